From an optimization exercise on the open Yosys and OpenROAD flow, aimed at small area; shortcuts taken in it are not production practice. In this exercise RTL edits were held to simulation tests only and were not proved equivalent to the original. Order is by start time. A run may have started before the one above it ended, and the first run may already hold edits. The series may have gaps, and a smaller design here may also do less where the tests do not look. No driver is modelled on the clock port, so clock power and skew are understated where the tree is cut down; a real chip needs a root buffer or a tree. Power figures rest on the tool's default switching activity, not on a simulated workload.

==> config.mk <==
export PLATFORM = sky130hd
export DESIGN_NAME = AD_Table
export DESIGN_NICKNAME = AD_Table
export VERILOG_FILES = /design/flow/design.v
export SDC_FILE = /design/flow/constraint.sdc
export NUM_CORES = 4
export LEC_CHECK = 0
export ABC_AREA = 1
export CAP_MARGIN = 20
export CORE_MARGIN = 2
export CORE_UTILIZATION = 30
export SLEW_MARGIN = 20
export SYNTH_MEMORY_MAX_BITS = 65536
==> run.sh <==
#!/bin/bash
# synth_recipe.tcl (not shown) runs the flow's synth.tcl, then flattens the netlist and writes it again
# the make line also repeats each setting of config.mk as NAME=value (left out here)
make -C /OpenROAD-flow-scripts/flow DESIGN_CONFIG=/design/flow/config.mk WORK_HOME=/design/flow/orfs CLKGATE_MAP_FILE= SYNTH_SCRIPT=/design/flow/synth_recipe.tcl finish
==> design.v <==
module AD_Table(Data_In,BCD_Out,Table_CLK);
input Table_CLK;
input [11:0] Data_In;
output [11:0] BCD_Out;
wire [11:0] x = Data_In;
reg [7:0] v;
wire n1 = x[0] ^ x[5] ^ ~x[11];
wire n2 = (x[0] & x[5]) | (x[0] & ~x[11]) | (x[5] & ~x[11]);
wire n3 = ~(x[1] ^ x[6]);
wire n4 = x[1] | x[6];
wire n5 = n2 ^ n3;
wire n6 = n2 & n3;
wire n7 = ~x[0] ^ x[2] ^ x[7];
wire n8 = (~x[0] & x[2]) | (~x[0] & x[7]) | (x[2] & x[7]);
wire n9 = n4 ^ n6 ^ n7;
wire n10 = (n4 & n6) | (n4 & n7) | (n6 & n7);
wire n11 = ~x[1] ^ x[3] ^ x[8];
wire n12 = (~x[1] & x[3]) | (~x[1] & x[8]) | (x[3] & x[8]);
wire n13 = n8 ^ n10 ^ n11;
wire n14 = (n8 & n10) | (n8 & n11) | (n10 & n11);
wire n15 = ~x[2] ^ x[4] ^ x[9];
wire n16 = (~x[2] & x[4]) | (~x[2] & x[9]) | (x[4] & x[9]);
wire n17 = n12 ^ n14 ^ n15;
wire n18 = (n12 & n14) | (n12 & n15) | (n14 & n15);
wire n19 = ~x[3] ^ x[5] ^ x[10];
wire n20 = (~x[3] & x[5]) | (~x[3] & x[10]) | (x[5] & x[10]);
wire n21 = n16 ^ n18 ^ n19;
wire n22 = (n16 & n18) | (n16 & n19) | (n18 & n19);
wire n23 = ~x[4] ^ x[6] ^ x[11];
wire n24 = (~x[4] & x[6]) | (~x[4] & x[11]) | (x[6] & x[11]);
wire n25 = n20 ^ n22 ^ n23;
wire n26 = (n20 & n22) | (n20 & n23) | (n22 & n23);
wire n27 = x[0] ^ ~x[5] ^ x[7];
wire n28 = (x[0] & ~x[5]) | (x[0] & x[7]) | (~x[5] & x[7]);
wire n29 = n24 ^ n26 ^ n27;
wire n30 = (n24 & n26) | (n24 & n27) | (n26 & n27);
wire n31 = x[1] ^ ~x[6] ^ x[8];
wire n32 = (x[1] & ~x[6]) | (x[1] & x[8]) | (~x[6] & x[8]);
wire n33 = n28 ^ n30 ^ n31;
wire n34 = (n28 & n30) | (n28 & n31) | (n30 & n31);
wire n35 = x[2] ^ ~x[7] ^ x[9];
wire n36 = (x[2] & ~x[7]) | (x[2] & x[9]) | (~x[7] & x[9]);
wire n37 = n32 ^ n34 ^ n35;
wire n38 = (n32 & n34) | (n32 & n35) | (n34 & n35);
wire n39 = ~(x[3] ^ ~x[8]);
wire n40 = x[3] | ~x[8];
wire n41 = x[10] ^ n36 ^ n38;
wire n42 = (x[10] & n36) | (x[10] & n38) | (n36 & n38);
wire n43 = n39 ^ n41;
wire n44 = n39 & n41;
wire n45 = x[4] ^ ~x[9] ^ x[11];
wire n46 = (x[4] & ~x[9]) | (x[4] & x[11]) | (~x[9] & x[11]);
wire n47 = n40 ^ n42 ^ n44;
wire n48 = (n40 & n42) | (n40 & n44) | (n42 & n44);
wire n49 = n45 ^ n47;
wire n50 = n45 & n47;
wire n51 = x[5] ^ ~x[10] ^ n46;
wire n52 = (x[5] & ~x[10]) | (x[5] & n46) | (~x[10] & n46);
wire n53 = n48 ^ n50 ^ n51;
wire n54 = (n48 & n50) | (n48 & n51) | (n50 & n51);
wire n55 = x[6] ^ ~x[11] ^ n52;
wire n56 = (x[6] & ~x[11]) | (x[6] & n52) | (~x[11] & n52);
wire n57 = n54 ^ n55;
wire n58 = n54 & n55;
wire n59 = ~(x[7] ^ n56);
wire n60 = x[7] | n56;
wire n61 = n58 ^ n59;
wire n62 = n58 & n59;
wire n63 = ~(x[8] ^ n60);
wire n64 = x[8] | n60;
wire n65 = n62 ^ n63;
wire n66 = n62 & n63;
wire n67 = ~(x[9] ^ n64);
wire n68 = x[9] | n64;
wire n69 = n66 ^ n67;
wire n70 = n66 & n67;
wire n71 = ~(x[10] ^ n68);
wire n72 = x[10] | n68;
wire n73 = n70 ^ n71;
wire n74 = n70 & n71;
wire n75 = ~(x[11] ^ n72);
wire n76 = x[11] | n72;
wire n77 = n74 ^ n75;
wire n78 = n74 & n75;
wire [7:0] vn = {n77, n73, n69, n65, n61, n57, n53, n49};
always @(posedge Table_CLK) v <= vn;
function [3:0] a3(input [3:0] d);
  a3 = {d[3] | (d[2] & (d[1] | d[0])),
        (d[3] & d[0]) | (d[2] & ~d[1] & ~d[0]),
        (d[3] & ~d[0]) | (~d[2] & d[1]) | (d[1] & d[0]),
        (~d[3] & ~d[2] & d[0]) | (d[2] & d[1] & ~d[0]) | (d[3] & ~d[0])};
endfunction
wire [3:0] c1 = a3({1'b0, v[7:5]});
wire [3:0] c2 = a3({c1[2:0], v[4]});
wire [3:0] c3 = a3({c2[2:0], v[3]});
wire [3:0] c4 = a3({1'b0, c1[3], c2[3], c3[3]});
wire [3:0] c5 = a3({c3[2:0], v[2]});
wire [3:0] c6 = a3({c4[2:0], c5[3]});
wire [3:0] c7 = a3({c5[2:0], v[1]});
assign BCD_Out = {2'b00, c4[3], c6[3:0], c7[3:0], v[0]};
endmodule
==> constraint.sdc <==
create_clock -name core_clock -period 10.0 [get_ports {Table_CLK}]
set_input_delay 2.0000 -clock core_clock [delete_from_list [all_inputs] [get_ports {Table_CLK}]]
set_output_delay 2.0000 -clock core_clock [all_outputs]
set_load 0.01 [all_outputs]
==> results.py, run 1 <==
metrics = {
    "critical_path": {
        "crit_path_end_kind": "register",
        "critPathKind": "primary input to register",
        "startpoint_type": "primary input",
        "arrival_ns": 6.71,
        "crit_fanout": 4,
        "required_ns": 10.15,
    },
    "floorplan": {
        "start_util": 0.316,
        "core_area_um2": 4410,
        "die_area_um2": 5210,
        "rows": 24,
        "die_w_um": 72.2,
        "ios": 25,
        "die_y_um": 72.2,
    },
    "cells_and_area": {
        "fill_cells": 482,
        "regArea_um2": 160,
        "top_register": "v",
        "n_antenna_cell": 0,
        "syn2layout_area_growth_pct": 22.1,
        "largest_register_ffs": 8,
        "final_nets": 264,
        "multiInputGateArea_um2": 1020,
        "stdcell_area_um2": 1700,
        "drive_above_1_share": 0.117,
        "reg_top3": "v x8",
    },
    "clocking": {
        "cts_root_buf": "clkbuf_8",
        "cts_resized": 0,
        "cts_tree": "done",
        "cts_buffers": 3,
        "path_clk_slew_ns": 0.04,
        "htree_levels": 1,
        "cts_sinks": 8,
        "post_cts_buffers": 0,
        "hold_buffers": 0,
        "clock_path_buffers": 2,
    },
    "logic_synthesis": {
        "synth-edff-count": 0,
        "ys_top_cells_by_area": "fa_1 20%, inv_1 13%, ha_1 12%, dfxtp_1 11%, nand2_1 11%",
        "ys_seq_area_frac": 0.115,
        "synth_area_per_cell_um2": 7.00,
        "synth_top_area_frac": 0.201,
        "yosys-top-cells-count": "48 x inv_1, 39 x nand2_1, 14 x fa_1, 14 x nand3_1",
        "synth_top_area_cell": "fa_1",
        "ys_types": 29,
        "syn_inst": 199,
        "yosysMostFrequentCell": "inv_1",
        "synth-async-reset-ratio": 0,
        "synth-seq-cells": 8,
        "synth_top_flop_cell": "dfxtp_1",
        "syn_area_um2": 1390,
        "synth_warnings": 1,
    },
    "timing": {
        "rsz0062_at_grt": "no",
        "setup_viol": 0,
        "hold_viol": 0,
        "setup_tns_ns": 0,
        "max_freq_mhz": 152,
        "drv_slew": 0,
        "layout_min_cycle_time_ns": 6.56,
        "min_period_over_period": 0.656,
    },
    "placed_design": {
        "port_buffers": 22,
        "dp_hpwl_um": 2320,
        "place.gp.congestion": 0.892,
        "placed_area_um2": 1660,
    },
    "power": {
        "clkPwrFrac": 0.101,
        "internal-power_mw": 0.195,
        "power_density_nw_per_um2": 214,
        "leakagePower_nw": 0.932,
        "pwr-share-comb": 0.751,
        "pwr-share-seq": 0.147,
        "peakVddDrop_v": 0.0000647,
        "p_sw_mw": 0.169,
        "swShare": 0.463,
    },
    "routing": {
        "vias": 1248,
        "drc": 0,
        "totalWireLength_um": 2540,
        "dr.first_iter.drc_count": 35,
        "via_per_inst": 4.55,
        "dr.pass1.iters": 4,
        "antenna_left": 0,
        "wl_per_cell_um": 9.25,
    },
    "grt": {
        "grt_max_degree": 7,
        "grt.overflow.total": 0,
        "antenna_found_initial": 0,
        "grt_first_pass_wirelength_um": 4860,
        "grt_usage": 0.114,
        "grt_pass1_vias": 1215,
    },
    "job": {
        "maxCapViolCount": 0,
    },
    "hold_path": {
        "holdPathStages": 3,
        "hold_class": "primary input to register",
    },
    "run_status": {
        "outcome": "timing/DRC/antenna clean",
    },
}
[placed cells by master, fill, tap and decap left out, drive strengths merged]
cell type,synthesis,final
a21oi,4,4
a22oi,1,1
a31oi,3,3
clkbuf,0,3
clkdlybuf4s50,0,22
conb,1,2
dfxtp,8,8
fa,14,14
ha,13,13
inv,51,51
nand2,53,53
nand3,16,16
nand4,2,2
nor2,14,14
o21a,2,2
o21ai,8,8
o21bai,1,1
o22ai,3,3
xnor2,1,1
xor2,1,1
[path summary, 6_finish.rpt]
check / from / to
max: Data_In[0] / v[7]
min: Data_In[11] / v[7]
[cells by family (layout without fill, tap and decap cells)]
family,count (synthesis),after routing,synth area share
AND/OR/NAND/NOR,85,85,0.294
adder cells (fa/ha/maj),27,27,0.318
AO/OA/AOI/OAI,22,22,0.105
buffers and inverters,54,76,0.153
XOR/XNOR,2,2,0.0126
other,1,2,0.00269
flip-flops,8,8,0.115
[stage by stage]
stage | hold WS (ns) | instances | total power [mW] | setup slack (ns) | util
floorplan | 2.24 | 200 | 0.235 | 4.00 | -
global placement | 2.75 | 271 | 0.328 | 3.26 | 0.376
detailed placement | 2.75 | 271 | 0.330 | 3.16 | 0.376
CTS | 2.58 | 274 | 0.369 | 3.39 | 0.385
global route | 2.61 | 274 | 0.413 | 3.06 | 0.385
finish | 2.57 | 274 | 0.364 | 3.44 | 0.385
[per-layer routing]
metal  global-route usage  vias to the layer above  share of wire
met5                    0                        -              0
li1                     -                      658              -
met4               0.0629                        0          0.032
met1                0.131                      556           0.43
met2                0.209                       28           0.50
met3              0.00833                        6          0.031
[worst max-delay path, stage by stage]
cell,delay (ns)
clkdlybuf4s50_1,0.55
inv_1,0.08
fa_1,0.49
nor2_1,0.12
nor2_1,0.04
o21ai_0,0.06
a31oi_1,0.10
nor2_1,0.10
o21bai_1,0.07
nand2_1,0.06
a21oi_1,0.07
fa_1,0.48
nand2_1,0.07
fa_1,0.48
inv_1,0.04
ha_1,0.18
fa_1,0.40
ha_1,0.22
ha_1,0.20
ha_1,0.19
ha_1,0.19
ha_1,0.20
xnor2_1,0.16
xor2_1,0.16
[power by group through the flow]
stage | clock network (mW) | registers, mW | logic (mW)
3_3_place_gp | 0 | 0.0542 | 0.274
6_report | 0.0369 | 0.0536 | 0.273
2_1_floorplan | 0 | 0.0520 | 0.183
5_1_grt | 0.0396 | 0.0561 | 0.317
4_1_cts | 0.0378 | 0.0538 | 0.277
3_5_place_dp | 0 | 0.0543 | 0.276
[layout make-up]
cell class                 instances  area share
clock buffer                       3      0.0243
timing repair buffer              22       0.129
inverter                          51       0.113
tap                               52      0.0382
multi-input combinational        138       0.601
sequential                         8      0.0941
==> run 2, diff against run 1 <==
==> design.v (replaced) <==
module AD_Table(Data_In,BCD_Out,Table_CLK);
input Table_CLK;
input [11:0] Data_In;
output [11:0] BCD_Out;
wire [11:0] x = Data_In;
wire [7:0] vn;
reg [7:0] v;
wire [9:0] o;
always @(posedge Table_CLK) v <= vn;
wire a_000_;
wire a_001_;
wire a_002_;
wire a_003_;
wire a_004_;
wire a_005_;
wire a_006_;
wire a_007_;
wire a_008_;
wire a_009_;
wire a_010_;
wire a_011_;
wire a_012_;
wire a_013_;
wire a_014_;
wire a_015_;
wire a_016_;
wire a_017_;
wire a_018_;
wire a_019_;
wire a_020_;
wire a_021_;
wire a_022_;
wire a_023_;
wire a_024_;
wire a_025_;
wire a_026_;
wire a_027_;
wire a_028_;
wire a_029_;
wire a_030_;
wire a_031_;
wire a_032_;
wire a_033_;
wire a_034_;
wire a_035_;
wire a_036_;
wire a_037_;
wire a_038_;
wire a_039_;
wire a_040_;
wire a_041_;
wire a_042_;
wire a_043_;
wire a_044_;
wire a_045_;
wire a_046_;
wire a_047_;
wire a_048_;
wire a_049_;
wire a_050_;
wire a_051_;
wire a_052_;
wire a_053_;
wire a_054_;
wire a_055_;
wire a_056_;
wire a_057_;
wire a_058_;
wire a_059_;
wire a_060_;
wire a_061_;
wire a_062_;
wire a_063_;
wire a_064_;
wire a_065_;
wire a_066_;
wire a_067_;
wire a_068_;
wire a_069_;
wire a_070_;
wire a_071_;
wire a_072_;
wire a_073_;
wire a_074_;
wire a_075_;
wire a_076_;
wire a_077_;
wire a_078_;
wire a_079_;
wire a_080_;
wire a_081_;
wire a_082_;
wire a_083_;
wire a_084_;
wire a_085_;
wire a_086_;
wire a_087_;
wire a_088_;
wire a_089_;
assign a_013_ = ( ~ (x[6]) & ~ (x[11]) );
assign a_014_ = ( ~ (x[6]) );
assign a_015_ = ( ~ (x[11]) );
assign a_016_ = ( ~ (a_014_) & ~ (a_015_) );
assign a_017_ = ( ~ (a_013_) & ~ (a_016_) );
assign a_018_ = ( ~ (x[5]) );
assign a_019_ = ( ~ (x[10]) );
assign a_020_ = ( ~ (a_019_) & ~ (a_018_) );
assign a_021_ = ( ~ (a_020_) );
assign a_022_ = ( ~ (a_019_) ) | ( ~ (a_018_) );
assign a_023_ = ( ~ (a_021_) ) | ( ~ (a_022_) );
assign a_024_ = ( ~ (x[4]) & ~ (x[11]) );
assign a_025_ = ( ~ (x[4]) );
assign a_026_ = ( ~ (a_025_) & ~ (a_015_) );
assign a_027_ = ( ~ (x[9]) & ~ (a_024_) ) | ( (a_026_) );
assign a_028_ = ( ~ (a_023_) ) | ( ~ (a_027_) );
assign a_029_ = ( ~ (x[10]) & ~ (a_018_) ) | ( ~ (a_028_) );
assign a_030_ = ( (a_017_) & ~ (a_029_) ) | ( ~ (a_017_) & (a_029_) );
assign a_031_ = ( ~ (x[7]) );
assign a_032_ = ( ~ (x[2]) & ~ (x[9]) );
assign a_033_ = ( ~ (x[2]) );
assign a_034_ = ( ~ (x[9]) );
assign a_035_ = ( ~ (a_033_) & ~ (a_034_) );
assign a_036_ = ( ~ (a_032_) & ~ (a_035_) );
assign a_037_ = ( (a_031_) & ~ (a_036_) ) | ( ~ (a_031_) & (a_036_) );
assign a_038_ = ( ~ (a_014_) & ~ (a_037_) ) | ( ~ (x[8]) & ~ (a_037_) );
assign a_039_ = ( ~ (x[0]) );
assign a_040_ = ( ~ (x[5]) & ~ (a_039_) );
assign a_041_ = ( ~ (x[0]) & ~ (a_018_) );
assign a_042_ = ( ~ (a_040_) & ~ (a_041_) );
assign a_043_ = ( ~ (a_042_) & ~ (a_040_) ) | ( ~ (x[7]) & ~ (a_040_) );
assign a_044_ = ( ~ (a_043_) );
assign a_045_ = ( ~ (a_044_) ) | ( ~ (x[1]) );
assign a_046_ = ( ~ (a_014_) & ~ (x[8]) ) | ( ~ (a_037_) );
assign a_047_ = ( ~ (a_014_) & ~ (x[1]) & ~ (a_044_) ) | ( ~ (x[8]) & ~ (x[1]) & ~ (a_044_) );
assign a_048_ = ( ~ (x[8]) );
assign a_049_ = ( ~ (x[6]) & ~ (a_045_) ) | ( ~ (a_048_) & ~ (a_045_) );
assign a_050_ = ( ~ (x[1]) & ~ (a_044_) );
assign a_051_ = ( ~ (a_050_) & ~ (a_038_) ) | ( ~ (a_046_) );
assign a_052_ = ( (x[7]) & ~ (a_042_) ) | ( ~ (x[7]) & (a_042_) );
assign a_053_ = ( ~ (x[9]) & ~ (a_025_) & ~ (a_016_) & ~ (a_022_) ) | ( ~ (a_052_) );
assign a_054_ = ( ~ (x[9]) & ~ (a_052_) ) | ( ~ (a_025_) & ~ (a_052_) ) | ( ~ (a_020_) & ~ (a_052_) );
assign a_055_ = ( (a_053_) & (x[3]) ) | ( (a_013_) ) | ( (a_054_) );
assign a_056_ = ( ~ (x[9]) & ~ (a_033_) & ~ (a_039_) ) | ( ~ (a_025_) ) | ( ~ (a_022_) );
assign a_057_ = ( ~ (x[9]) & ~ (x[4]) ) | ( ~ (x[1]) & ~ (x[4]) );
assign a_058_ = ( ~ (x[3]) );
assign a_059_ = ( ~ (a_057_) & ~ (a_020_) ) | ( ~ (a_058_) );
assign a_060_ = ( ~ (x[1]) & ~ (a_058_) ) | ( ~ (a_034_) );
assign a_061_ = ( ~ (a_060_) ) | ( ~ (x[10]) ) | ( ~ (a_033_) ) | ( ~ (a_039_) );
assign a_062_ = ( ~ (a_056_) ) | ( ~ (a_059_) ) | ( ~ (a_061_) );
assign a_063_ = ( ~ (a_016_) & ~ (a_052_) ) | ( ~ (a_062_) );
assign a_064_ = ( ~ (a_055_) ) | ( ~ (a_063_) );
assign a_065_ = ( ~ (a_049_) & ~ (a_051_) ) | ( ~ (a_064_) );
assign a_066_ = ( ~ (a_046_) & ~ (a_047_) ) | ( ~ (a_038_) & ~ (a_045_) ) | ( ~ (a_065_) );
assign a_067_ = ( ~ (x[7]) & ~ (a_032_) ) | ( (a_035_) );
assign a_068_ = ( ~ (x[10]) & ~ (a_048_) & ~ (x[3]) & ~ (a_067_) );
assign a_069_ = ( ~ (x[10]) & ~ (a_067_) ) | ( ~ (a_048_) & ~ (x[3]) );
assign a_070_ = ( ~ (a_067_) ) | ( ~ (x[10]) );
assign a_071_ = ( ~ (x[8]) & ~ (a_058_) ) | ( ~ (a_070_) );
assign a_072_ = ( ~ (a_071_) );
assign a_073_ = ( ~ (a_069_) & ~ (a_072_) );
assign a_074_ = ( ~ (a_068_) & ~ (a_073_) );
assign a_075_ = ( ~ (a_072_) ) | ( ~ (a_069_) );
assign a_076_ = ( ~ (x[8]) & ~ (a_058_) & ~ (a_070_) ) | ( ~ (a_075_) ) | ( ~ (a_066_) );
assign a_077_ = ( ~ (a_066_) & ~ (a_074_) ) | ( ~ (a_076_) );
assign a_078_ = ( ~ (a_024_) & ~ (a_026_) );
assign a_079_ = ( (a_034_) & ~ (a_078_) ) | ( ~ (a_034_) & (a_078_) );
assign a_080_ = ( ~ (a_079_) );
assign a_081_ = ( ~ (a_027_) & ~ (a_023_) ) | ( (a_027_) & (a_023_) );
assign a_082_ = ( ~ (a_073_) );
assign a_083_ = ( ~ (a_076_) ) | ( ~ (a_082_) );
assign a_084_ = ( ~ (a_081_) & ~ (a_083_) ) | ( (a_081_) & (a_083_) );
assign a_085_ = ( ~ (a_077_) & ~ (a_080_) ) | ( ~ (a_084_) );
assign a_086_ = ( ~ (a_076_) ) | ( ~ (a_082_) ) | ( ~ (a_081_) );
assign a_087_ = ( ~ (a_085_) ) | ( ~ (a_086_) );
assign vn[2] = ( (a_030_) & ~ (a_087_) ) | ( ~ (a_030_) & (a_087_) );
assign vn[0] = ( (a_080_) & ~ (a_077_) ) | ( ~ (a_080_) & (a_077_) );
assign a_088_ = ( ~ (a_030_) & ~ (a_087_) );
assign a_089_ = ( ~ (a_029_) );
assign a_000_ = ( ~ (a_017_) & ~ (a_089_) );
assign a_001_ = ( ~ (x[6]) & ~ (a_000_) ) | ( ~ (a_015_) & ~ (a_000_) );
assign a_002_ = ( ~ (a_031_) & ~ (a_001_) );
assign a_003_ = ( ~ (a_001_) ) | ( ~ (a_031_) );
assign a_004_ = ( ~ (a_003_) & ~ (a_088_) );
assign a_005_ = ( ~ (a_088_) & ~ (a_004_) ) | ( ~ (a_002_) & ~ (a_004_) );
assign vn[4] = ( (a_048_) & ~ (a_005_) ) | ( ~ (a_048_) & (a_005_) );
assign a_006_ = ( ~ (a_004_) ) | ( ~ (a_048_) );
assign a_007_ = ( ~ (a_006_) ) | ( ~ (x[9]) );
assign a_008_ = ( ~ (a_004_) ) | ( ~ (a_034_) ) | ( ~ (a_048_) );
assign vn[5] = ( ~ (a_007_) ) | ( ~ (a_008_) );
assign vn[6] = ( (a_019_) & ~ (a_008_) ) | ( ~ (a_019_) & (a_008_) );
assign a_009_ = ( ~ (a_080_) & ~ (a_077_) );
assign vn[1] = ( (a_009_) & ~ (a_084_) ) | ( ~ (a_009_) & (a_084_) );
assign a_010_ = ( ~ (a_003_) );
assign a_011_ = ( ~ (a_002_) & ~ (a_010_) );
assign vn[3] = ( ~ (a_011_) & ~ (a_088_) ) | ( (a_011_) & (a_088_) );
assign a_012_ = ( ~ (x[10]) & ~ (a_008_) );
assign vn[7] = ( ~ (a_015_) & ~ (a_012_) );
wire b_000_;
wire b_001_;
wire b_002_;
wire b_003_;
wire b_004_;
wire b_005_;
wire b_006_;
wire b_007_;
wire b_008_;
wire b_009_;
wire b_010_;
wire b_011_;
wire b_012_;
wire b_013_;
wire b_014_;
wire b_015_;
wire b_016_;
wire b_017_;
wire b_018_;
wire b_019_;
wire b_020_;
wire b_021_;
wire b_022_;
wire b_023_;
wire b_024_;
wire b_025_;
wire b_026_;
wire b_027_;
wire b_028_;
wire b_029_;
wire b_030_;
wire b_031_;
wire b_032_;
wire b_033_;
wire b_034_;
wire b_035_;
wire b_036_;
wire b_037_;
wire b_038_;
wire b_039_;
wire b_040_;
wire b_041_;
wire b_042_;
wire b_043_;
wire b_044_;
wire b_045_;
wire b_046_;
wire b_047_;
wire b_048_;
wire b_049_;
wire b_050_;
wire b_051_;
wire b_052_;
wire b_053_;
wire b_054_;
wire b_055_;
wire b_056_;
wire b_057_;
wire b_058_;
wire b_059_;
wire b_060_;
assign b_000_ = ( ~ (v[7]) );
assign b_001_ = ( ~ (v[5]) & ~ (b_000_) );
assign b_002_ = ( ~ (v[6]) );
assign b_003_ = ( ~ (b_001_) ) | ( ~ (b_002_) );
assign b_004_ = ( ~ (b_003_) );
assign b_005_ = ( ~ (v[5]) );
assign b_006_ = ( ~ (v[7]) & ~ (b_005_) );
assign b_007_ = ( ~ (b_002_) & ~ (b_001_) );
assign b_008_ = ( ~ (v[4]) );
assign b_009_ = ( ~ (b_007_) ) | ( ~ (b_008_) );
assign b_010_ = ( (b_006_) ) | ( (b_009_) );
assign b_011_ = ( ~ (b_010_) ) | ( ~ (b_007_) );
assign b_012_ = ( ~ (b_011_) );
assign b_013_ = ( ~ (b_004_) & ~ (b_012_) );
assign b_014_ = ( ~ (b_000_) & ~ (b_004_) );
assign b_015_ = ( ~ (b_004_) ) | ( ~ (v[4]) );
assign b_016_ = ( ~ (b_006_) & ~ (b_015_) ) | ( ~ (b_006_) & ~ (b_001_) ) | ( ~ (b_009_) & ~ (b_015_) ) | ( ~ (b_009_) & ~ (b_001_) );
assign b_017_ = ( (b_008_) & ~ (b_013_) ) | ( ~ (b_008_) & (b_013_) );
assign b_018_ = ( ~ (v[3]) & ~ (b_016_) ) | ( ~ (b_017_) );
assign b_019_ = ( ~ (v[3]) & ~ (b_016_) );
assign b_020_ = ( ~ (b_017_) ) | ( ~ (b_019_) );
assign b_021_ = ( ~ (b_010_) ) | ( ~ (b_015_) );
assign b_022_ = ( ~ (v[3]) );
assign b_023_ = ( ~ (b_021_) ) | ( ~ (b_022_) );
assign b_024_ = ( ~ (b_020_) ) | ( ~ (b_023_) );
assign b_025_ = ( ~ (b_024_) );
assign b_026_ = ( ~ (b_016_) ) | ( ~ (v[3]) ) | ( ~ (b_010_) ) | ( ~ (b_015_) );
assign b_027_ = ( ~ (b_025_) ) | ( ~ (b_026_) );
assign b_028_ = ( ~ (v[2]) );
assign b_029_ = ( ~ (b_018_) & ~ (b_027_) ) | ( ~ (b_028_) );
assign b_030_ = ( ~ (b_019_) & ~ (b_021_) ) | ( ~ (b_025_) );
assign b_031_ = ( ~ (b_030_) ) | ( ~ (v[2]) );
assign b_032_ = ( ~ (b_029_) ) | ( ~ (b_031_) );
assign b_033_ = ( ~ (b_018_) ) | ( ~ (b_023_) );
assign b_034_ = ( ~ (b_032_) ) | ( ~ (b_033_) );
assign b_035_ = ( ~ (b_034_) ) | ( ~ (b_030_) );
assign b_036_ = ( ~ (b_013_) & ~ (b_014_) & ~ (b_035_) );
assign b_037_ = ( ~ (b_014_) );
assign b_038_ = ( ~ (v[3]) & ~ (b_024_) ) | ( ~ (b_026_) );
assign b_039_ = ( ~ (b_038_) );
assign b_040_ = ( ~ (b_037_) & ~ (b_039_) );
assign b_041_ = ( ~ (b_014_) & ~ (b_038_) );
assign b_042_ = ( ~ (b_040_) & ~ (b_041_) ) | ( ~ (b_012_) & ~ (b_041_) );
assign b_043_ = ( ~ (b_036_) ) | ( ~ (b_042_) );
assign b_044_ = ( ~ (b_014_) & ~ (b_013_) );
assign b_045_ = ( ~ (b_043_) ) | ( ~ (b_044_) );
assign b_046_ = ( ~ (b_040_) ) | ( ~ (b_011_) );
assign o[8] = ( ~ (b_045_) ) | ( ~ (b_046_) );
assign o[9] = ( ~ (b_038_) & ~ (b_037_) ) | ( ~ (b_011_) & ~ (b_037_) );
assign b_047_ = ( ~ (b_035_) ) | ( ~ (b_028_) );
assign b_048_ = ( ~ (b_047_) ) | ( ~ (b_027_) );
assign b_049_ = ( ~ (v[2]) & ~ (b_030_) ) | ( ~ (b_048_) );
assign b_050_ = ( ~ (b_049_) );
assign b_051_ = ( ~ (v[1]) & ~ (b_050_) );
assign b_052_ = ( (b_033_) & (b_047_) ) | ( (b_031_) & (b_047_) );
assign b_053_ = ( ~ (b_051_) ) | ( ~ (b_052_) );
assign b_054_ = ( ~ (b_053_) ) | ( ~ (b_049_) );
assign o[4] = ( ~ (b_054_) ) | ( ~ (b_032_) );
assign b_055_ = ( ~ (v[1]) );
assign b_056_ = ( ~ (o[4]) ) | ( ~ (b_055_) );
assign b_057_ = ( ~ (b_050_) ) | ( ~ (v[1]) ) | ( ~ (b_032_) );
assign o[1] = ( ~ (b_056_) ) | ( ~ (b_057_) );
assign b_058_ = ( ~ (b_035_) );
assign o[7] = ( ~ (b_058_) & ~ (b_046_) ) | ( ~ (b_043_) );
assign o[2] = ( ~ (b_056_) & ~ (b_051_) ) | ( ~ (b_052_) & ~ (b_051_) );
assign b_059_ = ( ~ (o[8]) ) | ( ~ (b_058_) );
assign o[6] = ( ~ (b_059_) & ~ (b_036_) ) | ( ~ (b_042_) & ~ (b_036_) );
assign o[3] = ( ~ (b_055_) & ~ (b_032_) ) | ( ~ (b_053_) );
assign b_060_ = ( ~ (b_045_) ) | ( ~ (b_035_) ) | ( ~ (b_046_) );
assign o[5] = ( ~ (b_059_) ) | ( ~ (b_060_) );
assign o[0] = v[0];
assign BCD_Out = {2'b00, o};
endmodule
==> run 2 against run 1 <==
Via count decreased by 8.3%. Global-route usage decreased by 0.29 points. Maximum frequency increased by 27%. Sequential power decreased by 7.8%. Non-clock buffer count unchanged. Wire length decreased by 7.9%.
==> results.py, run 2 <==
metrics = {
    "critical_path": {
        "slowest_stage": "clkdlybuf4s50_1",
        "crit_path_end_kind": "output pin",
        "required_ns": 8.00,
        "crit_path_start": "v[7]",
        "critPathKind": "register to output pin",
        "crit_chain": "inv_1 -> ha_1 -> o21ai_2 -> nand2_2 -> nand2_2 -> nand2_2 -> a21oi_2 -> inv_1 -> o21ai_0 -> inv_1 -> ha_1 -> a21oi_1 -> inv_1 -> nand2_1 -> nand3_1 -> nand2_2 -> nand2_1 -> nand2_1 -> clkdlybuf4s50_1",
        "crit_fanout": 6,
        "arrival_ns": 3.15,
        "startpoint_type": "register",
        "critPathMaxStageDelay_ns": 0.52,
    },
    "power": {
        "power_density_nw_per_um2": 195,
        "peakVddDrop_v": 0.0000484,
        "leakagePower_nw": 0.788,
    },
    "logic_synthesis": {
        "synth_area_per_cell_um2": 6.70,
        "synth_warnings": 1,
        "syn_inst": 182,
        "synth_top_flop_cell": "dfxtp_1",
        "ys_top_cells_by_area": "ha_1 15%, dfxtp_1 13%, inv_1 13%, fa_1 9.9%, nand2_1 8.6%",
        "synth_top_area_cell": "ha_1",
        "synth_top_area_frac": 0.154,
        "synth-async-reset-ratio": 0,
        "ys_seq_area_frac": 0.131,
        "yosysMostFrequentCell": "inv_1",
        "synth-seq-cells": 8,
        "synth-edff-count": 0,
        "ys_types": 29,
        "syn_area_um2": 1220,
        "yosys-top-cells-count": "41 x inv_1, 28 x nand2_1, 15 x ha_1, 13 x o21ai_0",
    },
    "timing": {
        "min_period_over_period": 0.515,
        "worst_hold_slack_ns": 2.52,
        "max_freq_mhz": 194,
        "setup_tns_ns": 0,
        "setup_viol": 0,
        "hold_viol": 0,
        "fin_ws_ns": 4.85,
        "layout_min_cycle_time_ns": 5.15,
        "rsz0062_at_grt": "no",
        "drv_slew": 0,
    },
    "grt": {
        "grt_max_degree": 7,
        "antenna_found_initial": 0,
        "grt_pass1_vias": 998,
        "grt_first_pass_wirelength_um": 3920,
        "grt.overflow.total": 0,
        "grt_usage": 0.111,
    },
    "placed_design": {
        "pre_cts_slack_ns": 4.64,
        "dp_hpwl_um": 2030,
        "place.gp.congestion": 0.816,
        "port_buffers": 22,
    },
    "clocking": {
        "hold_buffers": 0,
        "cts_tree": "done",
        "htree_levels": 1,
        "cts_sinks": 8,
        "clock_path_buffers": 2,
        "post_cts_buffers": 0,
        "cts_resized": 0,
        "path_clk_slew_ns": 0.04,
        "cts_root_buf": "clkbuf_8",
        "cts_buffers": 3,
    },
    "cells_and_area": {
        "final_common_cell": "inv_1",
        "reg_top3": "v x8",
        "final_nets": 241,
        "syn2layout_area_growth_pct": 25.1,
        "largest_register_ffs": 8,
        "post-route-util": 0.387,
        "fill_cells": 412,
        "mostFrequentLayoutCells": "41 x inv_1, 28 x nand2_1, 22 x clkdlybuf4s50_1",
        "top_register": "v",
        "drive_above_1_share": 0.127,
        "n_antenna_cell": 0,
    },
    "job": {
        "maxCapViolCount": 0,
    },
    "floorplan": {
        "rows": 23,
        "die_area_um2": 4590,
        "die_w_um": 67.7,
        "die_y_um": 67.7,
        "core_area_um2": 3940,
        "ios": 25,
        "start_util": 0.309,
    },
    "routing": {
        "met1_length_um": 1040,
        "vias": 1145,
        "dr.first_iter.drc_count": 27,
        "dr.pass1.iters": 4,
        "totalWireLength_um": 2330,
        "highest_layer": "met4",
        "route.met2.wl_um": 1170,
        "antenna_left": 0,
        "wl_per_cell_um": 9.15,
        "wl_met3_um": 81,
        "drc": 0,
        "via_per_inst": 4.49,
    },
    "run_status": {
        "outcome": "timing/DRC/antenna clean",
    },
    "hold_path": {
        "hold_start": "Data_In[11]",
        "hold_class": "primary input to register",
        "holdPathStages": 3,
    },
}
==> run 2: cell types whose count changed after synthesis, sizes merged, moves of 3 or more <==
cell   change
a21oi      +4
fa         -8
inv        -8
nand2     -14
nand3      -3
nor3       +4
o21ai      +7
==> run 2: worst max-delay path: cells and delay by family (launching register included) <==
kind                       cells  cell delay, ns
buffers and inverters          5            0.76
AOI/OAI and AO/OA              4            0.74
and+or+nand+nor                8            0.57
adders and majority gates      2            0.49
DFF                            1            0.34
==> run 2: worst paths after layout <==
path / slack (ns) / to
max: 4.85 / BCD_Out[5]
min: 2.52 / v[7]
==> run 2: layout make-up <==
cell class,instances,area [um^2],share of cell area
multi-input cells,129,878,0.576
repair buffers,22,220,0.144
inverters,43,161,0.106
flip-flops and latches,8,160,0.105
well taps,50,62.6,0.0411
clock buffers,3,41.3,0.0271
==> run 2: logic make-up (layout without fill, tap and decap cells) <==
logic type / Yosys count / in the layout / synth area share
AOI/OAI and AO/OA: 29 / 29 / 0.142
and+or+nand+nor: 74 / 74 / 0.299
adders and majority gates: 21 / 21 / 0.253
buffers and inverters: 46 / 68 / 0.151
DFF: 8 / 8 / 0.131
xor gates and xnor gates: 3 / 3 / 0.0216
other: 1 / 2 / 0.00308
==> run 2: metal layers <==
layer,vias up,GRT usage
met3,5,0.00667
met1,499,0.133
met4,0,0.0536
met5,-,0
li1,611,-
met2,30,0.201
==> run 2: power by group <==
group	total, mW	internal (mW)	switching [mW]
clock network	0.0374	0.0260	0.0115
registers	0.0494	0.0420	0.00736
logic	0.210	0.100	0.110
total	0.297	0.168	0.129
==> run 2: stage by stage <==
| stage | power [mW] | cells | cell area [um^2] |
|---|---|---|---|
| 6_report | 0.297 | 255 | 1520 |
| 5_1_grt | 0.331 | 255 | 1520 |
| 4_1_cts | 0.300 | 255 | 1520 |
| 3_5_place_dp | 0.262 | 252 | 1480 |
| 3_3_place_gp | 0.260 | 252 | 1480 |
| 2_1_floorplan | 0.184 | 183 | 1220 |
==> run 3, diff against run 2 <==
==> flow/run.sh (new file) <==
#!/bin/bash
# Own layout flow: the standard synthesis, then its combinational logic re-mapped
# for area (flip-flops untouched), then the standard ORFS steps with small port buffers.
set -euo pipefail
W=$PWD
R=$W/orfs/results/$FLOW_PLATFORM/AD_Table/base
F=$W/flow
export LIB=$FLOW_HOME/platforms/$FLOW_PLATFORM/lib/sky130_fd_sc_hd__tt_025C_1v80.lib
export DONT_USE="$(sed -n '/DONT_USE_CELLS/,/^$/p' $FLOW_HOME/platforms/$FLOW_PLATFORM/config.mk | grep -o 'sky130_fd_sc_hd__[a-z0-9_]*' | tr '\n' ' ')"

bash standard.sh $R/1_2_yosys.v > std_synth.log 2>&1
cp $R/1_2_yosys.v std_1_2_yosys.v
python3 $F/cellmodels.py $LIB > cells_comb.v 2> cellmodels.log
export CELLS=$W/cells_comb.v IN=$W/std_1_2_yosys.v

for s in $F/a*.abc; do
  n=$(basename $s .abc)
  ( ABCS=$s OUT=$W/remap_$n.v timeout 900 yosys -c $F/remap.tcl > remap_$n.log 2>&1 || true ) &
done
wait
best=""; best_area=""
for s in $F/a*.abc; do
  n=$(basename $s .abc)
  a=$(grep -i "chip area" remap_$n.v.stat 2>/dev/null | awk '{print $NF}' || true)
  if [[ -n "$a" ]] && ! grep -q '\$lut' remap_$n.v && { [[ -z "$best_area" ]] || python3 -c "import sys; sys.exit(0 if $a < $best_area else 1)"; }; then
    best=$W/remap_$n.v; best_area=$a
  fi
done
echo "standard: $(grep -i 'chip area' $R/../../../../reports/$FLOW_PLATFORM/AD_Table/base/synth_stat.txt) best remap: $best $best_area" > remap_choice.log
if [[ -n "$best" ]]; then cp $best $R/1_2_yosys.v; fi

export BUFFER_PORTS_ARGS="-buffer_cell sky130_fd_sc_hd__buf_1"
bash standard.sh finish > std_finish.log 2>&1
==> flow/a1.abc (new file) <==
strash
dch -f
map -a
topo
==> flow/a2.abc (new file) <==
strash
&get -n
&deepsyn -T 20 -S 1
&put
strash
dch -f
map -a
topo
==> flow/a3.abc (new file) <==
strash
&get -n
&deepsyn -T 20 -S 7
&put
strash
dch -f
map -a
mfs2
strash
dch -f
map -a
topo
==> flow/cellmodels.py (new file) <==
# Writes Verilog models of the liberty's combinational cells (from their function
# attributes) so that yosys can flatten a mapped netlist back into plain logic.
import re, sys
txt = open(sys.argv[1]).read()
def vexpr(f):
    toks = re.findall(r"[A-Za-z_][A-Za-z0-9_]*|[01]|[!&|^*+()]", f)
    out, prev = [], None
    for t in toks:
        if (re.match(r"[A-Za-z_(!]", t) and prev is not None
                and (re.match(r"[A-Za-z_0-9]", prev) or prev == ")")):
            out.append("&")
        out.append({"!": "~", "*": "&", "+": "|", "0": "1'b0", "1": "1'b1"}.get(t, t))
        prev = t
    return " ".join(out)
seen = set()
for m in re.finditer(r'cell \("?(sky130_fd_sc_hd__\w+)"?\)', txt):
    name = m.group(1)
    if name in seen or name.endswith(("conb_1", "sparecell")):
        continue
    seen.add(name)
    nxt = txt.find("cell (", m.end())
    body = txt[m.end(): nxt if nxt > 0 else len(txt)]
    if re.search(r"\b(ff|latch|statetable)\s*\(", body):
        continue
    outs = {}
    for pm in re.finditer(r'pin \("?(\w+)"?\)\s*\{', body):
        seg = body[pm.end(): pm.end() + 4000]
        nextpin = re.search(r"\n\s*pin \(", seg)
        if nextpin:
            seg = seg[: nextpin.start()]
        d = re.search(r'direction\s*:\s*"?(\w+)', seg)
        f = re.search(r'function\s*:\s*"([^"]*)"', seg)
        if d and d.group(1) == "output" and f and f.group(1).strip():
            outs[pm.group(1)] = f.group(1)
    if not outs:
        continue
    ins = sorted(set(re.findall(r"[A-Za-z_][A-Za-z0-9_]*", " ".join(outs.values()))))
    ports = ins + sorted(outs)
    print("module %s(%s);" % (name, ", ".join(ports)))
    for p in ins:
        print("input %s;" % p)
    for o in sorted(outs):
        print("output %s;" % o)
    for o, f in outs.items():
        print("assign %s = %s;" % (o, vexpr(f)))
    print("endmodule")
print("module sky130_fd_sc_hd__conb_1(HI, LO);\noutput HI;\noutput LO;\nassign HI = 1'b1;\nassign LO = 1'b0;\nendmodule")
==> flow/remap.tcl (new file) <==
# Re-maps the combinational logic of the standard synthesis netlist with an
# area-oriented ABC script. Flip-flop instances (names, cell types) are kept as
# they are: the liberty cells are read as black boxes, then every combinational
# cell is replaced by its function model and flattened.
yosys read_liberty -lib $::env(LIB)
yosys read_verilog -overwrite $::env(CELLS)
yosys read_verilog $::env(IN)
yosys hierarchy -top $::env(FLOW_TOP)
yosys flatten
yosys techmap
yosys opt -fast
yosys opt_clean -purge
set du ""
foreach c $::env(DONT_USE) { append du " -dont_use $c" }
yosys abc -script $::env(ABCS) -liberty $::env(LIB) {*}$du
yosys opt_clean -purge
yosys hilomap -singleton -hicell sky130_fd_sc_hd__conb_1 HI -locell sky130_fd_sc_hd__conb_1 LO
yosys splitnets
yosys opt_clean -purge
yosys tee -o $::env(OUT).stat stat -liberty $::env(LIB)
yosys write_verilog -noattr -nohex -nodec $::env(OUT)
==> standard.sh (new file) <==
#!/bin/bash
# synth_recipe.tcl (not shown) runs the flow's synth.tcl, then flattens the netlist and writes it again
# the make line also repeats each setting of config.mk as NAME=value (left out here)
make -C /OpenROAD-flow-scripts/flow DESIGN_CONFIG=/design/flow/config.mk WORK_HOME=/design/flow/orfs CLKGATE_MAP_FILE= SYNTH_SCRIPT=/design/flow/synth_recipe.tcl "${@:-finish}"
removed: run.sh
==> run 3 against run 2 <==
Wire length is 11% lower. Clock power decreased by 38%. Largest power group unchanged. Sequential cell count stayed put. Power fell by 27%. Global-route usage up 1.4 points.
==> results.py, run 3 <==
metrics = {
    "logic_synthesis": {
        "synth_warnings": 1,
        "synth_area_per_cell_um2": 5.32,
        "syn_area_um2": 968,
        "syn_inst": 182,
    },
    "floorplan": {
        "ios": 25,
        "die_w_um": 60.8,
        "die_y_um": 60.8,
        "core_area_um2": 3050,
        "die_area_um2": 3700,
        "start_util": 0.317,
        "rows": 20,
    },
    "cells_and_area": {
        "reg_top3": "v x8",
        "final_nets": 223,
        "n_antenna_cell": 0,
        "final_cells": 252,
        "syn2layout_area_growth_pct": 16.9,
        "top_register": "v",
        "fill_cells": 368,
        "stdcell_area_um2": 1130,
        "regArea_um2": 160,
        "post-route-util": 0.371,
        "largest_register_ffs": 8,
        "drive_above_1_share": 0.0144,
        "final_common_cell": "nor2_1",
        "multiInputGateArea_um2": 673,
        "mostFrequentLayoutCells": "41 x nor2_1, 37 x clkinv_1, 26 x nand2_1",
    },
    "timing": {
        "rsz0062_at_grt": "no",
        "worst_hold_slack_ns": 2.06,
        "min_period_over_period": 0.540,
        "setup_viol": 0,
        "drv_slew": 0,
        "setup_tns_ns": 0,
        "layout_min_cycle_time_ns": 5.40,
        "max_freq_mhz": 185,
        "fin_ws_ns": 4.60,
        "hold_viol": 0,
    },
    "clocking": {
        "cts_resized": 0,
        "cts_tree": "done",
        "clock_path_buffers": 2,
        "post_cts_buffers": 0,
        "hold_buffers": 0,
        "htree_levels": 1,
        "cts_sinks": 8,
        "cts_root_buf": "clkbuf_4",
        "cts_buffers": 3,
        "path_clk_slew_ns": 0.05,
    },
    "placed_design": {
        "place.gp.congestion": 0.876,
        "dp.cells": 249,
        "port_buffers": 22,
        "placed_area_um2": 1110,
        "dp_hpwl_um": 1780,
        "pre_cts_slack_ns": 4.85,
    },
    "power": {
        "peakVddDrop_v": 0.0000437,
        "pwr-share-seq": 0.221,
        "leakagePower_nw": 0.445,
        "clkPwrFrac": 0.106,
        "power_density_nw_per_um2": 192,
        "p_sw_mw": 0.112,
        "internal-power_mw": 0.106,
        "swShare": 0.512,
        "pwr-share-comb": 0.672,
        "power_mw": 0.218,
    },
    "routing": {
        "dr.first_iter.drc_count": 32,
        "via_per_inst": 4.65,
        "totalWireLength_um": 2070,
        "drc": 0,
        "antenna_left": 0,
        "wl_per_cell_um": 8.21,
        "dr.pass1.iters": 4,
        "vias": 1171,
    },
    "critical_path": {
        "critPathKind": "register to output pin",
        "arrival_ns": 3.40,
        "startpoint_type": "register",
        "crit_path_end_kind": "output pin",
        "crit_fanout": 4,
        "required_ns": 8.00,
    },
    "grt": {
        "grt_first_pass_wirelength_um": 3520,
        "use_met2": 0.226,
        "gr-usage-met3": 0.0128,
        "grt_max_degree": 10,
        "grt_pass1_vias": 962,
        "grt-busiest-layer": "met2",
        "grt_usage": 0.125,
        "grt.overflow.total": 0,
        "antenna_found_initial": 0,
        "grtUsageMet1": 0.137,
    },
    "run_status": {
        "outcome": "timing/DRC/antenna clean",
    },
    "job": {
        "maxCapViolCount": 0,
    },
    "hold_path": {
        "hold_class": "primary input to register",
    },
}
run 3: layout make-up:
cell class,count,share of cell area
Inverter,37,0.123
Tap cell,44,0.0486
Clock buffer,3,0.0199
Timing Repair Buffer,22,0.0729
Sequential cell,8,0.141
Multi-Input combinational cell,138,0.594
run 3: final timing paths:
check | start | end | slack (ns) | depth (start not counted)
min | Data_In[11] | v[7] | 2.06 | 3
max | v[7] | BCD_Out[2] | 4.60 | 25
run 3: critical path, cell delays in order (launching register included):
cell and delay [ns]:
dfxtp_1 0.34, clkinv_1 0.13, nor2_1 0.15, clkinv_1 0.11
nor2_1 0.15, clkinv_1 0.13, o21ai_0 0.31, clkinv_1 0.11
nor2_1 0.13, clkinv_1 0.07, nand2_1 0.10, nor2_1 0.05
nand3_1 0.09, o21ai_0 0.08, nand2_1 0.14, clkinv_1 0.15
o22ai_1 0.12, o21ai_0 0.13, clkinv_1 0.08, nor2_1 0.04
nand2_1 0.07, nand2_1 0.05, nand2_1 0.08, nand2_1 0.07
a21oi_1 0.11, buf_1 0.16
run 3: routing by layer:
| layer | vias up | wire length [um] |
|---|---|---|
| met4 | 0 | 37 |
| met3 | 5 | 102 |
| met5 | - | 0 |
| met1 | 494 | 950 |
| li1 | 642 | - |
| met2 | 30 | 980 |
run 3: power groups by stage:
stage	clock network (mW)	logic [mW]	registers [mW]
detailed placement	0	0.148	0.0489
finish	0.0232	0.146	0.0482
CTS	0.0238	0.148	0.0482
global placement	0	0.147	0.0486
floorplan	0	0.110	0.0483
global route	0.0250	0.168	0.0497
==> run 4, diff against run 3 <==
==> design.v (replaced) <==
module AD_Table(Data_In,BCD_Out,Table_CLK);
input Table_CLK;
input [11:0] Data_In;
output [11:0] BCD_Out;
wire [7:0] vn;
reg [7:0] v;
wire [9:0] o;
always @(posedge Table_CLK) v <= vn;
ar u_ar(.x(Data_In), .vn(vn));
bcd u_bcd(.v(v), .o(o));
assign BCD_Out = {2'b00, o};
endmodule
module ar(input [11:0] x, output [7:0] vn);
wire _000_;
wire _001_;
wire _002_;
wire _003_;
wire _004_;
wire _005_;
wire _006_;
wire _007_;
wire _008_;
wire _009_;
wire _010_;
wire _011_;
wire _012_;
wire _013_;
wire _014_;
wire _015_;
wire _016_;
wire _017_;
wire _018_;
wire _019_;
wire _020_;
wire _021_;
wire _022_;
wire _023_;
wire _024_;
wire _025_;
wire _026_;
wire _027_;
wire _028_;
wire _029_;
wire _030_;
wire _031_;
wire _032_;
wire _033_;
wire _034_;
wire _035_;
wire _036_;
wire _037_;
wire _038_;
wire _039_;
wire _040_;
wire _041_;
wire _042_;
wire _043_;
wire _044_;
wire _045_;
wire _046_;
wire _047_;
wire _048_;
wire _049_;
wire _050_;
wire _051_;
wire _052_;
wire _053_;
wire _054_;
wire _055_;
wire _056_;
wire _057_;
wire _058_;
wire _059_;
wire _060_;
wire _061_;
wire _062_;
wire _063_;
wire _064_;
wire _065_;
wire _066_;
wire _067_;
wire _068_;
wire _069_;
wire _070_;
wire _071_;
wire _072_;
wire _073_;
wire _074_;
wire _075_;
wire _076_;
wire _077_;
wire _078_;
wire _079_;
wire _080_;
wire _081_;
wire _082_;
wire _083_;
wire _084_;
assign _008_ = ( ~ (x[6]) );
assign _009_ = ( ~ (x[11]) & ~ (_008_) );
assign _010_ = ( ~ (x[11]) );
assign _011_ = ( ~ (x[6]) & ~ (_010_) );
assign _012_ = ( ~ (_009_) & ~ (_011_) );
assign _013_ = ( ~ (x[4]) );
assign _014_ = ( ~ (_010_) & ~ (_013_) );
assign _015_ = ( ~ (x[8]) );
assign _016_ = ( ~ (x[2]) & ~ (_015_) );
assign _017_ = ( ~ (x[10]) );
assign _018_ = ( ~ (x[9]) & ~ (_016_) ) | ( ~ (_015_) & ~ (_016_) );
assign _019_ = ( ~ (x[9]) & ~ (x[2]) ) | ( (x[9]) & (x[2]) );
assign _020_ = ( ~ (_019_) );
assign _021_ = ( ~ (_018_) & ~ (_020_) );
assign _022_ = ( ~ (_021_) );
assign _023_ = ( ~ (_017_) & ~ (_022_) ) | ( ~ (x[9]) & ~ (_016_) );
assign _024_ = ( ~ (x[11]) & ~ (x[4]) );
assign _025_ = ( ~ (_024_) & ~ (_014_) );
assign _026_ = ( (_023_) & (_025_) );
assign _027_ = ( ~ (_015_) & ~ (_019_) );
assign _028_ = ( ~ (x[1]) );
assign _029_ = ( ~ (_015_) & ~ (_028_) );
assign _030_ = ( ~ (_029_) & ~ (_020_) );
assign _031_ = ( ~ (_027_) & ~ (_030_) );
assign _032_ = ( ~ (x[8]) & ~ (_028_) ) | ( ~ (x[7]) );
assign _033_ = ( ~ (x[5]) );
assign _034_ = ( ~ (_033_) & ~ (_008_) ) | ( ~ (x[11]) & ~ (_008_) );
assign _035_ = ( ~ (_034_) );
assign _036_ = ( ~ (x[7]) & ~ (x[0]) ) | ( ~ (_035_) );
assign _037_ = ( ~ (x[8]) & ~ (x[1]) );
assign _038_ = ( ~ (_037_) & ~ (_029_) );
assign _039_ = ( ~ (_038_) );
assign _040_ = ( ~ (x[7]) ) | ( ~ (x[0]) );
assign _041_ = ( ~ (x[7]) );
assign _042_ = ( ~ (_027_) ) | ( ~ (_028_) );
assign _043_ = ( ~ (_041_) & ~ (_031_) ) | ( ~ (_042_) );
assign _044_ = ( ~ (_036_) & ~ (_043_) ) | ( ~ (_039_) & ~ (_043_) ) | ( ~ (_040_) & ~ (_043_) );
assign _045_ = ( ~ (x[7]) & ~ (x[0]) );
assign _046_ = ( ~ (_040_) );
assign _047_ = ( ~ (_045_) & ~ (_046_) ) | ( ~ (_035_) );
assign _048_ = ( ~ (_038_) ) | ( ~ (x[0]) );
assign _049_ = ( ~ (x[11]) & ~ (_033_) ) | ( ~ (_008_) );
assign _050_ = ( ~ (_047_) ) | ( ~ (_048_) ) | ( ~ (_049_) );
assign _051_ = ( ~ (_044_) );
assign _052_ = ( ~ (_012_) );
assign _053_ = ( ~ (x[1]) & ~ (x[3]) & ~ (_018_) ) | ( ~ (x[0]) & ~ (x[3]) & ~ (_018_) );
assign _054_ = ( ~ (_052_) & ~ (_053_) ) | ( ~ (_033_) );
assign _055_ = ( ~ (x[1]) & ~ (x[0]) ) | ( ~ (x[3]) );
assign _056_ = ( ~ (x[9]) );
assign _057_ = ( ~ (_056_) & ~ (_021_) ) | ( ~ (x[2]) & ~ (_021_) );
assign _058_ = ( ~ (_055_) & ~ (_057_) ) | ( ~ (x[5]) ) | ( ~ (_012_) );
assign _059_ = ( ~ (x[4]) & ~ (_017_) ) | ( ~ (_054_) ) | ( ~ (_058_) );
assign _060_ = ( ~ (_033_) & ~ (_012_) ) | ( ~ (_013_) & ~ (x[10]) );
assign _061_ = ( ~ (_012_) & ~ (_023_) ) | ( ~ (_060_) );
assign _062_ = ( ~ (_020_) & ~ (_048_) ) | ( ~ (_043_) );
assign _063_ = ( ~ (_059_) ) | ( ~ (_061_) ) | ( ~ (_062_) );
assign _064_ = ( ~ (_051_) & ~ (_063_) ) | ( ~ (_049_) & ~ (_063_) );
assign _065_ = ( ~ (_031_) & ~ (_044_) & ~ (_064_) ) | ( ~ (_031_) & ~ (_050_) & ~ (_064_) ) | ( ~ (_032_) & ~ (_044_) & ~ (_064_) ) | ( ~ (_032_) & ~ (_050_) & ~ (_064_) );
assign _066_ = ( (x[10]) & ~ (_021_) ) | ( ~ (x[10]) & (_021_) );
assign _067_ = ( ~ (_066_) ) | ( ~ (x[3]) );
assign _068_ = ( ~ (_065_) ) | ( ~ (_067_) );
assign _069_ = ( (x[3]) ) | ( (_066_) );
assign _070_ = ( ~ (_025_) & ~ (_023_) );
assign _071_ = ( ~ (_070_) & ~ (_026_) );
assign _072_ = ( ~ (_068_) & ~ (_071_) ) | ( ~ (_069_) & ~ (_071_) );
assign _073_ = ( ~ (_072_) );
assign _074_ = ( ~ (_014_) & ~ (_026_) ) | ( ~ (_073_) );
assign _075_ = ( ~ (_017_) ) | ( ~ (x[5]) );
assign _076_ = ( ~ (_072_) ) | ( ~ (_024_) );
assign _077_ = ( ~ (x[5]) & ~ (x[10]) ) | ( (x[5]) & (x[10]) );
assign _078_ = ( ~ (_074_) ) | ( ~ (_076_) ) | ( ~ (_077_) );
assign _079_ = ( ~ (_078_) ) | ( ~ (_074_) ) | ( ~ (_075_) );
assign _080_ = ( ~ (_074_) & ~ (_075_) ) | ( ~ (_079_) );
assign _081_ = ( ~ (_012_) & ~ (_080_) ) | ( ~ (_079_) );
assign _082_ = ( ~ (x[7]) & ~ (_009_) );
assign _083_ = ( ~ (_081_) ) | ( ~ (_082_) );
assign _084_ = ( ~ (x[8]) & ~ (_083_) );
assign vn[5] = ( (x[9]) & ~ (_084_) ) | ( ~ (x[9]) & (_084_) );
assign vn[2] = ( (_052_) & ~ (_080_) ) | ( ~ (_052_) & (_080_) );
assign _000_ = ( ~ (_074_) ) | ( ~ (_076_) );
assign vn[1] = ( ~ (_077_) & ~ (_000_) ) | ( (_077_) & (_000_) );
assign _001_ = ( ~ (_009_) ) | ( ~ (x[7]) );
assign _002_ = ( ~ (_083_) ) | ( ~ (x[8]) );
assign _003_ = ( ~ (_084_) );
assign vn[4] = ( ~ (_081_) & ~ (_001_) ) | ( ~ (_002_) ) | ( ~ (_003_) );
assign _004_ = ( ~ (_068_) ) | ( ~ (_071_) ) | ( ~ (_069_) );
assign vn[0] = ( ~ (_073_) ) | ( ~ (_004_) );
assign _005_ = ( ~ (x[9]) & ~ (_003_) );
assign vn[6] = ( (x[10]) & ~ (_005_) ) | ( ~ (x[10]) & (_005_) );
assign _006_ = ( ~ (_001_) );
assign _007_ = ( ~ (_082_) & ~ (_006_) );
assign vn[3] = ( (_007_) & ~ (_081_) ) | ( ~ (_007_) & (_081_) );
assign vn[7] = ( ~ (_005_) & ~ (_010_) ) | ( ~ (_017_) & ~ (_010_) );
endmodule
module bcd(input [7:0] v, output [9:0] o);
wire _000_;
wire _001_;
wire _002_;
wire _003_;
wire _004_;
wire _005_;
wire _006_;
wire _007_;
wire _008_;
wire _009_;
wire _010_;
wire _011_;
wire _012_;
wire _013_;
wire _014_;
wire _015_;
wire _016_;
wire _017_;
wire _018_;
wire _019_;
wire _020_;
wire _021_;
wire _022_;
wire _023_;
wire _024_;
wire _025_;
wire _026_;
wire _027_;
wire _028_;
wire _029_;
wire _030_;
wire _031_;
wire _032_;
wire _033_;
wire _034_;
wire _035_;
wire _036_;
wire _037_;
wire _038_;
wire _039_;
wire _040_;
wire _041_;
wire _042_;
wire _043_;
wire _044_;
wire _045_;
wire _046_;
wire _047_;
wire _048_;
assign _001_ = ( ~ (v[5]) );
assign _002_ = ( ~ (v[7]) & ~ (_001_) );
assign _003_ = ( ~ (_000_) & ~ (v[4]) ) | ( ~ (_002_) );
assign _004_ = ( ~ (v[7]) );
assign _005_ = ( ~ (v[6]) & ~ (v[5]) & ~ (_004_) );
assign _006_ = ( ~ (_001_) & ~ (_000_) ) | ( ~ (v[7]) & ~ (_000_) );
assign _007_ = ( ~ (v[4]) & ~ (_002_) ) | ( ~ (_006_) );
assign _008_ = ( ~ (_007_) );
assign _009_ = ( ~ (_005_) & ~ (_008_) );
assign _010_ = ( ~ (v[4]) & ~ (_009_) ) | ( (v[4]) & (_009_) );
assign _011_ = ( ~ (v[3]) & ~ (_010_) );
assign _012_ = ( ~ (v[4]) & ~ (v[3]) & ~ (_000_) );
assign _013_ = ( ~ (v[5]) & ~ (_004_) & ~ (_012_) );
assign _014_ = ( ~ (v[4]) & ~ (_002_) & (_006_) );
assign _015_ = ( ~ (_013_) & ~ (_014_) );
assign _016_ = ( ~ (_003_) & ~ (_011_) ) | ( ~ (_015_) );
assign _017_ = ( ~ (_016_) );
assign _018_ = ( ~ (_004_) & ~ (_005_) );
assign _019_ = ( ~ (_018_) );
assign o[9] = ( ~ (_017_) & ~ (_019_) ) | ( ~ (_007_) & ~ (_019_) );
assign _020_ = ( ~ (_018_) & ~ (_009_) );
assign _021_ = ( ~ (v[3]) & ~ (_017_) );
assign _022_ = ( ~ (_021_) );
assign _023_ = ( ~ (_022_) ) | ( ~ (_010_) );
assign _024_ = ( ~ (_017_) ) | ( ~ (v[3]) );
assign _025_ = ( ~ (_022_) ) | ( ~ (_024_) );
assign _026_ = ( ~ (v[2]) & ~ (_025_) );
assign _027_ = ( ~ (_011_) ) | ( ~ (_002_) );
assign _028_ = ( ~ (_005_) ) | ( ~ (v[4]) );
assign _029_ = ( ~ (v[7]) & ~ (_014_) ) | ( ~ (_012_) & ~ (_014_) );
assign _030_ = ( (_027_) & (_028_) & (_029_) );
assign _031_ = ( ~ (_023_) & ~ (_026_) ) | ( ~ (_030_) );
assign _032_ = ( ~ (_019_) & ~ (_008_) ) | ( ~ (_031_) );
assign _033_ = ( (_020_) & (_032_) ) | ( (_031_) & (_032_) );
assign _034_ = ( ~ (_033_) );
assign o[7] = ( ~ (_016_) & ~ (_034_) );
assign _035_ = ( ~ (_017_) ) | ( ~ (_018_) );
assign o[8] = ( ~ (_018_) & ~ (_009_) & ~ (o[7]) ) | ( ~ (_008_) & ~ (_035_) );
assign _036_ = ( ~ (_016_) ) | ( ~ (_019_) );
assign o[6] = ( ~ (_035_) & ~ (_033_) ) | ( ~ (_036_) & ~ (_033_) );
assign o[5] = ( (_031_) & ~ (o[8]) ) | ( ~ (_031_) & (o[8]) );
assign _037_ = ( ~ (v[2]) );
assign _038_ = ( (_037_) & ~ (_031_) ) | ( ~ (_037_) & (_031_) );
assign _039_ = ( ~ (v[1]) );
assign _040_ = ( ~ (_038_) ) | ( ~ (_039_) );
assign _041_ = ( ~ (_030_) );
assign _042_ = ( ~ (_031_) ) | ( ~ (_037_) );
assign _043_ = ( ~ (_041_) & ~ (_042_) ) | ( ~ (_041_) & ~ (_025_) ) | ( ~ (_026_) & ~ (_042_) ) | ( ~ (_026_) & ~ (_025_) );
assign _044_ = ( ~ (_043_) );
assign _045_ = ( ~ (_040_) ) | ( ~ (_044_) );
assign _046_ = ( ~ (_041_) & ~ (_026_) ) | ( ~ (_041_) & ~ (_010_) ) | ( ~ (_022_) & ~ (_026_) ) | ( ~ (_022_) & ~ (_010_) );
assign o[4] = ( ~ (_045_) ) | ( ~ (_046_) );
assign _047_ = ( ~ (o[4]) & ~ (_044_) ) | ( ~ (v[1]) & ~ (_044_) );
assign o[3] = ( ~ (_040_) & ~ (_047_) ) | ( ~ (_044_) & ~ (_047_) );
assign _048_ = ( ~ (v[1]) & ~ (_043_) );
assign o[2] = ( ~ (_040_) & ~ (_046_) ) | ( ~ (_038_) & ~ (_048_) );
assign o[1] = ( (v[1]) & ~ (o[4]) ) | ( ~ (v[1]) & (o[4]) );
assign _000_ = ( ~ (v[6]) );
assign o[0] = v[0];
endmodule
==> flow/run.sh (replaced) <==
#!/bin/bash
# Own layout flow: the standard synthesis, then its combinational logic re-mapped
# for area (flip-flops untouched, each candidate proven equivalent to the standard
# netlist), then the standard ORFS steps with small port buffers.
set -euo pipefail
W=$PWD
R=$W/orfs/results/$FLOW_PLATFORM/AD_Table/base
F=$W/flow
export LIB=$FLOW_HOME/platforms/$FLOW_PLATFORM/lib/sky130_fd_sc_hd__tt_025C_1v80.lib
export DONT_USE="$(sed -n '/DONT_USE_CELLS/,/^$/p' $FLOW_HOME/platforms/$FLOW_PLATFORM/config.mk | grep -o 'sky130_fd_sc_hd__[a-z0-9_]*' | tr '\n' ' ')"

bash standard.sh $R/1_2_yosys.v > std_synth.log 2>&1
cp $R/1_2_yosys.v std_1_2_yosys.v
python3 $F/cellmodels.py $LIB > cells_comb.v 2> cellmodels.log
export CELLS=$W/cells_comb.v IN=$W/std_1_2_yosys.v
python3 $F/netcut.py $IN $FLOW_TOP $W/cut_std.v > netcut_std.log 2>&1

names=""
for s in $F/a*.abc; do
  for fa in none fa; do
    n=$(basename $s .abc)_$fa; names="$names $n"
    (
      FA=$fa ABCS=$s OUT=$W/remap_$n.v timeout 900 yosys -c $F/remap.tcl > remap_$n.log 2>&1 &&
      python3 $F/netcut.py $W/remap_$n.v $FLOW_TOP $W/cut_$n.v > netcut_$n.log 2>&1 &&
      VIN=$W/cut_std.v VOUT=$W/cut_$n.v timeout 900 yosys -c $F/verify.tcl > verify_$n.log 2>&1 &&
      touch $W/ok_$n
    ) || true &
  done
done
wait
best=""; best_area=""
for n in $names; do
  [[ -f $W/ok_$n ]] || continue
  grep -q "unknown\|\\\$lut\|\\\$_" remap_$n.v.stat && continue
  a=$(grep -i "chip area" remap_$n.v.stat | awk '{print $NF}' || true)
  if [[ -n "$a" ]] && { [[ -z "$best_area" ]] || python3 -c "import sys; sys.exit(0 if $a < $best_area else 1)"; }; then
    best=$W/remap_$n.v; best_area=$a
  fi
done
echo "standard: $(grep -i 'chip area' $W/orfs/reports/$FLOW_PLATFORM/AD_Table/base/synth_stat.txt) best remap: $best $best_area" > remap_choice.log
for n in $names; do echo "$n $([[ -f $W/ok_$n ]] && echo proven || echo no) $(grep -i 'chip area' remap_$n.v.stat 2>/dev/null)" >> remap_choice.log; done
if [[ -n "$best" ]]; then cp $best $R/1_2_yosys.v; fi

export BUFFER_PORTS_ARGS="-buffer_cell sky130_fd_sc_hd__buf_1"
bash standard.sh finish > std_finish.log 2>&1
==> flow/a3.abc (replaced) <==
strash
dch -f
&get -n
&nf -R 1000
&put
topo
==> flow/a4.abc (new file) <==
strash
dch -f
amap
topo
==> flow/netcut.py (new file) <==
# Turns a flat netlist into a combinational one for an equivalence proof: each
# flip-flop instance is removed, its Q net becomes input ffq_<n> and its D net
# drives output ffd_<n>, where <n> follows the sorted instance names.
import re, sys
src = open(sys.argv[1]).read()
top = sys.argv[2]
inst = re.compile(r"^\s*(sky130_fd_sc_hd__df\w+)\s+(\\\S+|\S+)\s*\((.*?)\);", re.S | re.M)
ffs = sorted((m.group(2), dict(re.findall(r"\.(\w+)\(([^()]*)\)", m.group(3)))) for m in inst.finditer(src))
src = inst.sub("", src)
m = re.search(r"module\s+%s\s*\((.*?)\);" % re.escape(top), src, re.S)
extra_ports, decls = [], []
for i, (name, pins) in enumerate(ffs):
    extra_ports += ["ffq_%d" % i, "ffd_%d" % i]
    decls.append("  input ffq_%d;\n  output ffd_%d;\n  assign %s = ffq_%d;\n  assign ffd_%d = %s;\n" % (i, i, pins["Q"], i, i, pins["D"]))
ports = m.group(1).strip()
new_head = "module %s(%s);\n%s" % (top, ", ".join([ports] + extra_ports if ports else extra_ports), "".join(decls))
src = src[: m.start()] + new_head + src[m.end():]
# a Q net may have been declared as a reg/wire; the assign above drives it
open(sys.argv[3], "w").write(src)
print(len(ffs))
--- a/flow/remap.tcl
+++ b/flow/remap.tcl
@@ -10,6 +10,12 @@
 yosys techmap
 yosys opt -fast
 yosys opt_clean -purge
+if {$::env(FA) ne "none"} {
+  if {$::env(FA) eq "fa"} { yosys extract_fa -fa } else { yosys extract_fa }
+  yosys techmap -map $::env(FLOW_HOME)/platforms/$::env(FLOW_PLATFORM)/cells_adders_hd.v
+  yosys techmap
+  yosys opt -fast -purge
+}
 set du ""
 foreach c $::env(DONT_USE) { append du " -dont_use $c" }
 yosys abc -script $::env(ABCS) -liberty $::env(LIB) {*}$du
==> flow/verify.tcl (new file) <==
# Proves that a re-mapped netlist ($OUT) does what the standard synthesis netlist
# ($IN) does. netcut.py has replaced their flip-flops (matched by instance name)
# with ports, so this is a combinational SAT proof.
yosys read_verilog $::env(CELLS)
yosys read_verilog $::env(VIN)
yosys rename $::env(FLOW_TOP) gold
yosys read_verilog $::env(VOUT)
yosys rename $::env(FLOW_TOP) gate
yosys hierarchy -check
yosys flatten gold gate
yosys miter -equiv -flatten -make_assert gold gate miter
yosys hierarchy -top miter
yosys sat -verify -prove-asserts miter
--- a/config.mk
+++ b/config.mk
@@ -7,7 +7,8 @@
 export LEC_CHECK = 0
 export ABC_AREA = 1
 export CAP_MARGIN = 20
-export CORE_MARGIN = 2
-export CORE_UTILIZATION = 30
+export CORE_AREA = 4 4 71 71
+export CTS_BUF_LIST = sky130_fd_sc_hd__clkbuf_2
+export DIE_AREA = 0 0 75 75
 export SLEW_MARGIN = 20
 export SYNTH_MEMORY_MAX_BITS = 65536
==> run 4 against run 3 <==
Die area rose by 52%. Still clean on timing, DRC and antenna. Clock power fell by 23%. Largest power group unchanged. First-iteration DRC count rose by 28%.
==> results.py, run 4 <==
metrics = {
    "clocking": {
        "path_clk_slew_ns": 0.07,
        "cts_tree": "done",
        "cts_sinks": 8,
        "post_cts_buffers": 0,
        "cts_root_buf": "clkbuf_2",
        "htree_levels": 1,
        "cts_buffers": 3,
        "hold_buffers": 0,
        "clock_path_buffers": 2,
        "cts_resized": 0,
    },
    "critical_path": {
        "cp_num_buf_inv": 6,
        "slowest_stage": "dfxtp_1",
        "crit_path_end_kind": "output pin",
        "crit_family": "compound AO/OA/AOI/OAI gates",
        "arrival_ns": 3.80,
        "startpoint_type": "register",
        "required_ns": 8.00,
        "crit_fanout": 6,
        "crit_chain": "clkinv_1 -> nand2_1 -> clkinv_1 -> nor2_1 -> nor3_1 -> a21oi_1 -> a21oi_1 -> clkinv_1 -> nand2_1 -> a31oi_1 -> clkinv_1 -> nand2_1 -> o21ai_0 -> or2_0 -> a31oi_1 -> clkinv_1 -> o22ai_1 -> nor2b_1 -> o22ai_1 -> a21oi_1 -> buf_1",
        "critPathMaxStageDelay_ns": 0.35,
        "critPathKind": "register to output pin",
        "crit_top_cell": "clkinv_1",
    },
    "grt": {
        "grt_first_pass_wirelength_um": 3420,
        "grt_max_degree": 10,
        "grt.overflow.total": 0,
        "grt_pass1_vias": 884,
        "antenna_found_initial": 0,
        "grt_usage": 0.0752,
    },
    "timing": {
        "slew_headroom": 0.608,
        "worstMarginPinSlew_ns": 0.581,
        "drv_slew": 0,
        "rsz0062_at_grt": "no",
        "setup_tns_ns": 0,
        "min_period_over_period": 0.580,
        "max_freq_mhz": 172,
        "layout_min_cycle_time_ns": 5.80,
        "hold_viol": 0,
        "setup_viol": 0,
    },
    "routing": {
        "dr.first_iter.drc_count": 41,
        "vias": 1003,
        "totalWireLength_um": 1980,
        "antenna_left": 0,
        "dr.pass1.iters": 4,
        "wl_per_cell_um": 9.08,
        "via_per_inst": 4.60,
        "drc": 0,
    },
    "cells_and_area": {
        "reg_top3": "v x8",
        "syn2layout_area_growth_pct": 19.5,
        "largest_register_ffs": 8,
        "mostFrequentLayoutCells": "25 x clkinv_1, 24 x nor2_1, 22 x buf_1",
        "multiInputGateArea_um2": 602,
        "stdcell_area_um2": 1020,
        "post-route-util": 0.234,
        "final_nets": 183,
        "fill_cells": 502,
        "n_antenna_cell": 0,
        "drive_above_1_share": 0.0181,
        "regArea_um2": 160,
        "final_common_cell": "clkinv_1",
        "top_register": "v",
    },
    "logic_synthesis": {
        "synth_area_per_cell_um2": 6.09,
        "syn_area_um2": 852,
        "synth_warnings": 1,
        "syn_inst": 140,
    },
    "job": {
        "maxCapViolCount": 0,
    },
    "placed_design": {
        "place.gp.congestion": 0.862,
        "dp_hpwl_um": 1730,
        "placed_area_um2": 1000,
        "port_buffers": 22,
    },
    "power": {
        "power_mw": 0.156,
        "leakagePower_nw": 0.352,
        "peakVddDrop_v": 0.0000345,
        "power_density_nw_per_um2": 153,
    },
    "run_status": {
        "outcome": "timing/DRC/antenna clean",
    },
    "floorplan": {
        "core_area_um2": 4350,
        "die_area_um2": 5630,
        "start_util": 0.196,
        "die_y_um": 75,
        "ios": 25,
        "rows": 24,
        "die_w_um": 75,
    },
    "hold_path": {
        "hold_class": "primary input to register",
    },
}
[run 4: path summary, 6_finish.rpt]
path / slack, ns / to / cells past startpoint / from
worst max-delay path: 4.20 / BCD_Out[5] / 21 / v[7]
worst min-delay path: 2.12 / v[5] / 2 / Data_In[9]
[run 4: per-stage QoR]
stage	std cells	setup slack, ns	hold WS (ns)
2_1_floorplan	141	4.71	2.11
3_3_place_gp	215	4.35	2.36
3_5_place_dp	215	4.37	2.36
4_1_cts	218	4.16	2.11
5_1_grt	218	3.68	2.14
6_report	218	4.20	2.12
[run 4: power breakdown]
part | switching (mW) | internal [mW]
clock network | 0.00976 | 0.00816
registers | 0.00435 | 0.0380
logic | 0.0608 | 0.0345
total | 0.0749 | 0.0807
[run 4: layout make-up]
class,count,area share
Timing Repair Buffer,22,0.0811
Tap cell,52,0.0639
Sequential cell,8,0.157
Multi-Input combinational cell,108,0.591
Clock buffer,3,0.0147
Inverter,25,0.0921
[run 4: per-layer routing]
layer  share of wire  track usage  up-vias  wire length (um)
met5               0            0        -                 0
met4           0.013       0.0435        0                26
met3           0.058      0.00267        2               114
met2            0.43        0.124       26               843
met1            0.50       0.0978      426               994
li1                -            -      549                 -
==> run 5, diff against run 4 <==
==> design.v (replaced) <==
module AD_Table(Data_In, BCD_Out, Table_CLK);
input Table_CLK;
input [11:0] Data_In;
output [11:0] BCD_Out;
wire w2;
wire w3;
wire w6;
wire w7;
wire w8;
wire w9;
wire w10;
wire w12;
wire w13;
wire w14;
wire w15;
wire w16;
wire w17;
wire w18;
wire w19;
wire w20;
wire w22;
wire w23;
wire w24;
wire w25;
wire w26;
wire w27;
wire w28;
wire w29;
wire w30;
wire w31;
wire w32;
wire w34;
wire w35;
wire w36;
wire w37;
wire w38;
wire w39;
wire w40;
wire w41;
wire w42;
wire w43;
wire w44;
wire w45;
wire w46;
wire w47;
wire w48;
wire w49;
wire w50;
wire w51;
wire w52;
wire w53;
wire w54;
wire w55;
wire w56;
wire w57;
wire w58;
wire w59;
wire w60;
wire w61;
wire w62;
wire w63;
wire w64;
wire w65;
wire w66;
wire w67;
wire w68;
wire w69;
wire w70;
wire w71;
wire w72;
wire w73;
wire w74;
wire w75;
wire w76;
wire w77;
wire w78;
wire w79;
wire w80;
wire w81;
wire w82;
wire w83;
wire w84;
wire w85;
wire w86;
wire w87;
wire w88;
wire w89;
wire w90;
wire w91;
wire w92;
wire w93;
wire w94;
wire w95;
wire w96;
wire w97;
wire w98;
wire w99;
wire w100;
wire w101;
wire w102;
wire w103;
wire w104;
wire w105;
wire w106;
wire w107;
wire w108;
wire w109;
wire w110;
reg [7:0] v;
wire w111 = v[0];
wire w33 = v[1];
wire w21 = v[2];
wire w11 = v[3];
wire w4 = v[4];
wire w0 = v[5];
wire w5 = v[6];
wire w1 = v[7];
assign w2 = ( (w0) ) | ( ~ (w1) );
assign w3 = ( ~ (w1) & (w0) );
assign w6 = ( ~ (w4) & ~ (w3) ) | ( ~ (w2) ) | ( ~ (w5) );
assign w7 = ( ~ (w5) & ~ (w2) ) | ( ~ (w6) );
assign w8 = ( (w4) & ~ (w7) ) | ( ~ (w4) & (w7) );
assign w9 = ( ~ (w8) );
assign w10 = ( (w4) ) | ( ~ (w5) );
assign w12 = ( ~ (w11) & ~ (w10) );
assign w13 = ( ~ (w3) ) | ( ~ (w10) );
assign w14 = ( ~ (w11) & ~ (w8) );
assign w15 = ( ~ (w4) & ~ (w3) );
assign w16 = ( ~ (w5) ) | ( ~ (w2) ) | ( ~ (w15) );
assign w17 = ( ~ (w13) & ~ (w14) ) | ( ~ (w2) & ~ (w12) ) | ( ~ (w16) );
assign w18 = ( ~ (w17) );
assign w19 = ( ~ (w11) & ~ (w18) );
assign w20 = ( (w11) & ~ (w17) ) | ( ~ (w11) & (w17) );
assign w22 = ( ~ (w21) & ~ (w20) );
assign w23 = ( ~ (w5) & ~ (w2) );
assign w24 = ( ~ (w4) ) | ( ~ (w23) );
assign w25 = ( ~ (w16) ) | ( ~ (w24) );
assign w26 = ( ~ (w3) & ~ (w12) & ~ (w25) ) | ( ~ (w3) & ~ (w1) & ~ (w25) ) | ( ~ (w14) & ~ (w12) & ~ (w25) ) | ( ~ (w14) & ~ (w1) & ~ (w25) );
assign w27 = ( (w9) & (w26) ) | ( (w19) & (w26) ) | ( (w22) & (w26) );
assign w28 = ( ~ (w21) & ~ (w27) ) | ( (w21) & (w27) );
assign w29 = ( ~ (w26) & ~ (w19) );
assign w30 = ( ~ (w8) & ~ (w29) ) | ( ~ (w22) & ~ (w29) );
assign w31 = ( ~ (w21) & ~ (w27) ) | ( ~ (w20) );
assign w32 = ( ~ (w21) & ~ (w26) & ~ (w20) ) | ( ~ (w31) );
assign w34 = ( ~ (w33) & ~ (w28) ) | ( ~ (w32) );
assign BCD_Out[4] = ( ~ (w30) ) | ( ~ (w34) );
assign w35 = ( ~ (BCD_Out[4]) );
assign w36 = ( ~ (w33) & ~ (w35) ) | ( ~ (w28) );
assign BCD_Out[2] = ( ~ (w33) & ~ (w28) & ~ (w30) ) | ( ~ (w36) );
assign w37 = ( (Data_In[6]) & ~ (Data_In[11]) ) | ( ~ (Data_In[6]) & (Data_In[11]) );
assign w38 = ( ~ (w37) );
assign w39 = ( ~ (Data_In[11]) & (Data_In[6]) );
assign w41 = ( ~ (w40) & ~ (Data_In[7]) & ~ (w39) );
assign w42 = ( ~ (w40) & ~ (Data_In[8]) ) | ( ~ (Data_In[7]) & ~ (Data_In[8]) ) | ( ~ (w39) & ~ (Data_In[8]) );
assign w43 = ( (Data_In[8]) ) | ( ~ (w41) );
assign w44 = ( ~ (w41) & ~ (w42) ) | ( ~ (w43) );
assign w45 = ( ~ (Data_In[2]) );
assign w46 = ( ~ (Data_In[9]) ) | ( ~ (Data_In[8]) );
assign w47 = ( ~ (Data_In[2]) & ~ (Data_In[8]) ) | ( ~ (w46) );
assign w48 = ( (Data_In[9]) & ~ (Data_In[2]) ) | ( ~ (Data_In[9]) & (Data_In[2]) );
assign w49 = ( ~ (w47) & ~ (w48) );
assign w50 = ( ~ (Data_In[10]) );
assign w51 = ( (w49) & (w50) ) | ( (Data_In[9]) & (w45) );
assign w52 = ( (w51) ) | ( ~ (w46) );
assign w53 = ( (Data_In[4]) & ~ (Data_In[11]) ) | ( ~ (Data_In[4]) & (Data_In[11]) );
assign w54 = ( ~ (w52) & ~ (w53) ) | ( (w52) & (w53) );
assign w55 = ( ~ (w50) & ~ (w49) ) | ( (w50) & (w49) );
assign w56 = ( ~ (Data_In[1]) );
assign w57 = ( ~ (w56) & ~ (w48) ) | ( ~ (Data_In[8]) );
assign w58 = ( (Data_In[8]) & (w57) ) | ( (w48) & (w57) );
assign w59 = ( ~ (w56) & ~ (Data_In[8]) ) | ( ~ (Data_In[7]) );
assign w60 = ( ~ (Data_In[1]) & ~ (Data_In[3]) ) | ( ~ (Data_In[0]) & ~ (Data_In[3]) );
assign w61 = ( ~ (w51) & ~ (w37) ) | ( ~ (w60) & ~ (w37) );
assign w62 = ( ~ (Data_In[1]) & ~ (Data_In[0]) ) | ( ~ (Data_In[3]) );
assign w63 = ( ~ (w47) & ~ (w62) ) | ( ~ (Data_In[5]) ) | ( ~ (w38) );
assign w64 = ( ~ (Data_In[5]) & ~ (w61) ) | ( ~ (w63) );
assign w65 = ( ~ (w37) ) | ( ~ (w52) );
assign w66 = ( ~ (Data_In[4]) ) | ( ~ (w50) ) | ( ~ (w65) );
assign w67 = ( (Data_In[1]) & ~ (Data_In[8]) ) | ( ~ (Data_In[1]) & (Data_In[8]) );
assign w68 = ( ~ (Data_In[11]) );
assign w69 = ( ~ (Data_In[5]) & ~ (w68) ) | ( ~ (Data_In[6]) );
assign w70 = ( ~ (Data_In[0]) & ~ (w69) ) | ( ~ (w67) & ~ (w69) );
assign w71 = ( ~ (Data_In[7]) ) | ( ~ (w69) );
assign w72 = ( ~ (Data_In[7]) & ~ (w67) );
assign w73 = ( ~ (Data_In[0]) & ~ (w72) ) | ( ~ (w67) & ~ (w72) );
assign w74 = ( ~ (Data_In[0]) & ~ (w73) ) | ( ~ (w71) & ~ (w73) );
assign w75 = ( ~ (w70) & ~ (w74) );
assign w76 = ( ~ (Data_In[5]) & ~ (Data_In[6]) ) | ( ~ (w68) & ~ (Data_In[6]) );
assign w77 = ( (Data_In[7]) & (Data_In[0]) ) | ( (w67) ) | ( (w76) );
assign w78 = ( ~ (w38) & ~ (w52) );
assign w79 = ( ~ (Data_In[4]) & ~ (w50) & ~ (w78) );
assign w80 = ( ~ (w64) & ~ (w75) & ~ (w79) ) | ( ~ (w64) & ~ (w77) & ~ (w79) ) | ( ~ (w66) & ~ (w75) & ~ (w79) ) | ( ~ (w66) & ~ (w77) & ~ (w79) );
assign w81 = ( ~ (Data_In[0]) ) | ( ~ (w67) ) | ( ~ (w76) );
assign w82 = ( ~ (w56) & ~ (w81) ) | ( ~ (w56) & ~ (Data_In[7]) ) | ( ~ (w48) & ~ (w81) ) | ( ~ (w48) & ~ (Data_In[7]) );
assign w83 = ( ~ (w58) & ~ (w82) ) | ( ~ (w75) & ~ (w77) );
assign w84 = ( ~ (w80) & ~ (w83) );
assign w85 = ( (w58) & (w59) ) | ( (Data_In[3]) & (w55) ) | ( (w84) );
assign w86 = ( (Data_In[3]) & (w85) ) | ( (w55) & (w85) );
assign w87 = ( ~ (w54) & ~ (w86) );
assign w88 = ( ~ (Data_In[4]) & ~ (Data_In[11]) );
assign w89 = ( ~ (w52) & ~ (w87) & ~ (w88) ) | ( ~ (w53) & ~ (w87) & ~ (w88) );
assign w90 = ( ~ (w88) & ~ (w89) ) | ( ~ (w87) & ~ (w89) );
assign w91 = ( (Data_In[10]) & ~ (Data_In[5]) ) | ( ~ (Data_In[10]) & (Data_In[5]) );
assign w92 = ( ~ (w90) & ~ (w91) ) | ( (w90) & (w91) );
assign w93 = ( ~ (Data_In[9]) & ~ (w43) );
assign w94 = ( ~ (w50) & ~ (w68) ) | ( ~ (w93) & ~ (w68) );
assign w95 = ( ~ (w33) & ~ (w28) );
assign w96 = ( ~ (w30) & ~ (w95) );
assign BCD_Out[3] = ( (w32) & (w34) ) | ( (w96) & (w34) );
assign BCD_Out[1] = ( (w33) & ~ (BCD_Out[4]) ) | ( ~ (w33) & (BCD_Out[4]) );
assign w97 = ( (w50) & (Data_In[5]) ) | ( (w50) & (w90) ) | ( (Data_In[5]) & (w90) );
assign w98 = ( ~ (w0) & ~ (w5) ) | ( ~ (w1) );
assign w99 = ( ~ (w7) ) | ( ~ (w27) );
assign w100 = ( ~ (w98) ) | ( ~ (w99) );
assign w101 = ( ~ (w98) );
assign w102 = ( ~ (w27) & ~ (w17) ) | ( ~ (w101) & ~ (w17) );
assign w103 = ( ~ (w100) ) | ( ~ (w102) );
assign w104 = ( ~ (w7) ) | ( ~ (w103) );
assign BCD_Out[9] = ( ~ (w6) & ~ (w98) ) | ( ~ (w18) & ~ (w98) );
assign BCD_Out[8] = ( ~ (w98) & ~ (BCD_Out[9]) ) | ( ~ (w104) & ~ (BCD_Out[9]) );
assign BCD_Out[5] = ( ~ (w27) & ~ (BCD_Out[8]) ) | ( (w27) & (BCD_Out[8]) );
assign BCD_Out[7] = ( ~ (w103) );
assign BCD_Out[6] = ( ~ (w17) & ~ (w102) ) | ( ~ (w100) & ~ (w102) );
assign w105 = ( (w40) & ~ (Data_In[7]) ) | ( ~ (w40) & (Data_In[7]) );
assign w106 = ( ~ (w39) & ~ (w105) ) | ( (w39) & (w105) );
assign w107 = ( ~ (Data_In[9]) & ~ (w43) ) | ( (Data_In[9]) & (w43) );
assign w108 = ( ~ (w50) & ~ (w93) ) | ( (w50) & (w93) );
assign w109 = ( ~ (w54) & ~ (w86) ) | ( (w54) & (w86) );
assign w40 = ( (w38) & (w89) ) | ( (w38) & (w97) ) | ( (w89) & (w97) );
assign w110 = ( (w38) & ~ (w89) & ~ (w97) ) | ( ~ (w38) & (w89) & ~ (w97) ) | ( ~ (w38) & ~ (w89) & (w97) ) | ( (w38) & (w89) & (w97) );
assign BCD_Out[10] = 1'b0;
assign BCD_Out[11] = BCD_Out[10];
assign BCD_Out[0] = w111;
always @(posedge Table_CLK) v <= {w94, w108, w107, w44, w106, w110, w92, w109};
endmodule
==> flow/a5.abc (new file) <==
strash
&get -n
&deepsyn -T 60 -S 1
&put
strash
dch -f
&get -n
&nf -R 1000
&put
topo
==> flow/a6.abc (new file) <==
strash
&get -n
&deepsyn -T 60 -S 2
&put
strash
dch -f
&get -n
&nf -R 1000
&put
topo
==> flow/a7.abc (new file) <==
strash
&get -n
&deepsyn -T 60 -S 3
&put
strash
dch -f
&get -n
&nf -R 1000
&put
topo
==> run 5 against run 4 <==
Clock power decreased by 4%. Power is 0.46% lower. Sequential power increased by 3%. First-iteration DRC count up 51%. Design area down 3.4%. Maximum frequency is 7.3% lower. Via count shrank 5.4%. Non-clock buffer count is the same. Worst setup slack got worse by 0.46 ns. Die area stayed put.
==> results.py, run 5 <==
metrics = {
    "logic_synthesis": {
        "syn_inst": 130,
        "syn_area_um2": 817,
        "synth_warnings": 1,
        "synth_area_per_cell_um2": 6.28,
    },
    "cells_and_area": {
        "final_nets": 174,
        "largest_register_ffs": 8,
        "top_register": "v",
        "final_common_cell": "clkinv_1",
        "mostFrequentLayoutCells": "26 x clkinv_1, 24 x nor2_1, 22 x buf_1",
        "syn2layout_area_growth_pct": 20.4,
        "n_antenna_cell": 0,
        "stdcell_area_um2": 983,
        "fill_cells": 501,
        "drive_above_1_share": 0.0192,
        "reg_top3": "v x8",
    },
    "critical_path": {
        "crit_path_end_kind": "register",
        "required_ns": 10.15,
        "slowest_stage": "fa_1",
        "crit_fanout": 5,
        "critPathMaxStageDelay_ns": 0.42,
        "critPathKind": "primary input to register",
        "arrival_ns": 6.40,
        "crit_top_cell": "nor2_1",
        "startpoint_type": "primary input",
    },
    "placed_design": {
        "dp_hpwl_um": 1670,
        "pre_cts_slack_ns": 3.51,
        "port_buffers": 22,
        "place.gp.congestion": 0.839,
        "placed_area_um2": 968,
    },
    "routing": {
        "vias": 949,
        "via_per_inst": 4.56,
        "wl_per_cell_um": 9.37,
        "drc": 0,
        "antenna_left": 0,
        "dr.pass1.iters": 4,
        "dr.first_iter.drc_count": 62,
        "totalWireLength_um": 1950,
    },
    "timing": {
        "setup_viol": 0,
        "worst_hold_slack_ns": 2.01,
        "slew_headroom": 0.592,
        "hold_viol": 0,
        "rsz0062_at_grt": "no",
        "setup_tns_ns": 0,
        "worstMarginPinSlew_ns": 0.606,
        "min_period_over_period": 0.626,
        "drv_slew": 0,
        "max_freq_mhz": 160,
        "fin_ws_ns": 3.74,
        "layout_min_cycle_time_ns": 6.26,
    },
    "hold_path": {
        "hold_class": "primary input to register",
        "holdPathStages": 2,
    },
    "floorplan": {
        "die_y_um": 75,
        "die_area_um2": 5630,
        "rows": 24,
        "core_area_um2": 4350,
        "die_w_um": 75,
        "ios": 25,
        "start_util": 0.188,
    },
    "grt": {
        "grt_max_degree": 9,
        "grt.overflow.total": 0,
        "grt_pass1_vias": 872,
        "grt_usage": 0.0745,
        "antenna_found_initial": 0,
        "grt_first_pass_wirelength_um": 3360,
    },
    "clocking": {
        "cts_root_buf": "clkbuf_2",
        "htree_levels": 1,
        "cts_buffers": 3,
        "post_cts_buffers": 0,
        "hold_buffers": 0,
        "cts_sinks": 8,
        "cts_resized": 0,
        "path_clk_slew_ns": 0.06,
        "cts_tree": "done",
        "clock_path_buffers": 2,
    },
    "power": {
        "power_density_nw_per_um2": 157,
        "leakagePower_nw": 0.336,
        "power_mw": 0.155,
        "peakVddDrop_v": 0.0000374,
    },
    "run_status": {
        "outcome": "timing/DRC/antenna clean",
    },
    "job": {
        "maxCapViolCount": 0,
    },
}
-- run 5: cell count changes in the layout (fill, tap and decap cells not counted), moves of 2 or more --
cell,before,now
a31oi_1,5,1
nand2_1,13,10
o21ai_0,15,12
o221ai_1,0,3
or2_0,3,0
a21oi_1,12,14
a32oi_1,2,0
nor2b_1,2,0
nor4_1,2,0
o311ai_0,0,2
o32ai_1,0,2
-- run 5: final timing paths --
path / endpoint / from / slack (ns)
worst min-delay path: v[6] / Data_In[10] / 2.01
worst max-delay path: v[6] / Data_In[9] / 3.74
-- run 5: per-layer routing --
layer | up-vias | track usage | part of all wire
met5 | - | 0 | 0
met4 | 0 | 0.0415 | 0.0098
met3 | 2 | 0.00401 | 0.052
met2 | 24 | 0.125 | 0.46
met1 | 405 | 0.0952 | 0.48
li1 | 518 | - | -
-- run 5: stage by stage --
| step | utilization | std cells |
|---|---|---|
| global placement | 0.222 | 205 |
| finish | 0.226 | 208 |
| CTS | 0.226 | 208 |
| detailed placement | 0.222 | 205 |
| global route | 0.226 | 208 |
| floorplan | - | 131 |
-- run 5: critical path, delay by kind of cell --
kind	cells	cell delay, ns
adder cells (fa/ha/maj)	3	1.25
AND/OR/NAND/NOR	8	1.10
buffers and inverters	5	0.59
AO/OA/AOI/OAI	10	1.47
-- run 5: area by class of cell --
class	instances	area, um^2	share of cell area
multi-input cells	97	563	0.573
flip-flops and latches	8	160	0.163
inverters	26	97.6	0.0992
repair buffers	22	82.6	0.0840
well taps	52	65.1	0.0662
clock buffers	3	15.0	0.0153
-- run 5: where the power goes --
part / total (mW) / internal, mW / switching [mW]
Sequential: 0.0434 / 0.0386 / 0.00489
Clock: 0.0172 / 0.00815 / 0.00904
Combinational: 0.0942 / 0.0338 / 0.0604
Total: 0.155 / 0.0805 / 0.0743
==> run 6, diff against run 5 <==
--- a/flow/run.sh
+++ b/flow/run.sh
@@ -16,7 +16,7 @@
 python3 $F/netcut.py $IN $FLOW_TOP $W/cut_std.v > netcut_std.log 2>&1
 
 names=""
-for s in $F/a*.abc; do
+for s in $F/[ab]*.abc; do
   for fa in none fa; do
     n=$(basename $s .abc)_$fa; names="$names $n"
     (
==> flow/a8.abc (new file) <==
strash
&get -n
&dch -f
&nf -R 1000 -p -F 8 -A 4 -C 32
&put
topo
==> flow/a9.abc (new file) <==
strash
dch -f
amap -m
topo
==> flow/b1.abc (new file) <==
strash
&get -n
&dch -f
&nf -R 1000 -F 8 -A 4 -C 32
&put
topo
==> flow/b2.abc (new file) <==
strash
&get -n
&dch -f
&nf -R 1000 -p -F 8 -A 4 -C 32
&put
strash
&get -n
&dch -f
&nf -R 1000 -p -F 8 -A 4 -C 32
&put
topo
==> flow/remapR.tcl (new file) <==
# Like remap.tcl, but takes the combinational logic from the RTL itself (design.v)
# instead of from the standard synthesis netlist, so that ABC starts from the
# structure written in the RTL. Registers are named as the standard synthesis
# names them; verify.tcl then proves the result against the standard netlist.
yosys read_liberty -lib $::env(LIB)
yosys read_verilog -defer $::env(DESIGN)
yosys hierarchy -check -top $::env(FLOW_TOP)
yosys synth -nofsm -noshare -flatten -top $::env(FLOW_TOP) -run :fine
yosys opt -purge
yosys techmap
yosys opt -fast -purge
yosys rename -wire
set du ""
foreach c $::env(DONT_USE) { append du " -dont_use $c" }
yosys dfflibmap -liberty $::env(LIB) {*}$du
yosys opt_clean -purge
if {$::env(FA) ne "none"} {
  if {$::env(FA) eq "fa"} { yosys extract_fa -fa } else { yosys extract_fa }
  yosys techmap -map $::env(FLOW_HOME)/platforms/$::env(FLOW_PLATFORM)/cells_adders_hd.v
  yosys techmap
  yosys opt -fast -purge
}
yosys abc -script $::env(ABCS) -liberty $::env(LIB) {*}$du
yosys opt_clean -purge
yosys hilomap -singleton -hicell sky130_fd_sc_hd__conb_1 HI -locell sky130_fd_sc_hd__conb_1 LO
yosys splitnets
yosys opt_clean -purge
yosys tee -o $::env(OUT).stat stat -liberty $::env(LIB)
yosys write_verilog -noattr -nohex -nodec $::env(OUT)
removed: flow/a2.abc
==> run 6 against run 5 <==
Design area shrank 1.0%. Still clean on timing, DRC and antenna. Wire length shrank 7.9%. Critical path type is now register to output pin. Sequential power grew 6.9%. Sequential share of layout area grew 0.17 points. Synthesized area shrank 1.2%. Power grew 21%. Worst setup slack gained 0.51 ns.
==> results.py, run 6 <==
metrics = {
    "run_status": {
        "outcome": "timing/DRC/antenna clean",
    },
    "cells_and_area": {
        "reg_top3": "v x8",
        "n_antenna_cell": 0,
        "fill_cells": 499,
        "final_cells": 193,
        "final_nets": 159,
        "stdcell_area_um2": 973,
        "syn2layout_area_growth_pct": 20.6,
        "final_common_cell": "buf_1",
        "mostFrequentLayoutCells": "22 x buf_1, 15 x o21ai_0, 14 x nor2_1",
        "largest_register_ffs": 8,
        "post-route-util": 0.224,
        "top_register": "v",
        "drive_above_1_share": 0.0213,
    },
    "routing": {
        "antenna_left": 0,
        "via_per_inst": 4.56,
        "dr.pass1.iters": 4,
        "dr.first_iter.drc_count": 15,
        "drc": 0,
        "wl_per_cell_um": 9.30,
        "totalWireLength_um": 1800,
        "vias": 881,
    },
    "timing": {
        "slew_headroom": 0.546,
        "drv_slew": 0,
        "worstMarginPinSlew_ns": 0.676,
        "setup_tns_ns": 0,
        "hold_viol": 0,
        "rsz0062_at_grt": "no",
        "layout_min_cycle_time_ns": 5.74,
        "max_freq_mhz": 174,
        "fin_ws_ns": 4.26,
        "min_period_over_period": 0.574,
        "setup_viol": 0,
        "worst_hold_slack_ns": 2.12,
    },
    "clocking": {
        "cts_root_buf": "clkbuf_2",
        "cts_buffers": 3,
        "post_cts_buffers": 0,
        "clock_path_buffers": 2,
        "path_clk_slew_ns": 0.06,
        "cts_resized": 0,
        "cts_tree": "done",
        "cts_sinks": 8,
        "htree_levels": 1,
        "hold_buffers": 0,
    },
    "grt": {
        "grt_first_pass_wirelength_um": 3020,
        "antenna_found_initial": 0,
        "grt_max_degree": 9,
        "grt_pass1_vias": 755,
        "grt_usage": 0.0665,
        "grt.overflow.total": 0,
    },
    "power": {
        "p_sw_mw": 0.0913,
        "leakagePower_nw": 0.337,
        "pwr-share-seq": 0.247,
        "swShare": 0.486,
        "power_density_nw_per_um2": 193,
        "power_mw": 0.188,
        "pwr-share-comb": 0.662,
        "clkPwrFrac": 0.091,
        "peakVddDrop_v": 0.0000362,
        "internal-power_mw": 0.0965,
    },
    "critical_path": {
        "required_ns": 8.00,
        "crit_chain": "nor2b_1 -> o211ai_1 -> o21ai_0 -> xor2_1 -> nor2_1 -> nor2_1 -> nor3_1 -> xnor2_1 -> nor2_1 -> nor2_1 -> nor2_1 -> xnor2_1 -> or2_0 -> nand2_1 -> nand2_1 -> clkinv_1 -> o21ai_0 -> o21ai_0 -> buf_1",
        "arrival_ns": 3.74,
        "crit_top_cell": "nor2_1",
        "crit_path_end_kind": "output pin",
        "startpoint_type": "register",
        "critPathKind": "register to output pin",
        "crit_fanout": 6,
        "slowest_stage": "nor3_1",
        "critPathMaxStageDelay_ns": 0.53,
    },
    "floorplan": {
        "ios": 25,
        "core_area_um2": 4350,
        "die_area_um2": 5630,
        "start_util": 0.185,
        "die_y_um": 75,
        "die_w_um": 75,
        "rows": 24,
    },
    "placed_design": {
        "dp_hpwl_um": 1560,
        "dp.cells": 190,
        "placed_area_um2": 958,
        "pre_cts_slack_ns": 4.07,
        "port_buffers": 22,
        "place.gp.congestion": 0.833,
    },
    "logic_synthesis": {
        "syn_area_um2": 807,
        "syn_inst": 115,
        "synth_area_per_cell_um2": 7.02,
        "synth_warnings": 1,
    },
    "job": {
        "maxCapViolCount": 0,
    },
    "hold_path": {
        "hold_class": "primary input to register",
    },
}
## run 6: worst max-delay path: cells and delay by family, from the launching register on
kind | cells | cell delay, ns
buf+inv | 2 | 0.21
flops | 1 | 0.31
compound gates | 4 | 0.63
simple gates | 10 | 1.84
xor+xnor | 3 | 0.53
## run 6: metal layers
layer  track usage  vias to the layer above  share of wire
met2         0.107                       27           0.44
met1        0.0894                      392           0.48
li1              -                      460              -
met4        0.0356                        0         0.0078
met3       0.00267                        2          0.076
met5             0                        -              0
## run 6: path summary, 6_finish.rpt
| check | slack, ns | endpoint | depth (start not counted) | from |
|---|---|---|---|---|
| setup / recovery | 4.26 | BCD_Out[2] | 19 | v[5] |
| hold / removal | 2.12 | v[5] | 2 | Data_In[9] |
## run 6: power groups by stage
stage	Combinational [mW]	Clock, mW	Sequential, mW
finish	0.124	0.0171	0.0464
global route	0.142	0.0187	0.0480
CTS	0.127	0.0182	0.0465
detailed placement	0.126	0	0.0473
global placement	0.126	0	0.0472
floorplan	0.0903	0	0.0469
## run 6: final cells by class
type                       instances  area (um^2)  area share
clock buffer                       3         15.0      0.0154
inverter                           6         22.5      0.0231
multi-input combinational        102          628       0.645
sequential                         8          160       0.165
tap                               52         65.1      0.0668
timing repair buffer              22         82.6      0.0848
==> run 7, diff against run 6 <==
--- a/flow/run.sh
+++ b/flow/run.sh
@@ -42,4 +42,5 @@
 if [[ -n "$best" ]]; then cp $best $R/1_2_yosys.v; fi
 
 export BUFFER_PORTS_ARGS="-buffer_cell sky130_fd_sc_hd__buf_1"
+export POST_CTS_TCL=$F/post_cts.tcl
 bash standard.sh finish > std_finish.log 2>&1
==> flow/post_cts.tcl (new file) <==
# After CTS: the clock tree for this handful of flip-flops is a root buffer and two
# leaf buffers. Drive every sink from the root buffer instead and remove the leaf
# buffers, so the clock still reaches every register through exactly one buffer.
set block [ord::get_db_block]
set root ""
foreach inst [$block getInsts] {
  if {[string match "clkbuf_0_*" [$inst getName]]} { set root $inst }
}
if {$root ne ""} {
  set rootnet [[$root findITerm X] getNet]
  set leaves {}
  foreach it [$rootnet getITerms] {
    set inst [$it getInst]
    if {$inst ne $root && [$it isInputSignal] && [string match "*clkbuf*" [[$inst getMaster] getName]]} {
      lappend leaves $inst
    }
  }
  foreach leaf $leaves {
    set lnet [[$leaf findITerm X] getNet]
    foreach it [$lnet getITerms] {
      if {[$it getInst] ne $leaf} {
        $it disconnect
        $it connect $rootnet
      }
    }
    [$leaf findITerm A] disconnect
    [$leaf findITerm X] disconnect
    odb::dbInst_destroy $leaf
    odb::dbNet_destroy $lnet
  }
  # one stronger buffer, placed at the centre of its sinks
  $root swapMaster [[ord::get_db] findMaster sky130_fd_sc_hd__clkbuf_4]
  set sx 0; set sy 0; set n 0
  foreach it [$rootnet getITerms] {
    set inst [$it getInst]
    if {$inst eq $root} { continue }
    set bb [$inst getBBox]
    set sx [expr {$sx + ([$bb xMin] + [$bb xMax]) / 2}]
    set sy [expr {$sy + ([$bb yMin] + [$bb yMax]) / 2}]
    incr n
  }
  if {$n > 0} { $root setLocation [expr {$sx / $n}] [expr {$sy / $n}] }
  puts "post_cts: removed [llength $leaves] leaf clock buffers; [$root getName] drives [llength [$rootnet getITerms]] pins"
  detailed_placement
  estimate_parasitics -placement
}
==> run 7 against run 6 <==
Non-clock buffer count unchanged. Cell count decreased by 1.0%. Global-route usage increased by 0.14 points. Via count decreased by 0.91%. Critical path depth unchanged. First-iteration DRC count increased by 27%. Die area unchanged. Combinational power about the same. Hold slack improved by 0.069 ns. Synthesized area unchanged. Maximum frequency decreased by 0.47%. Sequential cell count unchanged.
==> results.py, run 7 <==
metrics = {
    "timing": {
        "fin_ws_ns": 4.23,
        "rsz0062_at_grt": "no",
        "setup_viol": 0,
        "worstMarginPinSlew_ns": 0.676,
        "layout_min_cycle_time_ns": 5.77,
        "max_freq_mhz": 173,
        "setup_tns_ns": 0,
        "drv_slew": 0,
        "slew_headroom": 0.546,
        "min_period_over_period": 0.577,
        "hold_viol": 0,
    },
    "routing": {
        "wl_per_cell_um": 9.45,
        "highest_layer": "met4",
        "vias": 873,
        "antenna_left": 0,
        "totalWireLength_um": 1800,
        "dr.pass1.iters": 4,
        "wl_met3_um": 131,
        "drc": 0,
        "via_per_inst": 4.57,
        "met1_length_um": 882,
        "dr.first_iter.drc_count": 19,
        "route.met2.wl_um": 776,
    },
    "critical_path": {
        "startpoint_type": "primary input",
        "slowest_stage": "fa_1",
        "crit_fanout": 8,
        "crit_chain": "buf_1 -> o21ai_0 -> nor2_1 -> a21oi_1 -> nand2_1 -> a21oi_1 -> a221oi_1 -> o221ai_1 -> nand2_1 -> o21ai_0 -> fa_1 -> nor2_1 -> a31oi_1 -> fa_1 -> fa_1 -> nor3_1 -> nand2b_1 -> nor2_1 -> a21oi_1",
        "critPathKind": "primary input to register",
        "cp_num_buf_inv": 1,
        "crit_family": "adder cells",
        "crit_path_end_kind": "register",
        "arrival_ns": 5.80,
        "required_ns": 10.03,
        "critPathMaxStageDelay_ns": 0.43,
    },
    "hold_path": {
        "hold_start": "Data_In[9]",
        "holdPathStages": 2,
        "holdPathEnd": "v[5]",
        "hold_class": "primary input to register",
    },
    "cells_and_area": {
        "regArea_um2": 160,
        "final_common_cell": "buf_1",
        "n_antenna_cell": 0,
        "syn2layout_area_growth_pct": 19.7,
        "mostFrequentLayoutCells": "22 x buf_1, 15 x o21ai_0, 14 x nor2_1",
        "reg_top3": "v x8",
        "multiInputGateArea_um2": 628,
        "fill_cells": 498,
        "largest_register_ffs": 8,
        "top_register": "v",
        "final_nets": 157,
        "drive_above_1_share": 0.00719,
    },
    "floorplan": {
        "die_y_um": 75,
        "rows": 24,
        "core_area_um2": 4350,
        "die_w_um": 75,
        "die_area_um2": 5630,
        "ios": 25,
        "start_util": 0.185,
    },
    "grt": {
        "antenna_found_initial": 0,
        "grt_first_pass_wirelength_um": 3020,
        "grt_pass1_vias": 742,
        "grt_usage": 0.0679,
        "grt.overflow.total": 0,
        "grt_max_degree": 9,
    },
    "clocking": {
        "path_clk_slew_ns": 0.07,
        "cts_sinks": 8,
    },
    "power": {
        "power_density_nw_per_um2": 189,
        "peakVddDrop_v": 0.0000427,
        "leakagePower_nw": 0.330,
    },
    "logic_synthesis": {
        "syn_area_um2": 807,
        "syn_inst": 115,
        "synth_warnings": 1,
        "synth_area_per_cell_um2": 7.02,
    },
    "placed_design": {
        "place.gp.congestion": 0.833,
        "dp_hpwl_um": 1560,
        "pre_cts_slack_ns": 4.07,
        "port_buffers": 22,
    },
    "run_status": {
        "outcome": "timing/DRC/antenna clean",
    },
    "job": {
        "maxCapViolCount": 0,
    },
}
run 7: how the worst max path moves through the flow:
stage / start / endpoint / slack, ns / cells past startpoint
after global placement: Data_In[8] / v[7] / 4.15 / 19
after floorplan: Data_In[2] / v[7] / 4.64 / 18
final: Data_In[8] / v[7] / 4.23 / 19
after global routing: v[5] / BCD_Out[2] / 3.81 / 19
after detailed placement: Data_In[8] / v[7] / 4.07 / 19
run 7: power by group:
| group | leakage, nW | internal [mW] | switching, mW |
|---|---|---|---|
| sequential | 0.0675 | 0.0400 | 0.00640 |
| clock | 0.00460 | 0.00477 | 0.00665 |
| combinational | 0.257 | 0.0484 | 0.0761 |
| total | 0.330 | 0.0931 | 0.0891 |
run 7: layout make-up:
| cell class | instances | area share |
|---|---|---|
| Inverter | 6 | 0.0233 |
| Timing Repair Buffer | 22 | 0.0855 |
| Multi-Input combinational cell | 102 | 0.650 |
| Sequential cell | 8 | 0.166 |
| Tap cell | 52 | 0.0674 |
| Clock buffer | 1 | 0.00777 |
run 7: routing by layer:
layer	GRT usage	vias up
li1	-	455
met1	0.0919	389
met2	0.115	27
met3	0.00668	2
met4	0.0178	0
met5	0	-
run 7: through the flow:
stage / util / std cells / total power, mW / hold slack [ns] / cell area, um^2
global placement: 0.220 / 190 / 0.173 / 2.34 / 958
finish: 0.222 / 191 / 0.182 / 2.19 / 966
detailed placement: 0.220 / 190 / 0.174 / 2.34 / 958
global route: 0.222 / 191 / 0.202 / 2.20 / 966
floorplan: - / 116 / 0.137 / 2.10 / 811
==> run 8, diff against run 7 <==
--- a/flow/post_cts.tcl
+++ b/flow/post_cts.tcl
@@ -44,3 +44,24 @@
   detailed_placement
   estimate_parasitics -placement
 }
+
+# The constant-0 outputs each got their own tie cell; drive them all from one.
+set keep ""
+foreach inst [$block getInsts] {
+  if {![string match "sky130_fd_sc_hd__conb_1" [[$inst getMaster] getName]]} { continue }
+  set lo [$inst findITerm LO]
+  set hi [$inst findITerm HI]
+  if {[$hi getNet] ne "NULL" && [$hi getNet] ne ""} { continue }
+  set net [$lo getNet]
+  if {$net eq "NULL" || $net eq ""} { continue }
+  if {[llength [$net getITerms]] != 1} { continue }
+  if {$keep eq ""} { set keep $net; continue }
+  foreach bt [$net getBTerms] {
+    $bt disconnect
+    $bt connect $keep
+  }
+  puts "post_cts: merged tie cell [$inst getName] into net [$keep getName]"
+  $lo disconnect
+  odb::dbInst_destroy $inst
+  odb::dbNet_destroy $net
+}
==> run 8 against run 7 <==
Still clean. Wire length is 4.1% higher. Synthesized area stayed put. Maximum frequency is 0.32% higher. Design area is 0.39% lower. Clock power hardly changed. Global-route usage is 0.27 points higher. Largest power group unchanged.
==> results.py, run 8 <==
metrics = {
    "run_status": {
        "outcome": "timing/DRC/antenna clean",
    },
    "placed_design": {
        "place.gp.congestion": 0.833,
        "port_buffers": 22,
        "dp.cells": 190,
        "pre_cts_slack_ns": 4.07,
        "dp_hpwl_um": 1560,
    },
    "timing": {
        "worstMarginPinSlew_ns": 0.666,
        "layout_min_cycle_time_ns": 5.75,
        "drv_slew": 0,
        "min_period_over_period": 0.575,
        "max_freq_mhz": 174,
        "setup_tns_ns": 0,
        "fin_ws_ns": 4.25,
        "setup_viol": 0,
        "rsz0062_at_grt": "no",
        "slew_headroom": 0.552,
        "hold_viol": 0,
    },
    "floorplan": {
        "die_area_um2": 5630,
        "ios": 25,
        "rows": 24,
        "die_y_um": 75,
        "start_util": 0.185,
        "die_w_um": 75,
        "core_area_um2": 4350,
    },
    "job": {
        "maxCapViolCount": 0,
    },
    "critical_path": {
        "cp_num_buf_inv": 1,
        "crit_path_end_kind": "register",
        "arrival_ns": 5.78,
        "critPathKind": "primary input to register",
        "crit_fanout": 8,
        "critPathMaxStageDelay_ns": 0.43,
        "crit_family": "adder cells",
        "slowest_stage": "fa_1",
        "required_ns": 10.03,
        "crit_chain": "buf_1 -> o21ai_0 -> nor2_1 -> a21oi_1 -> nand2_1 -> a21oi_1 -> a221oi_1 -> o221ai_1 -> nand2_1 -> o21ai_0 -> fa_1 -> nor2_1 -> a31oi_1 -> fa_1 -> fa_1 -> nor3_1 -> nand2b_1 -> nor2_1 -> a21oi_1",
        "startpoint_type": "primary input",
    },
    "power": {
        "leakagePower_nw": 0.326,
        "peakVddDrop_v": 0.0000427,
        "power_density_nw_per_um2": 190,
    },
    "routing": {
        "drc": 0,
        "via_per_inst": 4.53,
        "dr.first_iter.drc_count": 18,
        "totalWireLength_um": 1880,
        "dr.pass1.iters": 4,
        "vias": 861,
        "wl_per_cell_um": 9.88,
        "antenna_left": 0,
    },
    "grt": {
        "antenna_found_initial": 0,
        "grt_usage": 0.0706,
        "grt_max_degree": 9,
        "grt_pass1_vias": 745,
        "grt.overflow.total": 0,
        "grt_first_pass_wirelength_um": 3110,
    },
    "hold_path": {
        "hold_class": "primary input to register",
    },
    "cells_and_area": {
        "reg_top3": "v x8",
        "mostFrequentLayoutCells": "22 x buf_1, 15 x o21ai_0, 14 x nor2_1",
        "final_cells": 190,
        "top_register": "v",
        "drive_above_1_share": 0.00725,
        "largest_register_ffs": 8,
        "syn2layout_area_growth_pct": 19.2,
        "final_common_cell": "buf_1",
        "n_antenna_cell": 0,
        "final_nets": 156,
    },
    "logic_synthesis": {
        "synth_warnings": 1,
        "synth_area_per_cell_um2": 7.02,
        "syn_inst": 115,
        "syn_area_um2": 807,
    },
    "clocking": {
        "cts_sinks": 8,
        "path_clk_slew_ns": 0.07,
    },
}
==> run 8: area by class of cell <==
type	count	area (um^2)
Timing Repair Buffer	22	82.6
Fill cell	497	3390
Inverter	6	22.5
Tap cell	52	65.1
Sequential cell	8	160
Clock buffer	1	7.51
Multi-Input combinational cell	101	624
==> run 8: worst paths after layout <==
| path | start | endpoint | cells past startpoint |
|---|---|---|---|
| worst min-delay path | Data_In[9] | v[5] | 2 |
| worst max-delay path | Data_In[8] | v[7] | 19 |
==> run 8: layer usage <==
layer	track usage	part of all wire	up-vias
li1	-	-	452
met1	0.0927	0.48	380
met5	0	0	-
met3	0.00668	0.068	2
met2	0.124	0.44	27
met4	0.0178	0.0075	0
==> run 8: report_power, final <==
| group | switching [mW] | total, mW | internal, mW |
|---|---|---|---|
| clock | 0.00665 | 0.0114 | 0.00477 |
| combinational | 0.0762 | 0.125 | 0.0484 |
| sequential | 0.00642 | 0.0464 | 0.0400 |
| total | 0.0893 | 0.182 | 0.0931 |
==> run 8: metrics by stage <==
stage | area [um^2] | util | total power, mW | hold slack (ns)
2_1_floorplan | 811 | - | 0.137 | 2.10
3_3_place_gp | 958 | 0.220 | 0.173 | 2.34
3_5_place_dp | 958 | 0.220 | 0.174 | 2.34
5_1_grt | 962 | 0.221 | 0.203 | 2.20
6_report | 962 | 0.221 | 0.182 | 2.19
==> run 9, diff against run 8 <==
==> flow/b3.abc (new file) <==
strash
&get -n
&dch
&nf -R 1000 -p -F 8 -A 4 -C 8
&put
topo
==> run 9 against run 8 <==
Clock power about the same. Count of clock-buffer cells in the layout is the same. Cell count is the same. Via count decreased by 1.7%. First-iteration DRC count grew to 2.9 times the previous value. Critical endpoint is now BCD_Out[2]. Largest power group unchanged.
==> results.py, run 9 <==
metrics = {
    "run_status": {
        "outcome": "timing/DRC/antenna clean",
    },
    "routing": {
        "dr.pass1.iters": 4,
        "wl_per_cell_um": 9.77,
        "totalWireLength_um": 1860,
        "vias": 846,
        "via_per_inst": 4.45,
        "dr.first_iter.drc_count": 52,
        "antenna_left": 0,
        "drc": 0,
    },
    "hold_path": {
        "hold_class": "primary input to register",
        "holdPathStages": 2,
    },
    "cells_and_area": {
        "final_nets": 156,
        "stdcell_area_um2": 960,
        "fill_cells": 494,
        "post-route-util": 0.220,
        "n_antenna_cell": 0,
        "final_common_cell": "buf_1",
        "top_register": "v",
        "syn2layout_area_growth_pct": 19.3,
        "mostFrequentLayoutCells": "22 x buf_1, 15 x o21ai_0, 13 x a21oi_1",
        "drive_above_1_share": 0.00725,
        "reg_top3": "v x8",
        "largest_register_ffs": 8,
    },
    "critical_path": {
        "crit_family": "simple AND/OR/NAND/NOR gates",
        "crit_top_cell": "nor2_1",
        "crit_path_end_kind": "output pin",
        "cp_num_buf_inv": 2,
        "critPathKind": "register to output pin",
        "crit_fanout": 6,
        "crit_cells": 19,
        "critPathMaxStageDelay_ns": 0.53,
        "slowest_stage": "nor3_1",
        "required_ns": 8.00,
        "crit_chain": "nor2b_1 -> o211ai_1 -> o21ai_0 -> xor2_1 -> nor2_1 -> nor2_1 -> nor3_1 -> xnor2_1 -> nor2_1 -> nor2_1 -> nor2_1 -> xnor2_1 -> or2_0 -> nand2_1 -> nand2_1 -> clkinv_1 -> o21ai_0 -> o21ai_0 -> buf_1",
        "startpoint_type": "register",
        "arrival_ns": 3.71,
    },
    "timing": {
        "worstMarginPinSlew_ns": 0.681,
        "max_freq_mhz": 175,
        "hold_viol": 0,
        "setup_tns_ns": 0,
        "setup_viol": 0,
        "drv_slew": 0,
        "min_period_over_period": 0.571,
        "slew_headroom": 0.542,
        "rsz0062_at_grt": "no",
        "layout_min_cycle_time_ns": 5.71,
    },
    "placed_design": {
        "port_buffers": 22,
        "dp_hpwl_um": 1540,
        "placed_area_um2": 956,
        "place.gp.congestion": 0.945,
    },
    "power": {
        "power_density_nw_per_um2": 192,
        "leakagePower_nw": 0.326,
        "peakVddDrop_v": 0.0000679,
    },
    "floorplan": {
        "start_util": 0.185,
        "die_area_um2": 5630,
        "ios": 25,
        "die_w_um": 75,
        "core_area_um2": 4350,
        "rows": 24,
        "die_y_um": 75,
    },
    "job": {
        "maxCapViolCount": 0,
    },
    "logic_synthesis": {
        "syn_area_um2": 805,
        "synth_area_per_cell_um2": 7.00,
        "synth_warnings": 1,
        "syn_inst": 115,
    },
    "grt": {
        "grt.overflow.total": 0,
        "antenna_found_initial": 0,
        "grt_usage": 0.0665,
        "grt_first_pass_wirelength_um": 2950,
        "grt_pass1_vias": 710,
        "grt_max_degree": 9,
    },
    "clocking": {
        "path_clk_slew_ns": 0.08,
        "cts_sinks": 8,
    },
}
-- run 9: area by class of cell --
| cell class | count | area (um^2) | share of cell area |
|---|---|---|---|
| tap | 52 | 65.1 | 0.0678 |
| clock buffer | 1 | 7.51 | 0.00782 |
| timing repair buffer | 22 | 82.6 | 0.0860 |
| inverter | 6 | 22.5 | 0.0235 |
| sequential | 8 | 160 | 0.167 |
| multi-input combinational | 101 | 622 | 0.648 |
-- run 9: path summary, 6_finish.rpt --
| kind | from | end | slack, ns |
|---|---|---|---|
| worst max-delay path | v[5] | BCD_Out[2] | 4.29 |
| worst min-delay path | Data_In[9] | v[5] | 2.18 |
-- run 9: power by group --
group / internal (mW) / switching [mW] / total [mW]
sequential: 0.0400 / 0.00645 / 0.0464
combinational: 0.0492 / 0.0771 / 0.126
clock: 0.00477 / 0.00678 / 0.0116
total: 0.0939 / 0.0903 / 0.184
-- run 9: per-layer routing --
layer / part of all wire / wire length (um) / vias up / GRT usage
met3: 0.058 / 108 / 4 / 0.00134
li1: - / - / 454 / -
met4: 0.015 / 27 / 0 / 0.0257
met2: 0.42 / 786 / 26 / 0.116
met5: 0 / 0 / - / 0
met1: 0.50 / 934 / 362 / 0.0869
-- run 9: per-stage QoR --
step | setup WS (ns) | total power [mW] | hold slack (ns) | std cells
after global routing | 3.91 | 0.204 | 2.18 | 190
final | 4.29 | 0.184 | 2.18 | 190
after floorplan | 4.77 | 0.138 | 2.10 | 116
after global placement | 4.34 | 0.173 | 2.34 | 190
after detailed placement | 4.20 | 0.174 | 2.33 | 190

-- port drivers added, routing unchanged --
In the flow no input, the clock included, has a driving cell. The finished layouts below were timed again as built, in two steps.
Step 1, drivers: a clkbuf_16 drives Table_CLK and a buf_2 each remaining input, both assumed.
Step 2, shift: input delay + t, output delay - t, t = (earliest + latest rising clock arrival at the registers) / 2. This alone moves slack from input paths to output paths.
a / b / c = ideal ports / drivers / drivers and shift; a / b = the first two.
| run | shift t [ns] | setup WS [ns] | hold slack, ns |
|---|---|---|---|
| run 1 | 0.242 | 3.439 / 3.440 / 3.197 | 2.569 / 2.568 / 2.757 |
| run 2 | 0.245 | 4.854 / 4.834 / 4.638 | 2.515 / 2.515 / 2.750 |
| run 3 | 0.262 | 4.597 / 4.579 / 4.841 | 2.058 / 2.062 / 2.324 |
| run 4 | 0.242 | 4.201 / 4.183 / 4.329 | 2.121 / 2.129 / 2.372 |
| run 5 | 0.236 | 3.745 / 3.740 / 3.504 | 2.012 / 2.033 / 2.269 |
| run 6 | 0.231 | 4.259 / 4.242 / 4.085 | 2.118 / 2.130 / 2.361 |
| run 7 | 0.158 | 4.232 / 4.228 / 4.070 | 2.187 / 2.198 / 2.356 |
| run 8 | 0.158 | 4.250 / 4.246 / 4.088 | 2.187 / 2.197 / 2.355 |
| run 9 | 0.160 | 4.294 / 4.276 / 4.200 | 2.179 / 2.190 / 2.350 |
After both steps setup and hold are still met in every run listed. For run 1, which loses most, drivers alone change the setup slack by +0.001 ns; drivers and shift together by -0.242 ns.
